What follows belongs to an exercise in optimizing a design on an open flow for small area, a short achievable clock period and few clock cycles per item; a production flow would make more cautious choices. In this exercise RTL edits were held to simulation tests only and were not proved equivalent to the original. Order is by start time. A run may have started before the one above it ended, and the first run may already hold edits. Not every run is shown, and edits may drop behaviour that the tests do not exercise.

==> flow/design.v <==
module conv33_ctrl (
    input  wire clk,
    input  wire rst,
    input  wire input_valid_in,
    output wire input_ready_out,
    output wire calc_start,
    output wire out_valid_out,
    input  wire out_ready_in,
    output wire done
);
    localparam IDLE    = 2'd0;
    localparam COMPUTE = 2'd1;
    localparam OUTPUT  = 2'd2;
    reg [1:0] state, nxt;
    always @(posedge clk or posedge rst) begin
        if (rst)
            state <= IDLE;
        else
            state <= nxt;
    end
    always @(*) begin
        case (state)
            IDLE:    nxt = input_valid_in ? COMPUTE : IDLE;
            COMPUTE: nxt = OUTPUT;
            OUTPUT:  nxt = out_ready_in   ? IDLE    : OUTPUT;
            default: nxt = IDLE;
        endcase
    end
    assign input_ready_out = (state == IDLE);
    assign calc_start      = (state == COMPUTE);
    assign out_valid_out   = (state == OUTPUT);
    assign done            = out_valid_out && out_ready_in;
endmodule
module conv33_weight_buffer #(
    parameter DATA_WIDTH = 8
)(
    input  wire                   clk,
    input  wire                   rst,
    input  wire                   start,
    input  wire                   valid_in,
    output wire                   ready_out,
    input  wire [DATA_WIDTH-1:0]  data_in,
    output reg  [DATA_WIDTH-1:0]  weight_0,
    output reg  [DATA_WIDTH-1:0]  weight_1,
    output reg  [DATA_WIDTH-1:0]  weight_2,
    output reg  [DATA_WIDTH-1:0]  weight_3,
    output reg  [DATA_WIDTH-1:0]  weight_4,
    output reg  [DATA_WIDTH-1:0]  weight_5,
    output reg  [DATA_WIDTH-1:0]  weight_6,
    output reg  [DATA_WIDTH-1:0]  weight_7,
    output reg  [DATA_WIDTH-1:0]  weight_8
);
    reg [DATA_WIDTH-1:0] buffer [0:8];
    reg [3:0] cnt;
    assign ready_out = (cnt < 9) && !start;
    always @(posedge clk or posedge rst) begin
        if (rst)
            cnt <= 0;
        else if (start)
            cnt <= 0;
        else if (valid_in && ready_out)
            cnt <= cnt + 1;
    end
    always @(posedge clk) begin
        if (valid_in && ready_out)
            buffer[cnt] <= data_in;
    end
    always @(posedge clk or posedge rst) begin
        if (rst) begin
            weight_0 <= 0; weight_1 <= 0; weight_2 <= 0;
            weight_3 <= 0; weight_4 <= 0; weight_5 <= 0;
            weight_6 <= 0; weight_7 <= 0; weight_8 <= 0;
        end else if (start) begin
            weight_0 <= buffer[0]; weight_1 <= buffer[1]; weight_2 <= buffer[2];
            weight_3 <= buffer[3]; weight_4 <= buffer[4]; weight_5 <= buffer[5];
            weight_6 <= buffer[6]; weight_7 <= buffer[7]; weight_8 <= buffer[8];
        end
    end
endmodule
module conv33_input_buffer #(
    parameter DATA_WIDTH = 8
)(
    input  wire clk,
    input  wire rst,
    input  wire valid_in,
    input  wire ready_out,
    input  wire [DATA_WIDTH-1:0] in_0_0,
    input  wire [DATA_WIDTH-1:0] in_0_1,
    input  wire [DATA_WIDTH-1:0] in_0_2,
    input  wire [DATA_WIDTH-1:0] in_1_0,
    input  wire [DATA_WIDTH-1:0] in_1_1,
    input  wire [DATA_WIDTH-1:0] in_1_2,
    input  wire [DATA_WIDTH-1:0] in_2_0,
    input  wire [DATA_WIDTH-1:0] in_2_1,
    input  wire [DATA_WIDTH-1:0] in_2_2,
    output reg  [DATA_WIDTH-1:0] out_0_0,
    output reg  [DATA_WIDTH-1:0] out_0_1,
    output reg  [DATA_WIDTH-1:0] out_0_2,
    output reg  [DATA_WIDTH-1:0] out_1_0,
    output reg  [DATA_WIDTH-1:0] out_1_1,
    output reg  [DATA_WIDTH-1:0] out_1_2,
    output reg  [DATA_WIDTH-1:0] out_2_0,
    output reg  [DATA_WIDTH-1:0] out_2_1,
    output reg  [DATA_WIDTH-1:0] out_2_2
);
    always @(posedge clk or posedge rst) begin
        if (rst) begin
            out_0_0 <= 0; out_0_1 <= 0; out_0_2 <= 0;
            out_1_0 <= 0; out_1_1 <= 0; out_1_2 <= 0;
            out_2_0 <= 0; out_2_1 <= 0; out_2_2 <= 0;
        end else if (valid_in && ready_out) begin
            out_0_0 <= in_0_0; out_0_1 <= in_0_1; out_0_2 <= in_0_2;
            out_1_0 <= in_1_0; out_1_1 <= in_1_1; out_1_2 <= in_1_2;
            out_2_0 <= in_2_0; out_2_1 <= in_2_1; out_2_2 <= in_2_2;
        end
    end
endmodule
module conv33_calc #(
    parameter DATA_WIDTH = 8,
    parameter MUL_WIDTH  = 16,
    parameter OUT_WIDTH  = 32
)(
    input  wire                   clk,
    input  wire                   rst,
    input  wire                   start,
    input  wire signed [DATA_WIDTH-1:0]  data_0_0,
    input  wire signed [DATA_WIDTH-1:0]  data_0_1,
    input  wire signed [DATA_WIDTH-1:0]  data_0_2,
    input  wire signed [DATA_WIDTH-1:0]  data_1_0,
    input  wire signed [DATA_WIDTH-1:0]  data_1_1,
    input  wire signed [DATA_WIDTH-1:0]  data_1_2,
    input  wire signed [DATA_WIDTH-1:0]  data_2_0,
    input  wire signed [DATA_WIDTH-1:0]  data_2_1,
    input  wire signed [DATA_WIDTH-1:0]  data_2_2,
    input  wire signed [DATA_WIDTH-1:0]  weight_0,
    input  wire signed [DATA_WIDTH-1:0]  weight_1,
    input  wire signed [DATA_WIDTH-1:0]  weight_2,
    input  wire signed [DATA_WIDTH-1:0]  weight_3,
    input  wire signed [DATA_WIDTH-1:0]  weight_4,
    input  wire signed [DATA_WIDTH-1:0]  weight_5,
    input  wire signed [DATA_WIDTH-1:0]  weight_6,
    input  wire signed [DATA_WIDTH-1:0]  weight_7,
    input  wire signed [DATA_WIDTH-1:0]  weight_8,
    output reg  signed [OUT_WIDTH-1:0]   result
);
    wire signed [MUL_WIDTH-1:0] mul_0 = data_0_0 * weight_0;
    wire signed [MUL_WIDTH-1:0] mul_1 = data_0_1 * weight_1;
    wire signed [MUL_WIDTH-1:0] mul_2 = data_0_2 * weight_2;
    wire signed [MUL_WIDTH-1:0] mul_3 = data_1_0 * weight_3;
    wire signed [MUL_WIDTH-1:0] mul_4 = data_1_1 * weight_4;
    wire signed [MUL_WIDTH-1:0] mul_5 = data_1_2 * weight_5;
    wire signed [MUL_WIDTH-1:0] mul_6 = data_2_0 * weight_6;
    wire signed [MUL_WIDTH-1:0] mul_7 = data_2_1 * weight_7;
    wire signed [MUL_WIDTH-1:0] mul_8 = data_2_2 * weight_8;
    wire signed [MUL_WIDTH:0]   sum_0    = mul_0 + mul_1;
    wire signed [MUL_WIDTH:0]   sum_1    = mul_2 + mul_3;
    wire signed [MUL_WIDTH:0]   sum_2    = mul_4 + mul_5;
    wire signed [MUL_WIDTH:0]   sum_3    = mul_6 + mul_7;
    wire signed [MUL_WIDTH+1:0] sum_4    = sum_0 + sum_1;   
    wire signed [MUL_WIDTH+1:0] sum_5    = sum_2 + sum_3;   
    wire signed [OUT_WIDTH-1:0] conv_sum = sum_4 + sum_5 + mul_8;   
    always @(posedge clk or posedge rst) begin
        if (rst)
            result <= 0;
        else if (start)
            result <= conv_sum;
    end
endmodule
module conv33 #(
    parameter                       DATA_WIDTH = 8,
    parameter                       MUL_WIDTH  = 16,
    parameter                       OUT_WIDTH  = 32
)(
    input  wire                     clk,
    input  wire                     rst,
    input  wire                     start,
    output wire                     done,
    input  wire                     input_valid_in,
    output wire                     input_ready_out,
    input  wire                     weight_valid_in,
    output wire                     weight_ready_out,
    output wire                     out_valid_out,
    input  wire                     out_ready_in,
    input  wire [DATA_WIDTH-1:0]    weight_data,
    input  wire [DATA_WIDTH-1:0]    data_in_0_0,
    input  wire [DATA_WIDTH-1:0]    data_in_0_1,
    input  wire [DATA_WIDTH-1:0]    data_in_0_2,
    input  wire [DATA_WIDTH-1:0]    data_in_1_0,
    input  wire [DATA_WIDTH-1:0]    data_in_1_1,
    input  wire [DATA_WIDTH-1:0]    data_in_1_2,
    input  wire [DATA_WIDTH-1:0]    data_in_2_0,
    input  wire [DATA_WIDTH-1:0]    data_in_2_1,
    input  wire [DATA_WIDTH-1:0]    data_in_2_2,
    output wire [OUT_WIDTH-1:0]     out_data
);
    wire calc_start;
    wire [DATA_WIDTH-1:0] weight_0, weight_1, weight_2,
                          weight_3, weight_4, weight_5,
                          weight_6, weight_7, weight_8;
    wire [DATA_WIDTH-1:0] data_0_0, data_0_1, data_0_2,
                          data_1_0, data_1_1, data_1_2,
                          data_2_0, data_2_1, data_2_2;
    wire signed [OUT_WIDTH-1:0] result;
    conv33_ctrl u_ctrl(
        .clk                (clk),
        .rst                (rst),
        .input_valid_in     (input_valid_in),
        .input_ready_out    (input_ready_out),
        .calc_start         (calc_start),
        .out_valid_out      (out_valid_out),
        .out_ready_in       (out_ready_in),
        .done               (done)
    );
    conv33_weight_buffer #(.DATA_WIDTH(DATA_WIDTH)) u_weight(
        .clk                (clk),
        .rst                (rst),
        .start              (start),
        .valid_in           (weight_valid_in),
        .ready_out          (weight_ready_out),
        .data_in            (weight_data),
        .weight_0           (weight_0),
        .weight_1           (weight_1),
        .weight_2           (weight_2),
        .weight_3           (weight_3),
        .weight_4           (weight_4),
        .weight_5           (weight_5),
        .weight_6           (weight_6),
        .weight_7           (weight_7),
        .weight_8           (weight_8)
    );
    conv33_input_buffer #(.DATA_WIDTH(DATA_WIDTH)) u_input(
        .clk                (clk),
        .rst                (rst),
        .valid_in           (input_valid_in),
        .ready_out          (input_ready_out),
        .in_0_0             (data_in_0_0),
        .in_0_1             (data_in_0_1),
        .in_0_2             (data_in_0_2),
        .in_1_0             (data_in_1_0),
        .in_1_1             (data_in_1_1),
        .in_1_2             (data_in_1_2),
        .in_2_0             (data_in_2_0),
        .in_2_1             (data_in_2_1),
        .in_2_2             (data_in_2_2),
        .out_0_0            (data_0_0),
        .out_0_1            (data_0_1),
        .out_0_2            (data_0_2),
        .out_1_0            (data_1_0),
        .out_1_1            (data_1_1),
        .out_1_2            (data_1_2),
        .out_2_0            (data_2_0),
        .out_2_1            (data_2_1),
        .out_2_2            (data_2_2)
    );
    conv33_calc #(
        .DATA_WIDTH         (DATA_WIDTH),
        .MUL_WIDTH          (MUL_WIDTH),
        .OUT_WIDTH          (OUT_WIDTH)
    ) u_calc(
        .clk                (clk),
        .rst                (rst),
        .start              (calc_start),
        .data_0_0           (data_0_0),
        .data_0_1           (data_0_1),
        .data_0_2           (data_0_2),
        .data_1_0           (data_1_0),
        .data_1_1           (data_1_1),
        .data_1_2           (data_1_2),
        .data_2_0           (data_2_0),
        .data_2_1           (data_2_1),
        .data_2_2           (data_2_2),
        .weight_0           (weight_0),
        .weight_1           (weight_1),
        .weight_2           (weight_2),
        .weight_3           (weight_3),
        .weight_4           (weight_4),
        .weight_5           (weight_5),
        .weight_6           (weight_6),
        .weight_7           (weight_7),
        .weight_8           (weight_8),
        .result             (result)
    );
    assign out_data = result;
endmodule
==> flow/run.sh <==
#!/bin/bash
# synth_recipe.tcl (not shown) runs the flow's synth.tcl, then flattens the netlist and writes it again
# the make line also repeats each setting of config.mk as NAME=value (left out here)
make -C /OpenROAD-flow-scripts/flow DESIGN_CONFIG=/design/flow/config.mk WORK_HOME=/design/flow/orfs CLKGATE_MAP_FILE= SYNTH_SCRIPT=/design/flow/synth_recipe.tcl finish
==> flow/config.mk <==
export PLATFORM = sky130hd
export DESIGN_NAME = conv33
export DESIGN_NICKNAME = conv33
export VERILOG_FILES = /design/flow/design.v
export SDC_FILE = /design/flow/constraint.sdc
export NUM_CORES = 4
export LEC_CHECK = 0
export CAP_MARGIN = 20
export CORE_MARGIN = 2
export CORE_UTILIZATION = 40
export PLACE_DENSITY = 0.6
export SLEW_MARGIN = 20
==> flow/constraint.sdc <==
create_clock -name core_clock -period 12.0 [get_ports {clk}]
set_input_delay 2.4000 -clock core_clock [delete_from_list [all_inputs] [get_ports {clk}]]
set_output_delay 2.4000 -clock core_clock [all_outputs]
set_load 0.01 [all_outputs]
==> results of run 1 <==
[layout make-up]
type,instances,area [sq um],area share
Timing Repair Buffer,234,2050,0.0512
Clock buffer,49,1010,0.0252
Multi-Input combinational cell,2034,25400,0.635
Clock inverter,15,180,0.00450
Tap cell,1155,1450,0.0361
Inverter,844,3180,0.0795
Antenna cell,2,5.00,0.000125
Sequential cell,254,6740,0.168
[metrics by stage]
stage | hold slack, ns | util
6_report | 0.445 | 0.460
3_5_place_dp | 0.441 | 0.441
5_1_grt | 0.468 | 0.459
3_3_place_gp | 0.434 | 0.441
2_1_floorplan | 0.430 | -
4_1_cts | 0.446 | 0.455
[cells by family (layout without fill, tap and decap cells)]
kind of cell             Yosys count  in the layout  share of synthesized area
adder cells (fa/ha/maj)         1017           1017                      0.527
buffers and inverters            900           1142                     0.0963
AND/OR/NAND/NOR                  712            712                      0.107
flip-flops                       254            254                      0.190
multiplexers                     140            140                     0.0447
AO/OA/AOI/OAI                    116            116                     0.0228
XOR/XNOR                          49             49                     0.0122
other                              0              2                          0
[what timing repair did]
| item | CTS | global route |
|---|---|---|
| endpoints found under the setup margin | 2 | 14 |
| setup buffers | 0 | 20 |
| hold buffers | 0 | 0 |
| pin swaps | 0 | 17 |
| resized for setup | 1 | 76 |
[worst max path at each step]
| stage | cells after the start | slack [ns] | end |
|---|---|---|---|
| 3_3_place_gp | 35 | 0.16 | u_calc.result[22] |
| 6_report | 36 | 0.40 | u_calc.result[21] |
| 4_1_cts | 37 | 0.11 | u_calc.result[21] |
| 3_5_place_dp | 36 | 0.003 | u_calc.result[22] |
| 2_1_floorplan | 39 | 0.71 | u_calc.result[21] |
| 5_1_grt | 39 | -0.03 | u_calc.result[19] |
[placed cells by master (no fill, tap or decap), types with 32 or more instances in the layout]
cell and n:
o21ai_0 33, nand2_1 220, fa_1 768, mux2_2 140
nand2b_1 41, xnor2_1 32, inv_1 838, ha_1 224
nor2_1 54, clkdlybuf4s50_1 119, and2_1 336, dfrtp_1 160
clkbuf_16 37, buf_4 114, edfxtp_1 72
[per-layer routing]
layer	global-route usage	part of all wire	up-vias
met4	0.0458	0.021	4
met1	0.288	0.44	11500
li1	-	-	9846
met5	0	0.00041	-
met3	0.0411	0.058	92
met2	0.347	0.48	399
[critical path: cells and delay by family, from the launching register on]
family          cells  cell delay (ns)
fa+ha+maj          17             8.11
simple gates        2             0.37
compound gates      8             1.78
flops               1             0.48
xor+xnor            1             0.15
buf+inv             8             0.59
==> impl_metrics.py, run 1 <==
metrics = {
    "placement": {
        "port-buffer-count": 121,
        "numPlacedInstances": 4501,
        "place_ws_ns": 0.00261,
        "dp_hpwl_mm": 77.2,
        "gp_congestion": 0.911,
        "placed_area_sq_um": 38400,
    },
    "synth": {
        "synth_seq_cells": 254,
        "ys_top_cells_by_area": "fa_1, dfrtp_1, inv_1, ha_1, edfxtp_1",
        "synth_edf_count": 72,
        "synth_top_area_cell": "fa_1",
        "synth_area_per_cell_sq_um": 11.1,
        "postSynthCellCount": 3188,
        "netlist_area_sq_um": 35300,
        "syn-num-nets": 4291,
        "seq_area_frac_synth": 0.190,
        "ys.flop_type": "dfrtp_1",
        "ys_async_sr_fraction": 0.717,
        "synth.most_common_cell": "inv_1",
        "ys_top_cells_by_count": "inv_1, fa_1, and2_1, ha_1, nand2_1",
        "yosys_warnings": 4,
        "synth_top_area_frac": 0.444,
        "synth.distinct_cells": 65,
    },
    "timing": {
        "slew_violations": 0,
        "setup_viol": 0,
        "relSlewSlack": 0.430,
        "fmax_ghz": 0.0862,
        "tightestPinTransition_ns": 0.856,
        "final.setup.tns_ns": 0,
        "fin_crit_ns": 11.60,
        "setup_slack_ns": 0.401,
        "post-route-period-util": 0.967,
        "skew_ns": 0.0359,
        "finalHoldViolCount": 0,
    },
    "die": {
        "io_pins": 122,
        "start_util": 0.405,
        "dieWidth_microns": 301,
        "die_y_microns": 301,
        "die-area_sq_um": 90600,
        "row_count": 108,
        "core_area_sq_um": 87200,
    },
    "drt": {
        "vias": 21800,
        "wl_per_cell_microns": 19.8,
        "drt_iter0_drc": 1264,
        "drc": 0,
        "dr.pass1.iters": 5,
        "wirelength_mm": 90.8,
        "viasPerCell": 4.76,
        "postRouteAntennaNets": 0,
    },
    "layout": {
        "instances_no_fill": 4587,
        "largest_reg_flops": 72,
        "top_register": "u_weight.buffer",
        "design_area_sq_um": 40100,
        "fillCellCount": 8162,
        "layout.nets": 4508,
        "syn_to_final_growth_pct": 13.5,
        "reg_top3": "u_weight.buffer: 72 flops, u_calc.result: 32 flops",
        "drive_above_1_share": 0.114,
    },
    "setup_path": {
        "critPathMaxFanout": 9,
        "r2r_cells": 36,
        "cp-end-kind": "register",
        "cp.required_ns": 12.43,
        "crit_slowest_cell": "fa_1",
        "cp-startpoint": "u_weight.weight_1[1]",
        "reg2reg_to": "u_calc.result[21]",
        "worstPathArrival_ns": 12.03,
        "start_kind": "register",
        "critPathKind": "reg -> reg",
        "r2r_start": "u_weight.weight_1[1]",
        "path_common_cell": "fa_1",
        "cpPeakStageDelay_ns": 0.63,
        "rrSetupSlack_ns": 0.40,
    },
    "grt": {
        "grt_pass1_wl_mm": 142,
        "gr-total-overflow": 0,
        "grt_pass1_vias": 23900,
        "grt_usage": 0.210,
        "grt_max_degree": 82,
        "antenna_found_initial": 7,
    },
    "cts": {
        "cts_root_buf": "clkbuf_16",
        "cts.clk_slew.worst_paths_ns": 0.06,
        "cts.path.max_buffers": 3,
        "cts_max_level": 2,
        "cts_made_buffers": 37,
        "cts_sinks": 254,
        "clk_latency_ns": 0.56,
        "cts_tree": "yes",
    },
    "hold_path": {
        "holdPathEnd": "u_weight.weight_5[3]",
        "holdCritStartpoint": "u_weight.buffer[5][3]",
        "hp-class": "reg -> reg",
        "hold_path_depth": 1,
    },
    "job": {
        "max_cap_viol_count": 0,
    },
    "outcome": {
        "status": "no timing/DRC/antenna violations",
    },
}
Testbench counts, summed over its fixed seeds: cycles 12,360, items 4,096.
Power of run 1 is left out: the tool's default activity adds up to more than one toggle a clock period on the data nets, which glitch-free logic cannot reach.
--- run 2: outline of the changes from run 1 ---
flow/design.v: 284 -> 1942 lines; modules unchanged: 0
  conv33_ctrl: edited, 33 -> 32 lines
  conv33_weight_buffer: edited, 46 -> 49 lines
  conv33_input_buffer: edited, 38 -> 32 lines
  conv33_calc: edited, 51 -> 1731 lines, shown in part
  conv33: edited, 116 -> 98 lines
==> module conv33_ctrl as of run 2 <==
module conv33_ctrl (
    input  wire clk,
    input  wire rst,
    input  wire input_valid_in,
    output wire input_ready_out,
    output wire out_valid_out,
    input  wire out_ready_in,
    output wire done,
    output wire win_load,      
    output wire res_load,      
    output wire hold           
);
    reg win_valid;             
    reg res_valid;             
    assign hold            = win_valid && res_valid && !out_ready_in;
    assign input_ready_out = !hold;
    assign win_load        = !hold;
    assign res_load        = !res_valid || out_ready_in;
    assign out_valid_out   = res_valid;
    assign done            = res_valid && out_ready_in;
    always @(posedge clk or posedge rst) begin
        if (rst) begin
            win_valid <= 1'b0;
            res_valid <= 1'b0;
        end else begin
            if (!hold)
                win_valid <= input_valid_in;
            if (res_load)
                res_valid <= win_valid;
        end
    end
endmodule
==> module conv33_weight_buffer as of run 2 <==
module conv33_weight_buffer #(
    parameter DATA_WIDTH = 8
)(
    input  wire                   clk,
    input  wire                   rst,
    input  wire                   start,
    input  wire                   hold,
    input  wire                   valid_in,
    output wire                   ready_out,
    input  wire [DATA_WIDTH-1:0]  data_in,
    output reg  [DATA_WIDTH-1:0]  weight_0,
    output reg  [DATA_WIDTH-1:0]  weight_1,
    output reg  [DATA_WIDTH-1:0]  weight_2,
    output reg  [DATA_WIDTH-1:0]  weight_3,
    output reg  [DATA_WIDTH-1:0]  weight_4,
    output reg  [DATA_WIDTH-1:0]  weight_5,
    output reg  [DATA_WIDTH-1:0]  weight_6,
    output reg  [DATA_WIDTH-1:0]  weight_7,
    output reg  [DATA_WIDTH-1:0]  weight_8
);
    reg [9*DATA_WIDTH-1:0] buffer;    
    reg [3:0] cnt;
    reg       pending;         
    wire commit = (start || pending) && !hold;
    assign ready_out = (cnt != 4'd9) && !pending;
    always @(posedge clk or posedge rst) begin
        if (rst) begin
            cnt     <= 4'd0;
            pending <= 1'b0;
        end else begin
            pending <= (start || pending) && hold;
            if (start)
                cnt <= 4'd0;
            else if (valid_in && ready_out)
                cnt <= cnt + 4'd1;
        end
    end
    always @(posedge clk) begin
        if (valid_in && ready_out)
            buffer <= {data_in, buffer[9*DATA_WIDTH-1:DATA_WIDTH]};
    end
    always @(posedge clk) begin
        if (commit) begin
            weight_0 <= buffer[0*DATA_WIDTH +: DATA_WIDTH]; weight_1 <= buffer[1*DATA_WIDTH +: DATA_WIDTH]; weight_2 <= buffer[2*DATA_WIDTH +: DATA_WIDTH];
            weight_3 <= buffer[3*DATA_WIDTH +: DATA_WIDTH]; weight_4 <= buffer[4*DATA_WIDTH +: DATA_WIDTH]; weight_5 <= buffer[5*DATA_WIDTH +: DATA_WIDTH];
            weight_6 <= buffer[6*DATA_WIDTH +: DATA_WIDTH]; weight_7 <= buffer[7*DATA_WIDTH +: DATA_WIDTH]; weight_8 <= buffer[8*DATA_WIDTH +: DATA_WIDTH];
        end
    end
endmodule
==> module conv33_input_buffer as of run 2 <==
module conv33_input_buffer #(
    parameter DATA_WIDTH = 8
)(
    input  wire clk,
    input  wire load,
    input  wire [DATA_WIDTH-1:0] in_0_0,
    input  wire [DATA_WIDTH-1:0] in_0_1,
    input  wire [DATA_WIDTH-1:0] in_0_2,
    input  wire [DATA_WIDTH-1:0] in_1_0,
    input  wire [DATA_WIDTH-1:0] in_1_1,
    input  wire [DATA_WIDTH-1:0] in_1_2,
    input  wire [DATA_WIDTH-1:0] in_2_0,
    input  wire [DATA_WIDTH-1:0] in_2_1,
    input  wire [DATA_WIDTH-1:0] in_2_2,
    output reg  [DATA_WIDTH-1:0] out_0_0,
    output reg  [DATA_WIDTH-1:0] out_0_1,
    output reg  [DATA_WIDTH-1:0] out_0_2,
    output reg  [DATA_WIDTH-1:0] out_1_0,
    output reg  [DATA_WIDTH-1:0] out_1_1,
    output reg  [DATA_WIDTH-1:0] out_1_2,
    output reg  [DATA_WIDTH-1:0] out_2_0,
    output reg  [DATA_WIDTH-1:0] out_2_1,
    output reg  [DATA_WIDTH-1:0] out_2_2
);
    always @(posedge clk) begin
        if (load) begin
            out_0_0 <= in_0_0; out_0_1 <= in_0_1; out_0_2 <= in_0_2;
            out_1_0 <= in_1_0; out_1_1 <= in_1_1; out_1_2 <= in_1_2;
            out_2_0 <= in_2_0; out_2_1 <= in_2_1; out_2_2 <= in_2_2;
        end
    end
endmodule
==> module conv33_calc, changes in run 2, first 47 of 1780 lines <==
@@ -1,51 +1,1731 @@
-module conv33_calc #(
-    parameter DATA_WIDTH = 8,
-    parameter MUL_WIDTH  = 16,
-    parameter OUT_WIDTH  = 32
-)(
-    input  wire                   clk,
-    input  wire                   rst,
-    input  wire                   start,
-    input  wire signed [DATA_WIDTH-1:0]  data_0_0,
-    input  wire signed [DATA_WIDTH-1:0]  data_0_1,
-    input  wire signed [DATA_WIDTH-1:0]  data_0_2,
-    input  wire signed [DATA_WIDTH-1:0]  data_1_0,
-    input  wire signed [DATA_WIDTH-1:0]  data_1_1,
-    input  wire signed [DATA_WIDTH-1:0]  data_1_2,
-    input  wire signed [DATA_WIDTH-1:0]  data_2_0,
-    input  wire signed [DATA_WIDTH-1:0]  data_2_1,
-    input  wire signed [DATA_WIDTH-1:0]  data_2_2,
-    input  wire signed [DATA_WIDTH-1:0]  weight_0,
-    input  wire signed [DATA_WIDTH-1:0]  weight_1,
-    input  wire signed [DATA_WIDTH-1:0]  weight_2,
-    input  wire signed [DATA_WIDTH-1:0]  weight_3,
-    input  wire signed [DATA_WIDTH-1:0]  weight_4,
-    input  wire signed [DATA_WIDTH-1:0]  weight_5,
-    input  wire signed [DATA_WIDTH-1:0]  weight_6,
-    input  wire signed [DATA_WIDTH-1:0]  weight_7,
-    input  wire signed [DATA_WIDTH-1:0]  weight_8,
-    output reg  signed [OUT_WIDTH-1:0]   result
+module conv33_calc (
+    input  wire        clk,
+    input  wire        load,
+    input  wire [7:0]  x0,
+    input  wire [7:0]  x1,
+    input  wire [7:0]  x2,
+    input  wire [7:0]  x3,
+    input  wire [7:0]  x4,
+    input  wire [7:0]  x5,
+    input  wire [7:0]  x6,
+    input  wire [7:0]  x7,
+    input  wire [7:0]  x8,
+    input  wire [7:0]  w0,
+    input  wire [7:0]  w1,
+    input  wire [7:0]  w2,
+    input  wire [7:0]  w3,
+    input  wire [7:0]  w4,
+    input  wire [7:0]  w5,
+    input  wire [7:0]  w6,
==> module conv33 as of run 2 <==
module conv33 #(
    parameter                       DATA_WIDTH = 8,
    parameter                       MUL_WIDTH  = 16,
    parameter                       OUT_WIDTH  = 32
)(
    input  wire                     clk,
    input  wire                     rst,
    input  wire                     start,
    output wire                     done,
    input  wire                     input_valid_in,
    output wire                     input_ready_out,
    input  wire                     weight_valid_in,
    output wire                     weight_ready_out,
    output wire                     out_valid_out,
    input  wire                     out_ready_in,
    input  wire [DATA_WIDTH-1:0]    weight_data,
    input  wire [DATA_WIDTH-1:0]    data_in_0_0,
    input  wire [DATA_WIDTH-1:0]    data_in_0_1,
    input  wire [DATA_WIDTH-1:0]    data_in_0_2,
    input  wire [DATA_WIDTH-1:0]    data_in_1_0,
    input  wire [DATA_WIDTH-1:0]    data_in_1_1,
    input  wire [DATA_WIDTH-1:0]    data_in_1_2,
    input  wire [DATA_WIDTH-1:0]    data_in_2_0,
    input  wire [DATA_WIDTH-1:0]    data_in_2_1,
    input  wire [DATA_WIDTH-1:0]    data_in_2_2,
    output wire [OUT_WIDTH-1:0]     out_data
);
    wire win_load, res_load, hold;
    wire [DATA_WIDTH-1:0] weight_0, weight_1, weight_2,
                          weight_3, weight_4, weight_5,
                          weight_6, weight_7, weight_8;
    wire [DATA_WIDTH-1:0] data_0_0, data_0_1, data_0_2,
                          data_1_0, data_1_1, data_1_2,
                          data_2_0, data_2_1, data_2_2;
    conv33_ctrl u_ctrl(
        .clk                (clk),
        .rst                (rst),
        .input_valid_in     (input_valid_in),
        .input_ready_out    (input_ready_out),
        .out_valid_out      (out_valid_out),
        .out_ready_in       (out_ready_in),
        .done               (done),
        .win_load           (win_load),
        .res_load           (res_load),
        .hold               (hold)
    );
    conv33_weight_buffer #(.DATA_WIDTH(DATA_WIDTH)) u_weight(
        .clk                (clk),
        .rst                (rst),
        .start              (start),
        .hold               (hold),
        .valid_in           (weight_valid_in),
        .ready_out          (weight_ready_out),
        .data_in            (weight_data),
        .weight_0           (weight_0),
        .weight_1           (weight_1),
        .weight_2           (weight_2),
        .weight_3           (weight_3),
        .weight_4           (weight_4),
        .weight_5           (weight_5),
        .weight_6           (weight_6),
        .weight_7           (weight_7),
        .weight_8           (weight_8)
    );
    conv33_input_buffer #(.DATA_WIDTH(DATA_WIDTH)) u_input(
        .clk                (clk),
        .load               (win_load),
        .in_0_0             (data_in_0_0),
        .in_0_1             (data_in_0_1),
        .in_0_2             (data_in_0_2),
        .in_1_0             (data_in_1_0),
        .in_1_1             (data_in_1_1),
        .in_1_2             (data_in_1_2),
        .in_2_0             (data_in_2_0),
        .in_2_1             (data_in_2_1),
        .in_2_2             (data_in_2_2),
        .out_0_0            (data_0_0),
        .out_0_1            (data_0_1),
        .out_0_2            (data_0_2),
        .out_1_0            (data_1_0),
        .out_1_1            (data_1_1),
        .out_1_2            (data_1_2),
        .out_2_0            (data_2_0),
        .out_2_1            (data_2_1),
        .out_2_2            (data_2_2)
    );
    conv33_calc u_calc(
        .clk                (clk),
        .load               (res_load),
        .x0 (data_0_0), .x1 (data_0_1), .x2 (data_0_2),
        .x3 (data_1_0), .x4 (data_1_1), .x5 (data_1_2),
        .x6 (data_2_0), .x7 (data_2_1), .x8 (data_2_2),
        .w0 (weight_0), .w1 (weight_1), .w2 (weight_2),
        .w3 (weight_3), .w4 (weight_4), .w5 (weight_5),
        .w6 (weight_6), .w7 (weight_7), .w8 (weight_8),
        .result             (out_data)
    );
endmodule
==> run 2 against run 1 <==
Still clean. Critical path depth decreased by 32. Sequential share of layout area up 10 points. Core utilization down 0.37 points. Register-to-register slack better by 5.1 ns. Fmax is 78% higher. Critical path type is now in -> out.
==> impl_metrics.py, run 2 <==
metrics = {
    "drt": {
        "postRouteAntennaNets": 0,
        "wirelength_mm": 67.1,
        "wl_per_cell_microns": 23.0,
        "dr.pass1.iters": 5,
        "vias": 14200,
        "drt_iter0_drc": 1158,
        "viasPerCell": 4.88,
        "drc": 0,
    },
    "layout": {
        "largest_reg_flops": 72,
        "reg_top3": "u_weight.buffer: 72 flops, u_calc.sum_s: 19 flops",
        "drive_above_1_share": 0.0271,
        "post-route-util": 0.456,
        "final_cell_mix": "fa_1, inv_1, and2_1",
        "fillCellCount": 5642,
        "top_register": "u_weight.buffer",
        "multi_input_area_sq_um": 14800,
        "layout_commonest_cell": "fa_1",
        "register_area_sq_um": 7440,
        "syn_to_final_growth_pct": 12.9,
        "layout.nets": 2772,
        "antenna_cells": 0,
    },
    "die": {
        "start_util": 0.404,
        "io_pins": 122,
        "dieWidth_microns": 250,
        "die_y_microns": 250,
        "die-area_sq_um": 62700,
        "core_area_sq_um": 60100,
        "row_count": 90,
    },
    "setup_path": {
        "cp.required_ns": 9.60,
        "cp-end-kind": "primary output",
        "r2r_cells": 14,
        "start_kind": "input port",
        "critPathKind": "in -> out",
        "worstPathArrival_ns": 4.11,
        "critPathMaxFanout": 33,
    },
    "cts": {
        "cts_root_buf": "clkbuf_16",
        "post_cts_buffers": 0,
        "clk_latency_ns": 0.63,
        "cts_max_level": 1,
        "cts_hold_buffers": 0,
        "cts_tree": "yes",
        "cts_sinks": 249,
        "cts_made_buffers": 30,
        "cts.clk_slew.worst_paths_ns": 0.06,
        "cts_resized": 0,
        "cts.path.max_buffers": 3,
    },
    "synth": {
        "netlist_area_sq_um": 24300,
        "ys_top_cells_by_area": "fa_1, edfxtp_1, and2_1, inv_1, nand2_1",
        "synth.distinct_cells": 31,
        "ys_async_sr_fraction": 0.0281,
        "synth_mux_area_frac": 0,
        "synth_seq_cells": 249,
        "synth_top_area_frac": 0.455,
        "synthAdderAreaFrac": 0.464,
        "yosys_warnings": 4,
        "synth_edf_count": 242,
        "synth_compound_area_frac": 0.00407,
        "synth_top_area_cell": "fa_1",
        "ys_top_cells_by_count": "fa_1, inv_1, and2_1, edfxtp_1, nand2_1",
        "ys.flop_type": "edfxtp_1",
        "synth_simple_gate_area_frac": 0.138,
        "synth.most_common_cell": "fa_1",
        "synth_area_per_cell_sq_um": 12.3,
        "seq_area_frac_synth": 0.307,
        "syn-num-nets": 2629,
        "postSynthCellCount": 1974,
        "synth_top_family_by_area": "adder cells",
        "synthXorXnorAreaFrac": 0.00433,
    },
    "placement": {
        "place_ws_ns": 5.44,
        "port-buffer-count": 121,
        "dp_hpwl_mm": 57.4,
        "gp_congestion": 0.888,
    },
    "timing": {
        "whs_ns": 0.421,
        "setup_viol": 0,
        "post-route-period-util": 0.542,
        "final.setup.tns_ns": 0,
        "rsz0062_at_grt": "false",
        "finalHoldViolCount": 0,
        "setup_slack_ns": 5.49,
        "slew_violations": 0,
        "relSlewSlack": 0.422,
        "skew_ns": 0.0572,
        "tightestPinTransition_ns": 0.861,
        "fin_crit_ns": 6.51,
        "fmax_ghz": 0.154,
    },
    "grt": {
        "gr-total-overflow": 0,
        "grt_max_degree": 52,
        "antenna_found_initial": 0,
        "grt_usage": 0.222,
        "grt_pass1_wl_mm": 100,
        "grt_pass1_vias": 15900,
    },
    "hold_path": {
        "hold_path_depth": 0,
        "hp-class": "reg -> reg",
    },
    "outcome": {
        "status": "no timing/DRC/antenna violations",
    },
    "job": {
        "max_cap_viol_count": 0,
    },
}
-- run 2: path summary, 6_finish.rpt --
path / startpoint / endpoint / slack [ns]
hold reg to reg: u_weight.buffer[7] / u_weight.weight_0[7] / 0.42
setup / recovery: out_ready_in / input_ready_out / 5.49
max in group asynchronous: rst / u_weight.pending / 9.79
min in group asynchronous: rst / u_weight.cnt[3] / 2.00
setup reg to reg: u_input.out_2_1[5] / u_calc.sum_s[17] / 5.55
hold / removal: u_weight.buffer[7] / u_weight.weight_0[7] / 0.42
-- run 2: kinds of logic (layout without fill, tap and decap cells) --
kind of cell | after synthesis | after routing
and+or+nand+nor | 607 | 607
adders and majority gates | 569 | 569
buffers and inverters | 523 | 689
DFF | 249 | 249
AOI/OAI and AO/OA | 14 | 14
xor gates and xnor gates | 12 | 12
-- run 2: layer usage --
layer,up-vias,wire (microns),global-route usage
met3,116,4340,0.0334
met5,-,0,0
met2,539,33300,0.372
met1,7562,26200,0.291
li1,6028,-,-
met4,0,3310,0.0927
-- run 2: through the flow --
step / cell area (sq um) / std cells
2_1_floorplan: 24300 / 1974
6_report: 27400 / 2922
4_1_cts: 27400 / 2922
3_3_place_gp: 26400 / 2867
3_5_place_dp: 26400 / 2867
5_1_grt: 27400 / 2922
-- run 2: area by class of cell --
cell class                      instances  area share
Multi-Input combinational cell       1202       0.541
Sequential cell                       249       0.272
Inverter                              508      0.0696
Timing Repair Buffer                  126      0.0456
Tap cell                              782      0.0357
Clock buffer                           35      0.0281
Clock inverter                         20     0.00872
-- run 2: worst max-delay path, cell delays in order --
cell and delay, ns:
clkdlybuf4s50_1 0.48, nand3b_1 0.11, buf_4 0.47, clkdlybuf4s50_1 0.65
Testbench counts for the RTL of run 2, summed over its fixed seeds: cycles 4,184, items 4,096.
Power of run 2 is left out for the same reason.
--- run 3: outline of the changes from run 2 ---
flow/design.v: 1942 -> 1894 lines; modules unchanged: 0
  conv33_ctrl: edited, 32 -> 31 lines
  conv33_weight_buffer: edited, 49 -> 35 lines
  conv33_input_buffer: edited, 32 -> 18 lines
  conv33_calc: edited, 1731 -> 1729 lines, shown in part
  conv33_fa: new, 4 lines
  conv33_ha: new, 4 lines
  conv33: edited, 98 -> 73 lines
==> module conv33_ctrl as of run 3 <==
module conv33_ctrl (
    input  wire clk,
    input  wire rst,
    input  wire input_valid_in,
    output wire input_ready_out,
    output wire out_valid_out,
    input  wire out_ready_in,
    output wire done,
    output wire advance        
);
    reg win_valid;             
    reg res_valid;             
    reg res_valid_o;           
    assign advance         = !res_valid || out_ready_in;
    assign input_ready_out = !res_valid_o || out_ready_in;
    assign out_valid_out   = res_valid_o;
    assign done            = res_valid_o && out_ready_in;
    always @(posedge clk or posedge rst) begin
        if (rst) begin
            win_valid   <= 1'b0;
            res_valid   <= 1'b0;
            res_valid_o <= 1'b0;
        end else begin
            if (advance) begin
                win_valid <= input_valid_in;
                res_valid <= win_valid;
            end
            res_valid_o <= win_valid || (res_valid_o && !out_ready_in);
        end
    end
endmodule
==> module conv33_weight_buffer as of run 3 <==
module conv33_weight_buffer #(
    parameter DATA_WIDTH = 8
)(
    input  wire                     clk,
    input  wire                     rst,
    input  wire                     start,
    input  wire                     advance,
    input  wire                     valid_in,
    output wire                     ready_out,
    input  wire [DATA_WIDTH-1:0]    data_in,
    output reg  [9*DATA_WIDTH-1:0]  staged,    
    output wire                     commit
);
    localparam [DATA_WIDTH-1:0] INV = {1'b0, {(DATA_WIDTH-1){1'b1}}};
    reg [3:0] cnt;
    reg       pending;         
    assign commit    = (start || pending) && advance;
    assign ready_out = (cnt != 4'd9) && !pending;
    always @(posedge clk or posedge rst) begin
        if (rst) begin
            cnt     <= 4'd0;
            pending <= 1'b0;
        end else begin
            pending <= (start || pending) && !advance;
            if (start)
                cnt <= 4'd0;
            else if (valid_in && ready_out)
                cnt <= cnt + 4'd1;
        end
    end
    always @(posedge clk) begin
        if (valid_in && ready_out)
            staged <= {data_in ^ INV, staged[9*DATA_WIDTH-1:DATA_WIDTH]};
    end
endmodule
==> module conv33_input_buffer as of run 3 <==
module conv33_input_buffer #(
    parameter DATA_WIDTH = 8
)(
    input  wire [DATA_WIDTH-1:0] in_0_0,
    input  wire [DATA_WIDTH-1:0] in_0_1,
    input  wire [DATA_WIDTH-1:0] in_0_2,
    input  wire [DATA_WIDTH-1:0] in_1_0,
    input  wire [DATA_WIDTH-1:0] in_1_1,
    input  wire [DATA_WIDTH-1:0] in_1_2,
    input  wire [DATA_WIDTH-1:0] in_2_0,
    input  wire [DATA_WIDTH-1:0] in_2_1,
    input  wire [DATA_WIDTH-1:0] in_2_2,
    output wire [9*DATA_WIDTH-1:0] win     
);
    localparam [DATA_WIDTH-1:0] INV = {1'b0, {(DATA_WIDTH-1){1'b1}}};
    assign win = {in_2_2, in_2_1, in_2_0, in_1_2, in_1_1, in_1_0, in_0_2, in_0_1, in_0_0}
               ^ {9{INV}};
endmodule
==> module conv33_calc, changes in run 3, first 54 of 3449 lines <==
@@ -1,1731 +1,1729 @@
 module conv33_calc (
     input  wire        clk,
-    input  wire        load,
-    input  wire [7:0]  x0,
-    input  wire [7:0]  x1,
-    input  wire [7:0]  x2,
-    input  wire [7:0]  x3,
-    input  wire [7:0]  x4,
-    input  wire [7:0]  x5,
-    input  wire [7:0]  x6,
-    input  wire [7:0]  x7,
-    input  wire [7:0]  x8,
-    input  wire [7:0]  w0,
-    input  wire [7:0]  w1,
-    input  wire [7:0]  w2,
-    input  wire [7:0]  w3,
-    input  wire [7:0]  w4,
-    input  wire [7:0]  w5,
-    input  wire [7:0]  w6,
-    input  wire [7:0]  w7,
-    input  wire [7:0]  w8,
+    input  wire        win_load,     
+    input  wire        commit,       
+    input  wire        res_load,     
+    input  wire [71:0] win,          
+    input  wire [71:0] wstage,       
     output wire [31:0] result
 );
-    wire pp0_0_0 = ~(x0[0] & w0[0]);
-    wire pp0_0_1 = ~(x0[0] & w0[1]);
-    wire pp0_0_2 = ~(x0[0] & w0[2]);
-    wire pp0_0_3 = ~(x0[0] & w0[3]);
-    wire pp0_0_4 = ~(x0[0] & w0[4]);
-    wire pp0_0_5 = ~(x0[0] & w0[5]);
-    wire pp0_0_6 = ~(x0[0] & w0[6]);
-    wire pp0_0_7 = (x0[0] & w0[7]);
-    wire pp0_1_0 = ~(x0[1] & w0[0]);
-    wire pp0_1_1 = ~(x0[1] & w0[1]);
-    wire pp0_1_2 = ~(x0[1] & w0[2]);
-    wire pp0_1_3 = ~(x0[1] & w0[3]);
-    wire pp0_1_4 = ~(x0[1] & w0[4]);
-    wire pp0_1_5 = ~(x0[1] & w0[5]);
-    wire pp0_1_6 = ~(x0[1] & w0[6]);
-    wire pp0_1_7 = (x0[1] & w0[7]);
-    wire pp0_2_0 = ~(x0[2] & w0[0]);
-    wire pp0_2_1 = ~(x0[2] & w0[1]);
-    wire pp0_2_2 = ~(x0[2] & w0[2]);
-    wire pp0_2_3 = ~(x0[2] & w0[3]);
-    wire pp0_2_4 = ~(x0[2] & w0[4]);
-    wire pp0_2_5 = ~(x0[2] & w0[5]);
-    wire pp0_2_6 = ~(x0[2] & w0[6]);
-    wire pp0_2_7 = (x0[2] & w0[7]);
-    wire pp0_3_0 = ~(x0[3] & w0[0]);
==> module conv33_fa as of run 3 <==
module conv33_fa (input wire a, input wire b, input wire c, output wire s, output wire co);
    assign s  = a ^ b ^ c;
    assign co = (a & b) | (a & c) | (b & c);
endmodule
==> module conv33_ha as of run 3 <==
module conv33_ha (input wire a, input wire b, output wire s, output wire co);
    assign s  = a ^ b;
    assign co = a & b;
endmodule
==> module conv33 as of run 3 <==
module conv33 #(
    parameter                       DATA_WIDTH = 8,
    parameter                       MUL_WIDTH  = 16,
    parameter                       OUT_WIDTH  = 32
)(
    input  wire                     clk,
    input  wire                     rst,
    input  wire                     start,
    output wire                     done,
    input  wire                     input_valid_in,
    output wire                     input_ready_out,
    input  wire                     weight_valid_in,
    output wire                     weight_ready_out,
    output wire                     out_valid_out,
    input  wire                     out_ready_in,
    input  wire [DATA_WIDTH-1:0]    weight_data,
    input  wire [DATA_WIDTH-1:0]    data_in_0_0,
    input  wire [DATA_WIDTH-1:0]    data_in_0_1,
    input  wire [DATA_WIDTH-1:0]    data_in_0_2,
    input  wire [DATA_WIDTH-1:0]    data_in_1_0,
    input  wire [DATA_WIDTH-1:0]    data_in_1_1,
    input  wire [DATA_WIDTH-1:0]    data_in_1_2,
    input  wire [DATA_WIDTH-1:0]    data_in_2_0,
    input  wire [DATA_WIDTH-1:0]    data_in_2_1,
    input  wire [DATA_WIDTH-1:0]    data_in_2_2,
    output wire [OUT_WIDTH-1:0]     out_data
);
    wire advance;
    wire [9*DATA_WIDTH-1:0] win, staged;
    wire commit;
    conv33_ctrl u_ctrl(
        .clk                (clk),
        .rst                (rst),
        .input_valid_in     (input_valid_in),
        .input_ready_out    (input_ready_out),
        .out_valid_out      (out_valid_out),
        .out_ready_in       (out_ready_in),
        .done               (done),
        .advance            (advance)
    );
    conv33_weight_buffer #(.DATA_WIDTH(DATA_WIDTH)) u_weight(
        .clk                (clk),
        .rst                (rst),
        .start              (start),
        .advance            (advance),
        .valid_in           (weight_valid_in),
        .ready_out          (weight_ready_out),
        .data_in            (weight_data),
        .staged             (staged),
        .commit             (commit)
    );
    conv33_input_buffer #(.DATA_WIDTH(DATA_WIDTH)) u_input(
        .in_0_0             (data_in_0_0),
        .in_0_1             (data_in_0_1),
        .in_0_2             (data_in_0_2),
        .in_1_0             (data_in_1_0),
        .in_1_1             (data_in_1_1),
        .in_1_2             (data_in_1_2),
        .in_2_0             (data_in_2_0),
        .in_2_1             (data_in_2_1),
        .in_2_2             (data_in_2_2),
        .win                (win)
    );
    conv33_calc u_calc(
        .clk                (clk),
        .win_load           (advance),
        .commit             (commit),
        .res_load           (advance),
        .win                (win),
        .wstage             (staged),
        .result             (out_data)
    );
endmodule
--- a/flow/config.mk
+++ b/flow/config.mk
@@ -10,3 +10,4 @@
 export CORE_UTILIZATION = 40
 export PLACE_DENSITY = 0.6
 export SLEW_MARGIN = 20
+export SYNTH_HIERARCHICAL = 1
==> run 3 against run 2 <==
Via count is 4.3% lower. Setup slack better by 0.56 ns. Non-clock buffer count decreased by 2. Global-route usage is 0.34 points higher. Flip-flop and latch count increased by 13. Core utilization is 0.43 points lower. Sequential share of layout area grew 2.8 points. Synthesized cell count down 9.1%. Synthesized area shrank 3.1%. Largest cell class unchanged.
==> impl_metrics.py, run 3 <==
metrics = {
    "layout": {
        "largest_reg_flops": 72,
        "syn_to_final_growth_pct": 11.2,
        "fillCellCount": 5256,
        "layout_commonest_cell": "fa_1",
        "layout.nets": 2467,
        "drive_above_1_share": 0.0377,
        "instances_no_fill": 2595,
        "antenna_cells": 0,
        "multi_input_area_sq_um": 14700,
        "post-route-util": 0.451,
        "register_area_sq_um": 7830,
        "reg_top3": "u_weight.staged: 72 flops, u_calc.sum_c: 19 flops, u_calc.sum_s: 19 flops",
        "top_register": "u_weight.staged",
        "final_cell_mix": "fa_1, nor2_1, edfxtp_1",
    },
    "grt": {
        "gr-total-overflow": 0,
        "grt_pass1_vias": 15300,
        "grt_pass1_wl_mm": 98.2,
        "grt_max_degree": 73,
        "grt_usage": 0.225,
        "antenna_found_initial": 0,
    },
    "synth": {
        "syn-num-nets": 2455,
        "postSynthCellCount": 1795,
        "synth_simple_gate_area_frac": 0.123,
        "ys_async_sr_fraction": 0.0305,
        "synth.most_common_cell": "fa_1",
        "synth.distinct_cells": 55,
        "ys.flop_type": "edfxtp_1",
        "yosys_warnings": 9,
        "synth_edf_count": 254,
        "synth_compound_area_frac": 0.0190,
        "synth_top_area_cell": "fa_1",
        "synth_mux_area_frac": 0.00202,
        "seq_area_frac_synth": 0.333,
        "synth_seq_cells": 262,
        "synth_top_family_by_area": "adder cells",
        "ys_top_cells_by_count": "fa_1, nor2_1, edfxtp_1, nand2b_1, clkbuf_1",
        "synthXorXnorAreaFrac": 0.00410,
        "synth_top_area_frac": 0.459,
        "netlist_area_sq_um": 23500,
        "synthAdderAreaFrac": 0.478,
        "synth_area_per_cell_sq_um": 13.1,
        "ys_top_cells_by_area": "fa_1, edfxtp_1, nor2_1, nand2b_1, clkbuf_1",
    },
    "timing": {
        "fmax_ghz": 0.168,
        "slew_violations": 0,
        "tightestPinTransition_ns": 1.05,
        "skew_ns": 0.0290,
        "fin_crit_ns": 5.95,
        "relSlewSlack": 0.301,
        "final.setup.tns_ns": 0,
        "rsz0062_at_grt": "false",
        "post-route-period-util": 0.496,
        "whs_ns": 0.419,
        "setup_viol": 0,
        "finalHoldViolCount": 0,
    },
    "drt": {
        "wl_per_cell_microns": 24.7,
        "viasPerCell": 5.25,
        "drc": 0,
        "drt_iter0_drc": 1222,
        "vias": 13600,
        "wirelength_mm": 64.2,
        "wl_met1_mm": 24.9,
        "dr.pass1.iters": 5,
        "dr.max_layer_used": "met4",
        "wl_met3_mm": 4.60,
        "postRouteAntennaNets": 0,
        "dr_wl_met2_mm": 31.7,
    },
    "die": {
        "die-area_sq_um": 60700,
        "io_pins": 122,
        "start_util": 0.406,
        "die_y_microns": 246,
        "row_count": 88,
        "dieWidth_microns": 246,
        "core_area_sq_um": 57900,
    },
    "setup_path": {
        "path_common_cell": "clkdlybuf4s50_1",
        "crit_slowest_cell": "clkdlybuf4s50_1",
        "path_delay_family": "buffers and inverters",
        "critPathKind": "in -> out",
        "cpPeakStageDelay_ns": 0.54,
        "worstPathArrival_ns": 3.55,
        "cp.required_ns": 9.60,
        "cp-end-kind": "primary output",
        "cp_cell_sequence": "clkdlybuf4s50_1 -> nand2b_1 -> clkdlybuf4s50_1",
        "critPathMaxFanout": 3,
        "path_buf_inv": 2,
        "start_kind": "input port",
    },
    "placement": {
        "dp_hpwl_mm": 54.3,
        "gp_congestion": 0.901,
        "numPlacedInstances": 2536,
        "port-buffer-count": 121,
    },
    "cts": {
        "cts.path.max_buffers": 3,
        "clk_latency_ns": 0.57,
        "post_cts_buffers": 0,
        "cts_made_buffers": 34,
        "cts_max_level": 2,
        "cts_sinks": 262,
        "cts.clk_slew.worst_paths_ns": 0.06,
        "cts_tree": "yes",
        "cts_hold_buffers": 0,
        "cts_resized": 0,
        "cts_root_buf": "clkbuf_16",
    },
    "hold_path": {
        "hp-class": "reg -> reg",
    },
    "job": {
        "max_cap_viol_count": 0,
    },
    "outcome": {
        "status": "no timing/DRC/antenna violations",
    },
}
## run 3: cell count changes after synthesis, moves of 7 or more
cell	change
nor2_1	+449
clkbuf_1	+122
ha_1	+17
and2_1	-398
nand2b_1	+126
fa_1	-12
buf_4	+9
nand2_1	-158
a21oi_1	+10
edfxtp_1	+12
a21o_1	+7
inv_1	-417
## run 3: logic make-up after synthesis
group | count (synthesis)
AND/OR/NAND/NOR | 644
buffers and inverters | 239
flip-flops | 262
multiplexers | 4
adder cells (fa/ha/maj) | 574
XOR/XNOR | 11
AO/OA/AOI/OAI | 61
## run 3: per-layer routing
| layer | global-route usage | vias up |
|---|---|---|
| li1 | - | 5628 |
| met1 | 0.296 | 7279 |
| met2 | 0.380 | 619 |
| met3 | 0.0270 | 109 |
| met4 | 0.0946 | 0 |
| met5 | 0 | - |
## run 3: path summary, 6_finish.rpt
check	from	slack (ns)	end	cells past startpoint
worst min register to register	u_weight.staged[1]	0.42	u_calc.w0[1]	0
worst min-delay path	u_weight.staged[1]	0.42	u_calc.w0[1]	0
max in group asynchronous	rst	9.75	u_weight.pending	2
worst max-delay path	out_ready_in	6.05	input_ready_out	3
worst max register to register	u_calc.x0[2]	6.37	u_calc.sum_c[13]	10
min in group asynchronous	rst	2.03	u_ctrl.res_valid	2
## run 3: area by class of cell
type,count,area share
sequential,262,0.299
tap,765,0.0366
clock inverter,20,0.00790
multi-input combinational,1294,0.563
clock buffer,39,0.0333
inverter,91,0.0131
timing repair buffer,124,0.0472
## run 3: metrics by stage
stage	worst slack [ns]	area [sq um]
2_1_floorplan	4.93	23500
4_1_cts	5.93	26100
3_3_place_gp	6.03	25100
3_5_place_dp	6.05	25100
5_1_grt	5.71	26100
6_report	6.05	26100
## run 3: Yosys stat by module, one instance, submodules excluded, excerpt
module	cells	copies in the design
conv33_calc	1056	1
conv33_fa	1	538
conv33_ha	1	10
conv33_ctrl	10	1
## run 3: worst register-to-register path: stages, from the launching register on
cell and delay [ns]:
edfxtp_1 0.55, nand2b_1 0.25, fa_1 0.53, fa_1 0.61, fa_1 0.46, fa_1 0.46, fa_1 0.48, fa_1 0.46
fa_1 0.53, fa_1 0.45, fa_1 0.56
Testbench counts for the RTL of run 3, summed over its fixed seeds: cycles 4,184, items 4,096.
Power of run 3 is left out for the same reason.
==> run 4, diff against run 3 <==
==> flow/flow/run.sh (new file) <==
#!/bin/bash
# The standard layout (standard.sh, unchanged synthesis), except that the
# port buffers are sky130_fd_sc_hd__buf_2 instead of the delay-cell buffer
# that buffer_ports picks by default. Every port still gets its own buffer.
set -euo pipefail
bash standard.sh "BUFFER_PORTS_ARGS=-buffer_cell sky130_fd_sc_hd__buf_2" finish > standard.log 2>&1
==> flow/standard.sh (new file) <==
#!/bin/bash
# synth_recipe.tcl (not shown) runs the flow's synth.tcl, then flattens the netlist and writes it again
# the make line also repeats each setting of config.mk as NAME=value (left out here)
make -C /OpenROAD-flow-scripts/flow DESIGN_CONFIG=/design/flow/config.mk WORK_HOME=/design/flow/orfs CLKGATE_MAP_FILE= SYNTH_SCRIPT=/design/flow/synth_recipe.tcl "${@:-finish}"
removed: flow/run.sh
==> run 4 against run 3 <==
Die area did not move. Synthesized cell count unchanged. Critical path depth increased by 8. Setup slack gained 0.27 ns. Critical endpoint is now u_calc.sum_c[12]. Still clean on timing, DRC and antenna. Routed wire length increased by 10%.
==> impl_metrics.py, run 4 <==
metrics = {
    "synth": {
        "synth_top_area_frac": 0.459,
        "ys_top_cells_by_area": "fa_1, edfxtp_1, nor2_1, nand2b_1, clkbuf_1",
        "syn-num-nets": 2455,
        "seq_area_frac_synth": 0.333,
        "synth_area_per_cell_sq_um": 13.1,
        "yosys_warnings": 9,
        "postSynthCellCount": 1795,
        "synth_edf_count": 254,
        "synth.distinct_cells": 55,
        "synth_top_area_cell": "fa_1",
        "netlist_area_sq_um": 23500,
        "synth.most_common_cell": "fa_1",
        "ys_async_sr_fraction": 0.0305,
        "ys.flop_type": "edfxtp_1",
        "ys_top_cells_by_count": "fa_1, nor2_1, edfxtp_1, nand2b_1, clkbuf_1",
        "synth_seq_cells": 262,
    },
    "grt": {
        "antenna_found_initial": 2,
        "gr-total-overflow": 0,
        "grt_pass1_wl_mm": 103,
        "grt_max_degree": 66,
        "grt_pass1_vias": 15300,
        "grt_usage": 0.243,
    },
    "layout": {
        "final_cell_mix": "fa_1, nor2_1, edfxtp_1",
        "drive_above_1_share": 0.106,
        "layout.nets": 2467,
        "syn_to_final_growth_pct": 8.85,
        "top_register": "u_weight.staged",
        "reg_top3": "u_weight.staged: 72 flops, u_calc.sum_c: 19 flops, u_calc.sum_s: 19 flops",
        "design_area_sq_um": 25600,
        "layout_commonest_cell": "fa_1",
        "largest_reg_flops": 72,
    },
    "outcome": {
        "status": "no timing/DRC/antenna violations",
    },
    "cts": {
        "cts_resized": 0,
        "cts_max_level": 2,
        "cts.clk_slew.worst_paths_ns": 0.06,
        "cts_made_buffers": 34,
        "cts_hold_buffers": 0,
        "cts_sinks": 262,
        "cts.path.max_buffers": 3,
        "clk_latency_ns": 0.56,
        "cts_root_buf": "clkbuf_16",
        "cts_tree": "yes",
        "post_cts_buffers": 0,
    },
    "timing": {
        "tightestPinTransition_ns": 0.958,
        "post-route-period-util": 0.473,
        "fmax_ghz": 0.176,
        "relSlewSlack": 0.361,
        "rsz0062_at_grt": "false",
        "setup_viol": 0,
        "final.setup.tns_ns": 0,
        "fin_crit_ns": 5.68,
        "finalHoldViolCount": 0,
        "skew_ns": 0.0289,
        "setup_slack_ns": 6.32,
        "slew_violations": 0,
    },
    "placement": {
        "gp_congestion": 0.959,
        "port-buffer-count": 121,
        "place_ws_ns": 6.32,
        "placed_area_sq_um": 24500,
        "dp_hpwl_mm": 59.9,
    },
    "job": {
        "max_cap_viol_count": 0,
    },
    "setup_path": {
        "cp-startpoint": "u_calc.w4[0]",
        "critPathMaxFanout": 8,
        "r2r_cells": 11,
        "critPathKind": "reg -> reg",
        "r2r_start": "u_calc.w4[0]",
        "cp.required_ns": 12.28,
        "start_kind": "register",
        "worstPathArrival_ns": 5.96,
        "cp-end-kind": "register",
    },
    "drt": {
        "dr.pass1.iters": 5,
        "vias": 13700,
        "drc": 0,
        "postRouteAntennaNets": 0,
        "drt_iter0_drc": 1349,
        "viasPerCell": 5.28,
        "wirelength_mm": 70.6,
        "wl_per_cell_microns": 27.2,
    },
    "die": {
        "die-area_sq_um": 60700,
        "dieWidth_microns": 246,
        "start_util": 0.406,
        "row_count": 88,
        "core_area_sq_um": 57900,
        "io_pins": 122,
        "die_y_microns": 246,
    },
    "hold_path": {
        "hold_path_depth": 0,
        "hp-class": "reg -> reg",
        "holdCritStartpoint": "u_weight.staged[7]",
    },
}
==> run 4: cell counts after synthesis <==
Identical to the previous run, type by type.
==> run 4: cell families (layout without fill, tap and decap cells) <==
group | after synthesis | count (layout) | share of synthesized area
simple gates | 644 | 644 | 0.123
fa+ha+maj | 574 | 574 | 0.478
flops | 262 | 262 | 0.333
buf+inv | 239 | 276 | 0.0418
compound gates | 61 | 61 | 0.0191
xor+xnor | 11 | 11 | 0.00410
mux | 4 | 4 | 0.00202
other cells | 0 | 2 | 0
==> run 4: worst paths after layout <==
kind / to / slack (ns)
worst min-delay path: u_calc.w0[7] / 0.40
max in group asynchronous: u_weight.cnt[3] / 10.07
worst max register to register: u_calc.sum_c[12] / 6.32
min in group asynchronous: u_ctrl.win_valid / 1.72
worst min register to register: u_calc.w0[7] / 0.40
worst max-delay path: u_calc.sum_c[12] / 6.32
==> run 4: critical path, cell delays in order, from the launching register on <==
cell,delay [ns]
edfxtp_1,0.61
nor2_1,0.33
fa_1,0.50
fa_1,0.49
fa_1,0.42
fa_1,0.47
fa_1,0.47
fa_1,0.39
fa_1,0.39
fa_1,0.48
fa_1,0.42
fa_1,0.45
==> run 4: area by class of cell <==
type	count	area, sq um
sequential	262	7830
antenna	2	5.00
tap	765	957
multi-input combinational	1294	14700
timing repair buffer	124	628
fill	5350	32300
clock buffer	37	862
clock inverter	24	263
inverter	91	342
==> run 4: Yosys stat by module (local to each module, per instance), a selection <==
module	flip-flops and latches	area, sq um
conv33_ha	0	12.5
conv33_calc	182	9700
conv33_ctrl	3	133
conv33_fa	0	20.0
==> run 4: per-layer routing <==
layer / share of wire / wire (microns) / global-route usage / vias to the layer above
met5: 0.00018 / 13 / 0 / -
met4: 0.047 / 3290 / 0.0987 / 2
met3: 0.075 / 5310 / 0.0353 / 128
met2: 0.48 / 33600 / 0.398 / 665
met1: 0.40 / 28400 / 0.328 / 7280
li1: - / - / - / 5640
==> run 4: metrics by stage <==
| step | instances | util | hold WS [ns] |
|---|---|---|---|
| 2_1_floorplan | 1795 | - | 0.400 |
| 3_3_place_gp | 2536 | 0.422 | 0.403 |
| 3_5_place_dp | 2536 | 0.422 | 0.405 |
| 4_1_cts | 2597 | 0.442 | 0.404 |
| 5_1_grt | 2597 | 0.442 | 0.413 |
| 6_report | 2599 | 0.442 | 0.405 |
Power of run 4 is left out for the same reason.
## Run 5: large edit since run 4, in outline
flow/design.v: 1894 -> 1908 lines; modules unchanged: 2
  conv33_ctrl: edited, 31 -> 34 lines
  conv33_weight_buffer: edited, 35 -> 34 lines
  conv33_input_buffer: edited, 18 -> 16 lines
  conv33_calc: edited, 1729 -> 1744 lines, shown in part
  conv33: edited, 73 -> 72 lines
==> module conv33_ctrl as of run 5 <==
module conv33_ctrl (
    input  wire clk,
    input  wire rst,
    input  wire input_valid_in,
    output wire input_ready_out,
    output wire out_valid_out,
    input  wire out_ready_in,
    output wire done,
    output wire advance        
);
    reg win_valid;             
    reg mid_valid;             
    reg res_valid;             
    reg res_valid_o;           
    assign advance         = !res_valid || out_ready_in;
    assign input_ready_out = !res_valid_o || out_ready_in;
    assign out_valid_out   = res_valid_o;
    assign done            = res_valid_o && out_ready_in;
    always @(posedge clk or posedge rst) begin
        if (rst) begin
            win_valid   <= 1'b0;
            mid_valid   <= 1'b0;
            res_valid   <= 1'b0;
            res_valid_o <= 1'b0;
        end else begin
            if (advance) begin
                win_valid <= input_valid_in;
                mid_valid <= win_valid;
                res_valid <= mid_valid;
            end
            res_valid_o <= mid_valid || (res_valid_o && !out_ready_in);
        end
    end
endmodule
==> module conv33_weight_buffer, changes in run 5 <==
@@ -11,7 +11,6 @@
     output reg  [9*DATA_WIDTH-1:0]  staged,    
     output wire                     commit
 );
-    localparam [DATA_WIDTH-1:0] INV = {1'b0, {(DATA_WIDTH-1){1'b1}}};
     reg [3:0] cnt;
     reg       pending;         
     assign commit    = (start || pending) && advance;
@@ -30,6 +29,6 @@
     end
     always @(posedge clk) begin
         if (valid_in && ready_out)
-            staged <= {data_in ^ INV, staged[9*DATA_WIDTH-1:DATA_WIDTH]};
+            staged <= {data_in, staged[9*DATA_WIDTH-1:DATA_WIDTH]};
     end
 endmodule
==> module conv33_input_buffer, changes in run 5 <==
@@ -12,7 +12,5 @@
     input  wire [DATA_WIDTH-1:0] in_2_2,
     output wire [9*DATA_WIDTH-1:0] win     
 );
-    localparam [DATA_WIDTH-1:0] INV = {1'b0, {(DATA_WIDTH-1){1'b1}}};
-    assign win = {in_2_2, in_2_1, in_2_0, in_1_2, in_1_1, in_1_0, in_0_2, in_0_1, in_0_0}
-               ^ {9{INV}};
+    assign win = {in_2_2, in_2_1, in_2_0, in_1_2, in_1_1, in_1_0, in_0_2, in_0_1, in_0_0};
 endmodule
==> module conv33_calc as of run 5, first 56 of 1744 lines <==
module conv33_calc (
    input  wire        clk,
    input  wire        advance,      
    input  wire        commit,       
    input  wire [71:0] win,          
    input  wire [71:0] wstage,       
    output wire [31:0] result
);
    reg [7:0] x0, x1, x2, x3, x4, x5, x6, x7, x8;
    reg [7:0] w0, w1, w2, w3, w4, w5, w6, w7, w8;
    always @(posedge clk) begin
        if (advance) begin
            x0 <= win[7:0];
            x1 <= win[15:8];
            x2 <= win[23:16];
            x3 <= win[31:24];
            x4 <= win[39:32];
            x5 <= win[47:40];
            x6 <= win[55:48];
            x7 <= win[63:56];
            x8 <= win[71:64];
        end
        if (commit) begin
            w0 <= wstage[7:0];
            w1 <= wstage[15:8];
            w2 <= wstage[23:16];
            w3 <= wstage[31:24];
            w4 <= wstage[39:32];
            w5 <= wstage[47:40];
            w6 <= wstage[55:48];
            w7 <= wstage[63:56];
            w8 <= wstage[71:64];
        end
    end
    wire u0_0_0 = ~(x0[0] & w0[0]);
    wire u0_0_1 = ~(x0[0] & w0[1]);
    wire u0_0_2 = ~(x0[0] & w0[2]);
    wire u0_0_3 = ~(x0[0] & w0[3]);
    wire u0_0_4 = ~(x0[0] & w0[4]);
    wire u0_0_5 = ~(x0[0] & w0[5]);
    wire u0_0_6 = ~(x0[0] & w0[6]);
    wire u0_0_7 = x0[0] & w0[7];
    wire u0_1_0 = ~(x0[1] & w0[0]);
    wire u0_1_1 = ~(x0[1] & w0[1]);
    wire u0_1_2 = ~(x0[1] & w0[2]);
    wire u0_1_3 = ~(x0[1] & w0[3]);
    wire u0_1_4 = ~(x0[1] & w0[4]);
    wire u0_1_5 = ~(x0[1] & w0[5]);
    wire u0_1_6 = ~(x0[1] & w0[6]);
    wire u0_1_7 = x0[1] & w0[7];
    wire u0_2_0 = ~(x0[2] & w0[0]);
    wire u0_2_1 = ~(x0[2] & w0[1]);
    wire u0_2_2 = ~(x0[2] & w0[2]);
    wire u0_2_3 = ~(x0[2] & w0[3]);
    wire u0_2_4 = ~(x0[2] & w0[4]);
    wire u0_2_5 = ~(x0[2] & w0[5]);
==> module conv33, changes in run 5 <==
@@ -63,9 +63,8 @@
     );
     conv33_calc u_calc(
         .clk                (clk),
-        .win_load           (advance),
+        .advance            (advance),
         .commit             (commit),
-        .res_load           (advance),
         .win                (win),
         .wstage             (staged),
         .result             (out_data)
--- a/flow/config.mk
+++ b/flow/config.mk
@@ -7,7 +7,7 @@
 export LEC_CHECK = 0
 export CAP_MARGIN = 20
 export CORE_MARGIN = 2
-export CORE_UTILIZATION = 40
-export PLACE_DENSITY = 0.6
+export CORE_UTILIZATION = 65
+export PLACE_DENSITY = 0.8
 export SLEW_MARGIN = 20
 export SYNTH_HIERARCHICAL = 1
==> run 5 against run 4 <==
Clock skew increased by 0.020 ns. First-iteration DRC count decreased by 0.44%. Sequential share of layout area increased by 2.8 points. Synthesized cell count decreased by 4.8%. Core utilization increased by 26 points. Routed wire length decreased by 19%. Flip-flop and latch count increased by 21. Global-route usage increased by 8.3 points.
==> impl_metrics.py, run 5 <==
metrics = {
    "cts": {
        "cts_resized": 0,
        "cts.clk_slew.worst_paths_ns": 0.06,
        "cts.path.max_buffers": 3,
        "post_cts_buffers": 0,
        "cts_max_level": 1,
        "cts_sinks": 283,
        "cts_made_buffers": 31,
        "cts_tree": "yes",
        "clk_latency_ns": 0.62,
        "cts_root_buf": "clkbuf_16",
        "cts_hold_buffers": 0,
    },
    "timing": {
        "setup_slack_ns": 6.81,
        "setup_viol": 0,
        "post-route-period-util": 0.433,
        "slew_violations": 0,
        "rsz0062_at_grt": "false",
        "finalHoldViolCount": 0,
        "fin_crit_ns": 5.19,
        "skew_ns": 0.0488,
        "tightestPinTransition_ns": 1.07,
        "fmax_ghz": 0.193,
        "final.setup.tns_ns": 0,
        "relSlewSlack": 0.288,
    },
    "synth": {
        "synth_edf_count": 274,
        "synth_simple_gate_area_frac": 0.113,
        "seq_area_frac_synth": 0.354,
        "synthAdderAreaFrac": 0.473,
        "ys_top_cells_by_count": "fa_1, nand2_1, edfxtp_1, and2_1, buf_4",
        "synth_top_area_cell": "fa_1",
        "netlist_area_sq_um": 23900,
        "synth_seq_cells": 283,
        "ys.flop_type": "edfxtp_1",
        "synth_top_family_by_area": "adder cells",
        "ys_async_sr_fraction": 0.0318,
        "synth.most_common_cell": "fa_1",
        "postSynthCellCount": 1708,
        "ys_top_cells_by_area": "fa_1, edfxtp_1, nand2_1, and2_1, buf_4",
        "yosys_warnings": 9,
        "synth_mux_area_frac": 0.00262,
        "synth_area_per_cell_sq_um": 14.0,
        "synth_compound_area_frac": 0.00980,
        "syn-num-nets": 2369,
        "synthXorXnorAreaFrac": 0.00550,
        "synth.distinct_cells": 39,
        "synth_top_area_frac": 0.456,
    },
    "setup_path": {
        "critPathKind": "in -> out",
        "path_buf_inv": 2,
        "rrSetupSlack_ns": 6.98,
        "cp_cell_sequence": "buf_2 -> nand2b_1 -> buf_2",
        "critPathMaxFanout": 3,
        "cp.depth": 3,
        "path_delay_family": "buffers and inverters",
        "path_common_cell": "buf_2",
        "worstPathArrival_ns": 2.79,
        "cp-end-kind": "primary output",
        "r2r_cells": 9,
        "start_kind": "input port",
        "cp.required_ns": 9.60,
        "cpPeakStageDelay_ns": 0.14,
        "crit_slowest_cell": "nand2b_1",
        "reg2reg_to": "u_calc.m[13]",
        "r2r_start": "u_calc.x7[5]",
    },
    "layout": {
        "antenna_cells": 0,
        "layout.nets": 2378,
        "reg_top3": "u_weight.staged: 72 flops, u_calc.m: 39 flops, u_calc.total: 19 flops",
        "syn_to_final_growth_pct": 6.14,
        "largest_reg_flops": 72,
        "layout_commonest_cell": "fa_1",
        "final_cell_mix": "fa_1, nand2_1, edfxtp_1",
        "post-route-util": 0.697,
        "drive_above_1_share": 0.110,
        "top_register": "u_weight.staged",
    },
    "die": {
        "die_y_microns": 196,
        "row_count": 70,
        "start_util": 0.657,
        "core_area_sq_um": 36300,
        "die-area_sq_um": 38300,
        "io_pins": 122,
        "dieWidth_microns": 196,
    },
    "drt": {
        "dr_wl_met2_mm": 27.2,
        "wl_met3_mm": 6.47,
        "dr.max_layer_used": "met4",
        "wirelength_mm": 57.5,
        "wl_met1_mm": 19.8,
        "vias": 13500,
        "wl_per_cell_microns": 26.0,
        "dr.pass1.iters": 6,
        "drc": 0,
        "drt_iter0_drc": 1343,
        "viasPerCell": 6.12,
        "postRouteAntennaNets": 0,
    },
    "hold_path": {
        "holdPathEnd": "u_calc.w0[1]",
        "hp-class": "reg -> reg",
        "hold_path_depth": 0,
        "holdCritStartpoint": "u_weight.staged[1]",
    },
    "grt": {
        "grt_max_degree": 75,
        "grt_usage": 0.327,
        "antenna_found_initial": 0,
        "grt_pass1_vias": 15400,
        "grt_pass1_wl_mm": 89.9,
        "gr-total-overflow": 0,
    },
    "job": {
        "max_cap_viol_count": 0,
    },
    "outcome": {
        "status": "no timing/DRC/antenna violations",
    },
    "placement": {
        "dp_hpwl_mm": 47.6,
        "gp_congestion": 0.941,
        "port-buffer-count": 121,
        "place_ws_ns": 6.81,
    },
}
[run 5: cell types whose count changed after synthesis, moves of 5 or more]
cell / delta
a21o_1: -8
and2_1: +116
buf_4: +63
clkbuf_1: -60
edfxtp_1: +20
fa_1: +5
inv_1: -56
nand2_1: +445
nand2b_1: -126
nor2_1: -444
xor2_1: +5
[run 5: per-module statistics from Yosys, one instance, submodules excluded, excerpt]
module	area [sq um]	cells inside
conv33_ha	12.5	1
conv33_ctrl	173	12
conv33_fa	20.0	1
conv33_calc	9730	972
[run 5: area by class of cell]
| class | count | area [sq um] |
|---|---|---|
| well taps | 468 | 586 |
| clock buffers | 34 | 787 |
| inverters | 35 | 131 |
| flip-flops and latches | 283 | 8450 |
| multi-input cells | 1241 | 14400 |
| repair buffers | 125 | 636 |
| fillers | 2406 | 11000 |
| clock inverters | 24 | 328 |
[run 5: metal layers]
layer	track usage	up-vias
met5	0	-
met4	0.183	0
met3	0.0712	198
met2	0.512	958
met1	0.433	6995
li1	-	5370
[run 5: worst max-delay path by stage]
stage                            start               to
after floorplan           out_ready_in     u_calc.w0[0]
after global routing      out_ready_in  input_ready_out
final                     out_ready_in  input_ready_out
after detailed placement  out_ready_in  input_ready_out
after global placement    out_ready_in  input_ready_out
after CTS                 out_ready_in  input_ready_out
[run 5: kinds of logic after synthesis]
logic type	count (synthesis)
buffers and inverters	184
muxes	5
and+or+nand+nor	614
adders and majority gates	575
DFF	283
AOI/OAI and AO/OA	32
xor gates and xnor gates	15
[run 5: per-stage QoR]
stage / instance area [sq um] / hold WS [ns] / cells
4_1_cts: 25300 / 0.380 / 2210
3_5_place_dp: 24200 / 0.405 / 2152
5_1_grt: 25300 / 0.395 / 2210
6_report: 25300 / 0.387 / 2210
2_1_floorplan: 23900 / 0.400 / 1708
3_3_place_gp: 24200 / 0.402 / 2152
Testbench counts for the RTL of run 5, summed over its fixed seeds: cycles 4,192, items 4,096.
Power of run 5 is left out for the same reason.
==> run 6, diff against run 5 <==
==> flow/flow/run.sh (replaced) <==
#!/bin/bash
# The standard layout (standard.sh, unchanged synthesis) with two changes:
# - the port buffers are sky130_fd_sc_hd__buf_2 instead of the delay-cell
#   buffer that buffer_ports picks by default (every port still gets its own
#   buffer);
# - clock tree synthesis uses clkbuf_4 buffers and no dummy loads (the same
#   CTS command and options as the standard flow otherwise).
set -euo pipefail
bash standard.sh \
  "BUFFER_PORTS_ARGS=-buffer_cell sky130_fd_sc_hd__buf_2" \
  "CTS_ARGS=-sink_clustering_enable -repair_clock_nets -buf_list sky130_fd_sc_hd__clkbuf_4 -dont_use_dummy_load" \
  finish > standard.log 2>&1
==> run 6 against run 5 <==
Still clean. Clock skew is 0.052 ns higher. Cell count grew 0.81%. Routed wire length fell by 0.83%. Synthesized cell count did not move. Global-route usage grew 0.069 points. Register-to-register slack got worse by 0.07 ns. Critical path type unchanged.
==> impl_metrics.py, run 6 <==
metrics = {
    "drt": {
        "wl_per_cell_microns": 25.6,
        "dr.pass1.iters": 5,
        "wirelength_mm": 57.1,
        "drc": 0,
        "vias": 13600,
        "drt_iter0_drc": 1387,
        "viasPerCell": 6.10,
        "postRouteAntennaNets": 0,
    },
    "cts": {
        "cts_root_buf": "clkbuf_4",
        "cts.clk_slew.worst_paths_ns": 0.07,
        "cts_tree": "yes",
        "cts_sinks": 283,
        "cts_max_level": 3,
        "cts.path.max_buffers": 3,
        "cts_resized": 0,
        "clk_latency_ns": 0.78,
        "post_cts_buffers": 0,
        "cts_hold_buffers": 0,
        "cts_made_buffers": 75,
    },
    "die": {
        "row_count": 70,
        "die-area_sq_um": 38300,
        "start_util": 0.657,
        "dieWidth_microns": 196,
        "io_pins": 122,
        "core_area_sq_um": 36300,
        "die_y_microns": 196,
    },
    "synth": {
        "netlist_area_sq_um": 23900,
        "synth_edf_count": 274,
        "yosys_warnings": 9,
        "syn-num-nets": 2369,
        "ys_async_sr_fraction": 0.0318,
        "ys_top_cells_by_area": "fa_1, edfxtp_1, nand2_1, and2_1, buf_4",
        "synth_top_area_cell": "fa_1",
        "synth_area_per_cell_sq_um": 14.0,
        "ys_top_cells_by_count": "fa_1, nand2_1, edfxtp_1, and2_1, buf_4",
        "synth.most_common_cell": "fa_1",
        "synth.distinct_cells": 39,
        "ys.flop_type": "edfxtp_1",
        "seq_area_frac_synth": 0.354,
        "synth_seq_cells": 283,
        "postSynthCellCount": 1708,
        "synth_top_area_frac": 0.456,
    },
    "timing": {
        "setup_viol": 0,
        "skew_ns": 0.101,
        "post-route-period-util": 0.433,
        "slew_violations": 0,
        "final.setup.tns_ns": 0,
        "finalHoldViolCount": 0,
        "setup_slack_ns": 6.81,
        "fin_crit_ns": 5.19,
        "rsz0062_at_grt": "false",
        "tightestPinTransition_ns": 1.07,
        "fmax_ghz": 0.193,
        "relSlewSlack": 0.289,
    },
    "layout": {
        "final_cell_mix": "fa_1, nand2_1, edfxtp_1",
        "fillCellCount": 2513,
        "largest_reg_flops": 72,
        "top_register": "u_weight.staged",
        "drive_above_1_share": 0.123,
        "layout_commonest_cell": "fa_1",
        "layout.nets": 2422,
        "syn_to_final_growth_pct": 3.84,
        "reg_top3": "u_weight.staged: 72 flops, u_calc.m: 39 flops, u_calc.total: 19 flops",
    },
    "setup_path": {
        "cp.required_ns": 9.60,
        "start_kind": "input port",
        "rrSetupSlack_ns": 6.91,
        "r2r_start": "u_calc.w0[5]",
        "reg2reg_to": "u_calc.m[13]",
        "critPathMaxFanout": 3,
        "path_common_cell": "buf_2",
        "critPathKind": "in -> out",
        "r2r_cells": 9,
        "cpPeakStageDelay_ns": 0.14,
        "cp-end-kind": "primary output",
        "cp_cell_sequence": "buf_2 -> nand2b_1 -> buf_2",
        "worstPathArrival_ns": 2.79,
        "crit_slowest_cell": "nand2b_1",
    },
    "hold_path": {
        "hp-class": "reg -> reg",
        "holdPathEnd": "u_calc.w0[7]",
        "hold_path_depth": 0,
        "holdCritStartpoint": "u_weight.staged[7]",
    },
    "grt": {
        "grt_pass1_vias": 15600,
        "grt_pass1_wl_mm": 89.5,
        "grt_max_degree": 75,
        "gr-total-overflow": 0,
        "antenna_found_initial": 1,
        "grt_usage": 0.327,
    },
    "placement": {
        "port-buffer-count": 121,
        "place_ws_ns": 6.81,
        "dp_hpwl_mm": 47.6,
        "gp_congestion": 0.941,
    },
    "outcome": {
        "status": "no timing/DRC/antenna violations",
    },
    "job": {
        "max_cap_viol_count": 0,
    },
}
[run 6: cell count changes in the layout (fill, tap and decap cells not counted), moves of 3 or more]
cell,before,now
bufinv_16,7,0
clkbuf_1,3,0
clkbuf_16,31,0
clkbuf_4,0,75
clkinv_1,4,0
clkinv_2,5,0
clkinvlp_4,3,0
inv_6,3,0
[run 6: worst max path at each step]
stage | startpoint | to | cells after the start
after CTS | out_ready_in | input_ready_out | 3
after global placement | out_ready_in | input_ready_out | 3
final | out_ready_in | input_ready_out | 3
after floorplan | out_ready_in | u_calc.w0[0] | 2
after global routing | u_calc.w1[4] | u_calc.m[13] | 9
after detailed placement | out_ready_in | input_ready_out | 3
[run 6: critical path, delay by kind of cell]
kind                   cells  cell delay [ns]
and+or+nand+nor            1             0.14
buffers and inverters      2             0.25
[run 6: per-stage QoR]
step           utilization  hold slack [ns]  std cells  area, sq um
2_1_floorplan            -            0.400       1708        23900
3_3_place_gp         0.666            0.402       2152        24200
3_5_place_dp         0.666            0.405       2152        24200
4_1_cts              0.682            0.341       2227        24800
5_1_grt              0.682            0.361       2228        24800
6_report             0.682            0.350       2228        24800
[run 6: Yosys stat by module (local to each module, per instance), a selection]
module / area [sq um] / cells inside / flops+latches / times used
conv33_fa: 20.0 / 1 / 0 / 544
conv33_ha: 12.5 / 1 / 0 / 6
conv33_ctrl: 173 / 12 / 4 / 1
conv33_calc: 9730 / 972 / 202 / 1
[run 6: final cells by class]
class | count | area (sq um) | area share
well taps | 468 | 586 | 0.0236
repair buffers | 125 | 636 | 0.0256
flip-flops and latches | 283 | 8450 | 0.341
inverters | 35 | 131 | 0.00530
clock buffers | 75 | 563 | 0.0227
multi-input cells | 1241 | 14400 | 0.582
diodes | 1 | 2.50 | 0.000101
[run 6: logic make-up after synthesis]
group,after synthesis,share of synthesized area
compound gates,32,0.00980
xor+xnor,15,0.00550
fa+ha+maj,575,0.473
buf+inv,184,0.0423
flops,283,0.354
mux,5,0.00262
simple gates,614,0.113
[run 6: metal layers]
layer / GRT usage / wire, microns
met5: 0 / 0
met4: 0.209 / 4060
met3: 0.0786 / 6080
met2: 0.501 / 26900
met1: 0.429 / 20000
Power of run 6 is left out for the same reason.
## Run 7: large edit since run 6, in outline
flow/design.v: 1908 -> 1932 lines; modules unchanged: 6
  conv33_calc: edited, 1744 -> 1768 lines, shown in part
==> module conv33_calc, changes in run 7, first 52 of 2419 lines <==
@@ -39,7 +39,7 @@
     wire u0_0_4 = ~(x0[0] & w0[4]);
     wire u0_0_5 = ~(x0[0] & w0[5]);
     wire u0_0_6 = ~(x0[0] & w0[6]);
-    wire u0_0_7 = x0[0] & w0[7];
+    wire v0_0_7 = ~(x0[0] & w0[7]);
     wire u0_1_0 = ~(x0[1] & w0[0]);
     wire u0_1_1 = ~(x0[1] & w0[1]);
     wire u0_1_2 = ~(x0[1] & w0[2]);
@@ -47,7 +47,7 @@
     wire u0_1_4 = ~(x0[1] & w0[4]);
     wire u0_1_5 = ~(x0[1] & w0[5]);
     wire u0_1_6 = ~(x0[1] & w0[6]);
-    wire u0_1_7 = x0[1] & w0[7];
+    wire v0_1_7 = ~(x0[1] & w0[7]);
     wire u0_2_0 = ~(x0[2] & w0[0]);
     wire u0_2_1 = ~(x0[2] & w0[1]);
     wire u0_2_2 = ~(x0[2] & w0[2]);
@@ -55,7 +55,7 @@
     wire u0_2_4 = ~(x0[2] & w0[4]);
     wire u0_2_5 = ~(x0[2] & w0[5]);
     wire u0_2_6 = ~(x0[2] & w0[6]);
-    wire u0_2_7 = x0[2] & w0[7];
+    wire v0_2_7 = ~(x0[2] & w0[7]);
     wire u0_3_0 = ~(x0[3] & w0[0]);
     wire u0_3_1 = ~(x0[3] & w0[1]);
     wire u0_3_2 = ~(x0[3] & w0[2]);
@@ -63,7 +63,7 @@
     wire u0_3_4 = ~(x0[3] & w0[4]);
     wire u0_3_5 = ~(x0[3] & w0[5]);
     wire u0_3_6 = ~(x0[3] & w0[6]);
-    wire u0_3_7 = x0[3] & w0[7];
+    wire v0_3_7 = ~(x0[3] & w0[7]);
     wire u0_4_0 = ~(x0[4] & w0[0]);
     wire u0_4_1 = ~(x0[4] & w0[1]);
     wire u0_4_2 = ~(x0[4] & w0[2]);
@@ -71,7 +71,7 @@
     wire u0_4_4 = ~(x0[4] & w0[4]);
     wire u0_4_5 = ~(x0[4] & w0[5]);
     wire u0_4_6 = ~(x0[4] & w0[6]);
-    wire u0_4_7 = x0[4] & w0[7];
+    wire v0_4_7 = ~(x0[4] & w0[7]);
     wire u0_5_0 = ~(x0[5] & w0[0]);
     wire u0_5_1 = ~(x0[5] & w0[1]);
     wire u0_5_2 = ~(x0[5] & w0[2]);
@@ -79,7 +79,7 @@
     wire u0_5_4 = ~(x0[5] & w0[4]);
     wire u0_5_5 = ~(x0[5] & w0[5]);
     wire u0_5_6 = ~(x0[5] & w0[6]);
-    wire u0_5_7 = x0[5] & w0[7];
+    wire v0_5_7 = ~(x0[5] & w0[7]);
     wire u0_6_0 = ~(x0[6] & w0[0]);
==> flow/flow/run.sh (replaced) <==
#!/bin/bash
# The standard layout (standard.sh, unchanged synthesis) with these changes:
# - every port still gets its own buffer, but a sky130_fd_sc_hd__buf_1
#   instead of the delay-cell buffer that buffer_ports picks by default;
#   flow/io_fix.tcl (run after global placement) makes the buffers on the
#   combinational handshake ports (out_ready_in, done, input_ready_out)
#   sky130_fd_sc_hd__buf_2;
# - clock tree synthesis uses clkbuf_4 buffers and no dummy loads (the same
#   CTS command and options as the standard flow otherwise).
set -euo pipefail
bash standard.sh \
  "BUFFER_PORTS_ARGS=-buffer_cell sky130_fd_sc_hd__buf_1" \
  "POST_GLOBAL_PLACE_TCL=$(pwd)/flow/io_fix.tcl" \
  "CTS_ARGS=-sink_clustering_enable -repair_clock_nets -buf_list sky130_fd_sc_hd__clkbuf_4 -dont_use_dummy_load" \
  finish > standard.log 2>&1
==> flow/flow/io_fix.tcl (new file) <==
# Run after global placement (POST_GLOBAL_PLACE_TCL). The ports were
# buffered with sky130_fd_sc_hd__buf_1; the buffers on the ports of the
# combinational handshake paths (out_ready_in to done and input_ready_out)
# are made sky130_fd_sc_hd__buf_2.
foreach port {out_ready_in done input_ready_out} {
  foreach pin [get_pins -of_objects [get_nets $port]] {
    set inst [get_cells -of_objects $pin]
    if {[get_property [get_lib_cells -of_objects $inst] name] eq "sky130_fd_sc_hd__buf_1"} {
      puts "io_fix: [get_full_name $inst] on $port -> sky130_fd_sc_hd__buf_2"
      replace_cell $inst sky130_fd_sc_hd__buf_2
    }
  }
}
==> run 7 against run 6 <==
Still clean. Critical path depth unchanged. Via count increased by 4.6%. Clock-buffer cell count increased by 1. Global-route usage increased by 2.2 points. Core utilization decreased by 1.0 points. Register-to-register slack got worse by 0.06 ns. Non-clock buffer count increased by 1. Worst hold slack improved by 0.066 ns. Critical path type unchanged.
==> impl_metrics.py, run 7 <==
metrics = {
    "outcome": {
        "status": "no timing/DRC/antenna violations",
    },
    "grt": {
        "grt_max_degree": 73,
        "antenna_found_initial": 1,
        "grt_pass1_wl_mm": 94.7,
        "gr-total-overflow": 0,
        "grt_usage": 0.349,
        "grt_pass1_vias": 15800,
    },
    "synth": {
        "ys.flop_type": "edfxtp_1",
        "ys_top_cells_by_area": "fa_1, edfxtp_1, nand2_1, buf_4, clkbuf_1",
        "synth_top_area_frac": 0.453,
        "yosys_warnings": 9,
        "postSynthCellCount": 1822,
        "ys_top_cells_by_count": "nand2_1, fa_1, edfxtp_1, clkbuf_1, buf_4",
        "synth_seq_cells": 284,
        "ys_async_sr_fraction": 0.0317,
        "synth_area_per_cell_sq_um": 13.2,
        "synth_top_area_cell": "fa_1",
        "synth_edf_count": 275,
        "seq_area_frac_synth": 0.353,
        "syn-num-nets": 2483,
        "netlist_area_sq_um": 24000,
        "synth.most_common_cell": "nand2_1",
        "synth.distinct_cells": 45,
    },
    "timing": {
        "post-route-period-util": 0.434,
        "slew_violations": 0,
        "whs_ns": 0.416,
        "setup_viol": 0,
        "rsz0062_at_grt": "false",
        "relSlewSlack": 0.277,
        "tightestPinTransition_ns": 1.08,
        "skew_ns": 0.0926,
        "final.setup.tns_ns": 0,
        "fmax_ghz": 0.192,
        "finalHoldViolCount": 0,
        "fin_crit_ns": 5.20,
    },
    "layout": {
        "top_register": "u_weight.staged",
        "reg_top3": "u_weight.staged: 72 flops, u_calc.m: 40 flops, u_calc.total: 19 flops",
        "layout.nets": 2458,
        "layout_commonest_cell": "nand2_1",
        "fillCellCount": 2527,
        "drive_above_1_share": 0.0591,
        "syn_to_final_growth_pct": 2.06,
        "final_cell_mix": "nand2_1, fa_1, edfxtp_1",
        "multi_input_area_sq_um": 14200,
        "register_area_sq_um": 8480,
        "largest_reg_flops": 72,
    },
    "drt": {
        "postRouteAntennaNets": 0,
        "dr_wl_met2_mm": 29.5,
        "wl_per_cell_microns": 27.0,
        "viasPerCell": 6.28,
        "dr.max_layer_used": "met4",
        "vias": 14200,
        "wl_met1_mm": 20.9,
        "wirelength_mm": 61.1,
        "dr.pass1.iters": 5,
        "wl_met3_mm": 6.46,
        "drt_iter0_drc": 1522,
        "drc": 0,
    },
    "die": {
        "row_count": 70,
        "io_pins": 122,
        "die_y_microns": 196,
        "core_area_sq_um": 36500,
        "die-area_sq_um": 38500,
        "start_util": 0.658,
        "dieWidth_microns": 196,
    },
    "setup_path": {
        "critPathKind": "in -> out",
        "worstPathArrival_ns": 2.80,
        "critPathMaxFanout": 3,
        "start_kind": "input port",
        "cp-end-kind": "primary output",
        "cp.required_ns": 9.60,
    },
    "placement": {
        "dp_hpwl_mm": 50.3,
        "port-buffer-count": 121,
    },
    "cts": {
        "cts_root_buf": "clkbuf_4",
        "cts_tree": "yes",
        "cts_made_buffers": 76,
        "cts_hold_buffers": 0,
        "post_cts_buffers": 0,
        "cts_max_level": 3,
        "cts.path.max_buffers": 3,
        "cts_sinks": 284,
        "cts.clk_slew.worst_paths_ns": 0.06,
        "cts_resized": 0,
        "clk_latency_ns": 0.79,
    },
    "hold_path": {
        "hp-class": "reg -> reg",
    },
    "job": {
        "max_cap_viol_count": 0,
    },
}
[run 7: area by class of cell]
class | instances | area share
multi-input cells | 1249 | 0.577
well taps | 468 | 0.0239
clock buffers | 76 | 0.0233
diodes | 1 | 0.000102
repair buffers | 126 | 0.0207
inverters | 60 | 0.00918
flip-flops and latches | 284 | 0.346
[run 7: per-stage QoR]
stage | instance area (sq um) | utilization | setup WS, ns | cells
final | 24500 | 0.672 | 6.80 | 2264
after global routing | 24500 | 0.672 | 6.73 | 2264
after CTS | 24500 | 0.671 | 6.79 | 2262
after detailed placement | 23900 | 0.655 | 6.79 | 2186
after global placement | 23900 | 0.655 | 6.82 | 2186
after floorplan | 24000 | - | 4.78 | 1822
[run 7: routing by layer]
layer | track usage | vias to the layer above
met5 | 0 | -
met4 | 0.221 | 0
met3 | 0.0679 | 248
met2 | 0.545 | 1086
met1 | 0.458 | 7348
li1 | - | 5527
[run 7: final timing paths]
kind | start | to | slack, ns | cells past startpoint
setup reg to reg | u_calc.x5[1] | u_calc.m[13] | 6.85 | 9
setup / recovery | out_ready_in | input_ready_out | 6.80 | 3
min in group asynchronous | rst | u_ctrl.mid_valid | 1.50 | 2
max in group asynchronous | rst | u_weight.pending | 10.30 | 2
hold / removal | u_weight.staged[7] | u_calc.w0[7] | 0.42 | 0
hold reg to reg | u_weight.staged[7] | u_calc.w0[7] | 0.42 | 0
[run 7: logic make-up (layout without fill, tap and decap cells)]
kind of cell	count (synthesis)	count (layout)	synth area share
xor+xnor	14	14	0.00510
other cells	0	1	0
flops	284	284	0.353
simple gates	623	623	0.103
fa+ha+maj	575	575	0.469
buf+inv	289	262	0.0584
compound gates	32	32	0.00890
mux	5	5	0.00260
[run 7: worst max-delay path, stage by stage]
cell and delay, ns:
buf_2 0.11, nand2b_1 0.15, buf_2 0.14
[run 7: modules after synthesis, one instance, submodules excluded, a selection]
module | flops+latches | copies in the design | area, sq um
conv33_calc | 203 | 1 | 9890
conv33_ctrl | 4 | 1 | 173
conv33_fa | 0 | 544 | 20.0
conv33_ha | 0 | 6 | 12.5
Testbench counts for the RTL of run 7, summed over its fixed seeds: cycles 4,192, items 4,096.
Power of run 7 is left out for the same reason.
==> run 8, diff against run 7 <==
--- a/flow/design.v
+++ b/flow/design.v
@@ -1843,10 +1843,55 @@
     conv33_ha u_s559 (.a(c556), .b(s558), .s(s559), .co(c559));
     wire [18:0] row_s = {c558, c557, c555, c553, c552, c550, c548, c546, c545, c544, c543, c541, s541, s540, s539, c537, s537, s536, m[0]};
     wire [18:0] row_c = {c559, s559, s557, s555, s553, s552, s550, s548, s546, s545, s544, s543, 1'b0, 1'b0, 1'b0, s538, 1'b0, 1'b0, 1'b0};
+    wire [18:0] g = row_s & row_c;
+    wire [18:0] p = row_s ^ row_c;
+    wire bg0 = g[1] | (p[1] & g[0]);
+    wire bg1 = g[3] | (p[3] & g[2]);
+    wire bp1 = p[3] & p[2];
+    wire bg2 = g[5] | (p[5] & g[4]);
+    wire bp2 = p[5] & p[4];
+    wire bg3 = g[7] | (p[7] & g[6]);
+    wire bp3 = p[7] & p[6];
+    wire bg4 = g[9] | (p[9] & g[8]);
+    wire bp4 = p[9] & p[8];
+    wire bg5 = g[11] | (p[11] & g[10]);
+    wire bp5 = p[11] & p[10];
+    wire bg6 = g[13] | (p[13] & g[12]);
+    wire bp6 = p[13] & p[12];
+    wire bg7 = g[15] | (p[15] & g[14]);
+    wire bp7 = p[15] & p[14];
+    wire bg8 = g[17] | (p[17] & g[16]);
+    wire bp8 = p[17] & p[16];
+    wire bg9 = bg1 | (bp1 & bg0);
+    wire bg10 = bg3 | (bp3 & bg2);
+    wire bp10 = bp3 & bp2;
+    wire bg11 = bg5 | (bp5 & bg4);
+    wire bp11 = bp5 & bp4;
+    wire bg12 = bg7 | (bp7 & bg6);
+    wire bp12 = bp7 & bp6;
+    wire bg13 = bg10 | (bp10 & bg9);
+    wire bg14 = bg12 | (bp12 & bg11);
+    wire bp14 = bp12 & bp11;
+    wire bg15 = bg14 | (bp14 & bg13);
+    wire bg16 = bg11 | (bp11 & bg13);
+    wire bg17 = bg2 | (bp2 & bg9);
+    wire bg18 = bg4 | (bp4 & bg13);
+    wire bg19 = bg6 | (bp6 & bg16);
+    wire bg20 = bg8 | (bp8 & bg15);
+    wire bg21 = g[2] | (p[2] & bg0);
+    wire bg22 = g[4] | (p[4] & bg9);
+    wire bg23 = g[6] | (p[6] & bg17);
+    wire bg24 = g[8] | (p[8] & bg13);
+    wire bg25 = g[10] | (p[10] & bg18);
+    wire bg26 = g[12] | (p[12] & bg16);
+    wire bg27 = g[14] | (p[14] & bg19);
+    wire bg28 = g[16] | (p[16] & bg15);
+    wire bg29 = g[18] | (p[18] & bg20);
+    wire [18:0] carry = {bg20, bg28, bg15, bg27, bg19, bg26, bg16, bg25, bg18, bg24, bg13, bg23, bg17, bg22, bg9, bg21, bg0, g[0], 1'b0};
     reg [18:0] total;
     always @(posedge clk) begin
         if (advance)
-            total <= ~(row_s + row_c);
+            total <= ~(p ^ carry);
     end
     assign result = {{13{total[18]}}, total};
 endmodule
==> run 8 against run 7 <==
Register-to-register slack is essentially flat. Synthesized area down 0.38%. Clock-buffer cell count is the same. Non-clock buffer count down 1. Largest cell class unchanged. Critical path type unchanged. Critical path depth is the same. Sequential share of layout area up 0.16 points. Cell count fell by 1.0%.
==> impl_metrics.py, run 8 <==
metrics = {
    "layout": {
        "layout_commonest_cell": "nand2_1",
        "drive_above_1_share": 0.0547,
        "largest_reg_flops": 72,
        "design_area_sq_um": 24400,
        "syn_to_final_growth_pct": 1.99,
        "final_cell_mix": "nand2_1, fa_1, edfxtp_1",
        "top_register": "u_weight.staged",
        "reg_top3": "u_weight.staged: 72 flops, u_calc.m: 40 flops, u_calc.total: 19 flops",
        "layout.nets": 2441,
    },
    "setup_path": {
        "crit_slowest_cell": "nand2b_1",
        "start_kind": "input port",
        "path_common_cell": "buf_2",
        "cp.required_ns": 9.60,
        "worstPathArrival_ns": 2.80,
        "cp_cell_sequence": "buf_2 -> nand2b_1 -> buf_2",
        "critPathKind": "in -> out",
        "critPathMaxFanout": 3,
        "cpPeakStageDelay_ns": 0.15,
        "cp-end-kind": "primary output",
    },
    "synth": {
        "ys_top_cells_by_count": "nand2_1, fa_1, edfxtp_1, clkbuf_1, buf_4",
        "seq_area_frac_synth": 0.354,
        "synth_top_area_frac": 0.459,
        "ys_top_cells_by_area": "fa_1, edfxtp_1, nand2_1, buf_4, clkbuf_1",
        "netlist_area_sq_um": 23900,
        "synth_area_per_cell_sq_um": 13.3,
        "synth.distinct_cells": 39,
        "synth_seq_cells": 284,
        "ys_async_sr_fraction": 0.0317,
        "yosys_warnings": 9,
        "ys.flop_type": "edfxtp_1",
        "synth_edf_count": 275,
        "synth.most_common_cell": "nand2_1",
        "syn-num-nets": 2467,
        "synth_top_area_cell": "fa_1",
        "postSynthCellCount": 1800,
    },
    "drt": {
        "vias": 13800,
        "wirelength_mm": 59.6,
        "drt_iter0_drc": 1570,
        "drc": 0,
        "wl_per_cell_microns": 26.6,
        "viasPerCell": 6.15,
        "postRouteAntennaNets": 0,
        "dr.pass1.iters": 6,
    },
    "cts": {
        "cts_resized": 0,
        "post_cts_buffers": 0,
        "cts_max_level": 3,
        "cts_hold_buffers": 0,
        "cts_root_buf": "clkbuf_4",
        "cts.path.max_buffers": 3,
        "cts_sinks": 284,
        "cts_tree": "yes",
        "clk_latency_ns": 0.78,
        "cts_made_buffers": 76,
        "cts.clk_slew.worst_paths_ns": 0.06,
    },
    "hold_path": {
        "hp-class": "reg -> reg",
    },
    "timing": {
        "final.setup.tns_ns": 0,
        "tightestPinTransition_ns": 1.03,
        "slew_violations": 0,
        "fmax_ghz": 0.192,
        "post-route-period-util": 0.433,
        "skew_ns": 0.0859,
        "relSlewSlack": 0.315,
        "setup_viol": 0,
        "fin_crit_ns": 5.20,
        "rsz0062_at_grt": "false",
        "finalHoldViolCount": 0,
    },
    "placement": {
        "dp_hpwl_mm": 49.3,
        "port-buffer-count": 121,
        "placed_area_sq_um": 23800,
    },
    "die": {
        "core_area_sq_um": 36400,
        "dieWidth_microns": 196,
        "start_util": 0.657,
        "die-area_sq_um": 38400,
        "die_y_microns": 196,
        "row_count": 70,
        "io_pins": 122,
    },
    "grt": {
        "gr-total-overflow": 0,
        "grt_usage": 0.341,
        "grt_max_degree": 75,
        "grt_pass1_vias": 15500,
        "grt_pass1_wl_mm": 92.4,
        "antenna_found_initial": 1,
    },
    "job": {
        "max_cap_viol_count": 0,
    },
    "outcome": {
        "status": "no timing/DRC/antenna violations",
    },
}
run 8: cell types whose count changed in the layout (fill, tap and decap cells not counted), moves of 5 or more:
cell	delta
a21oi_1	-9
fa_1	+5
inv_1	+8
xor2_1	-6
run 8: kinds of logic (layout without fill, tap and decap cells):
logic type      count (synthesis)  after routing  share of synthesized area
compound gates                 17             17                    0.00460
fa+ha+maj                     581            581                      0.476
xor+xnor                       10             10                    0.00366
mux                             6              6                    0.00303
buf+inv                       297            269                     0.0599
flops                         284            284                      0.354
other cells                     0              1                          0
simple gates                  605            605                     0.0986
run 8: per-module statistics from Yosys (local to each module, per instance), excerpt:
module       area [sq um]  flops+latches
conv33_ha            12.5              0
conv33_ctrl           173              4
conv33_fa            20.0              0
conv33_calc          9800            203
run 8: final cells by class:
type	instances	area, sq um
Timing Repair Buffer	125	488
Clock buffer	76	571
Antenna cell	1	2.50
Sequential cell	284	8480
Fill cell	2585	12000
Tap cell	468	586
Inverter	68	255
Multi-Input combinational cell	1219	14000
run 8: per-layer routing:
layer,GRT usage,share of wire,up-vias
li1,-,-,5428
met1,0.441,0.34,7115
met2,0.533,0.48,1009
met3,0.0622,0.10,225
met4,0.244,0.082,0
met5,0,0,-
run 8: path summary, 6_finish.rpt:
kind | from | to | slack, ns | cells past startpoint
max | out_ready_in | input_ready_out | 6.80 | 3
min | u_weight.staged[6] | u_calc.w0[6] | 0.41 | 0
max reg2reg | u_calc.w1[4] | u_calc.m[13] | 6.86 | 9
min reg2reg | u_weight.staged[6] | u_calc.w0[6] | 0.41 | 0
max in group asynchronous | rst | u_weight.cnt[2] | 10.30 | 2
min in group asynchronous | rst | u_ctrl.mid_valid | 1.48 | 2
run 8: worst max-delay path: cells and delay by family:
family,cells,cell delay (ns)
buf+inv,2,0.25
simple gates,1,0.15
run 8: stage by stage:
stage | hold WS [ns] | cells | worst slack, ns | util
3_5_place_dp | 0.406 | 2164 | 6.80 | 0.654
2_1_floorplan | 0.400 | 1800 | 4.78 | -
6_report | 0.412 | 2241 | 6.80 | 0.670
5_1_grt | 0.420 | 2241 | 6.77 | 0.670
3_3_place_gp | 0.402 | 2164 | 6.83 | 0.654
4_1_cts | 0.408 | 2240 | 6.79 | 0.670
Testbench counts for the RTL of run 8, summed over its fixed seeds: cycles 4,192, items 4,096.
Power of run 8 is left out for the same reason.

==> afterwards: timing with drivers on the ports <==
No port has a modelled driver above. Below, the same layouts with a new extraction and two added sets of constraints.
Step 1: set_driving_cell puts a clkbuf_16 on clk and a buf_2 on each other input, an assumption about the parent block.
Step 2 times the ports against the registers' clock, not the clock port: input delays grow and output delays shrink by t, the midpoint of the rising clock arrivals with the driver on.
Three values: ideal, step 1, step 2; two values: the first two.
run	t, ns	slack for setup (ns)	clock arrival spread, ns
run 1	0.609	0.401 / 0.401 / 0.401	0.037 / 0.037
run 2	0.657	5.492 / 5.470 / 5.470	0.058 / 0.059
run 3	0.611	6.049 / 6.018 / 6.025	0.029 / 0.029
run 4	0.602	6.319 / 6.319 / 6.319	0.030 / 0.030
run 5	0.649	6.809 / 6.788 / 6.788	0.051 / 0.051
run 6	0.783	6.810 / 6.789 / 6.789	0.101 / 0.101
run 7	0.792	6.797 / 6.779 / 6.779	0.092 / 0.092
run 8	0.790	6.799 / 6.780 / 6.780	0.086 / 0.086
After both steps setup and hold are still met in every run listed. For run 3, which loses most, drivers alone change the setup slack by -0.031 ns; drivers and shift together by -0.024 ns.
